Context: an optimization exercise on an open-source flow, tuned for small area and a short achievable clock period. The choices shown serve that exercise and are no tape-out recipe. RTL that was checked went through simulation tests only; none was proved equivalent to the original. Order is by start time. A run may have started before the one above it ended, and the first run may already hold edits. Not every run is shown, and edits may drop behaviour that the tests do not exercise. The RTL of run 1 was laid out without a check of its function.

==> design.v <==
module ProgramCounter (clock, BreakFlag, NopFlag, Reset, EntradaPC, SaidaPC);
	input NopFlag, BreakFlag;
	input Reset, clock;
	input [31:0] EntradaPC;
	output reg [31:0] SaidaPC;
	always @ (posedge clock) 
	begin
		SaidaPC <= EntradaPC;
		if (Reset == 1) SaidaPC <= 0;
		if (NopFlag==1) SaidaPC <= EntradaPC;
		else if (BreakFlag == 1) SaidaPC <= 0;
	end
endmodule
module UnidadeDeControle (opcode, controleULA, FlagMuxULA, FlagEscritaMemoria,
								  controleMuxMD, controleMuxBR, FlagEscritaReg, 
								  controleEnderecamento, controleSinal, controleDesvios,
								  BreakFlag, FlagJumpReg, NopFlag, PrintFlag, FlagLoad,
								  FlagULA, flagsaida);
	input [4:0] opcode;
	output reg [3:0] controleULA;
	output reg [1:0] controleDesvios, controleEnderecamento, FlagMuxULA;
	output reg BreakFlag, FlagEscritaMemoria, controleMuxMD,
				  controleMuxBR, NopFlag, FlagEscritaReg, FlagJumpReg, controleSinal,
				  PrintFlag, FlagLoad, FlagULA, flagsaida;
	always @ (opcode) 
	begin
		BreakFlag = 0;
		NopFlag = 0;
		controleEnderecamento = 0;
		FlagEscritaReg = 0;
		FlagJumpReg = 0;
		controleSinal = 0;
		FlagMuxULA = 0;
		controleULA = 0;
		controleDesvios = 0;
		FlagEscritaMemoria = 0;
		controleMuxMD = 0;
		controleMuxBR = 0;	
		PrintFlag = 0;
		FlagLoad = 0;
		FlagULA = 0;
		flagsaida = 0;
		case (opcode)
			5'b00000:
				begin
					BreakFlag = 0;
					NopFlag = 0;
					controleEnderecamento = 2'b10;
					FlagEscritaReg = 0;
					FlagJumpReg = 0;
					controleSinal = 1'b0;
					FlagMuxULA = 2'b10;
					controleULA = 4'b0000;
					FlagULA = 1;
					controleDesvios = 2'b00;
					FlagEscritaMemoria = 1'b0;
					controleMuxMD = 1;
					controleMuxBR = 0;
				end
			5'b00001:
				begin
					BreakFlag = 0;
					NopFlag = 0;
					controleEnderecamento = 2'b10;
					FlagEscritaReg = 0;
					FlagJumpReg = 0;
					controleSinal = 1'b0;
					FlagMuxULA = 2'b10;
					controleULA = 4'b0001;
					FlagULA = 1;
					controleDesvios = 2'b00;
					FlagEscritaMemoria = 1'b0;
					controleMuxMD = 1;
					controleMuxBR = 0;
				end
			5'b00010:
				begin
					BreakFlag = 0;
					NopFlag = 0;
					controleEnderecamento = 2'b10;
					FlagEscritaReg = 0;
					FlagJumpReg = 0;
					controleSinal = 1'b0;
					FlagMuxULA = 2'b10;
					controleULA = 4'b0010;
					FlagULA = 1;
					controleDesvios = 2'b00;
					FlagEscritaMemoria = 1'b0;
					controleMuxMD = 1;
					controleMuxBR = 0;	
				end
			5'b00011:
				begin
					BreakFlag = 0;
					NopFlag = 0;
					controleEnderecamento = 2'b10;
					FlagEscritaReg = 0;
					FlagJumpReg = 0;
					controleSinal = 1'b0;
					FlagMuxULA = 2'b10;
					controleULA = 4'b0011;
					FlagULA = 1;
					controleDesvios = 2'b00;
					FlagEscritaMemoria = 1'b0;
					controleMuxMD = 1;
					controleMuxBR = 0;	
				end
			5'b00100:
				begin
					BreakFlag = 0;
					NopFlag = 0;
					controleEnderecamento = 2'b10;
					FlagEscritaReg = 0;
					FlagJumpReg = 0;
					controleSinal = 1'b0;
					FlagMuxULA = 2'b10;
					controleULA = 4'b0100;
					FlagULA = 1;
					controleDesvios = 2'b00;
					FlagEscritaMemoria = 1'b0;
					controleMuxMD = 1;
					controleMuxBR = 0;	
				end
			5'b00101:
				begin
					BreakFlag = 0;
					NopFlag = 0;
					controleEnderecamento = 2'b11;
					FlagEscritaReg = 1;
					FlagJumpReg = 0;
					controleSinal = 1;
					FlagMuxULA = 2'b00;
					controleULA = 4'b1110;
					controleDesvios = 2'b00;
					FlagEscritaMemoria = 1'b0;
					controleMuxMD = 1'b0;
					controleMuxBR = 1'b0;
				end
			5'b00110:
				begin
					BreakFlag = 0;
					NopFlag = 0;
					controleEnderecamento = 2'b11;
					FlagEscritaReg = 0;
					FlagJumpReg = 0;
					controleSinal = 1;
					FlagMuxULA = 2'b00;
					controleULA = 4'b1110;
					controleDesvios = 2'b00;
					FlagEscritaMemoria = 1;
					controleMuxMD = 1'b0;
					controleMuxBR = 1'b0;
				end
			5'b00111:
				begin
					BreakFlag = 0;
					NopFlag = 0;
					controleEnderecamento = 2'b10;
					FlagEscritaReg = 0;
					FlagJumpReg = 0;
					controleSinal = 1'b0;
					FlagMuxULA = 2'b10;
					controleULA = 4'b0101;
					FlagULA = 1;
					controleDesvios = 2'b00;
					FlagEscritaMemoria = 1'b0;
					controleMuxMD = 1;
					controleMuxBR = 0;
				end
			5'b01000:
				begin
					BreakFlag = 0;
					NopFlag = 0;
					controleEnderecamento = 2'b10;
					FlagEscritaReg = 0;
					FlagJumpReg = 0;
					controleSinal = 1'b0;
					FlagMuxULA = 2'b10;
					controleULA = 4'b0110;
					FlagULA = 1;
					controleDesvios = 2'b00;
					FlagEscritaMemoria = 1'b0;
					controleMuxMD = 1;
					controleMuxBR = 0;
				end
			5'b01001:
				begin
					BreakFlag = 0;
					NopFlag = 0;
					controleEnderecamento = 2'b10;
					FlagEscritaReg = 0;
					FlagJumpReg = 0;
					controleSinal = 1'b0;
					FlagMuxULA = 2'b10;
					controleULA = 4'b1000;
					FlagULA = 1;
					controleDesvios = 2'b00;
					FlagEscritaMemoria = 1'b0;
					controleMuxMD = 1;
					controleMuxBR = 0;
				end
			5'b01010:
				begin
					BreakFlag = 0;
					NopFlag = 0;
					controleEnderecamento = 2'b10;
					FlagEscritaReg = 0;
					FlagJumpReg = 0;
					controleSinal = 1'b0;
					FlagMuxULA = 2'b10;
					controleULA = 4'b0111;
					FlagULA = 1;
					controleDesvios = 2'b00;
					FlagEscritaMemoria = 1'b0;
					controleMuxMD = 1;
					controleMuxBR = 0;
				end
			5'b01011:
				begin
					BreakFlag = 0;
					NopFlag = 0;
					controleEnderecamento = 2'b10;
					FlagEscritaReg = 0;
					FlagJumpReg = 0;
					controleSinal = 1'b0;
					FlagMuxULA = 2'b10;
					controleULA = 4'b1001;
					FlagULA = 1;
					controleDesvios = 2'b00;
					FlagEscritaMemoria = 1'b0;
					controleMuxMD = 1;
					controleMuxBR = 0;
				end
			5'b01100:
				begin
					BreakFlag = 0;
					NopFlag = 0;
					controleEnderecamento = 2'b10;
					FlagEscritaReg = 0;
					FlagJumpReg = 0;
					controleSinal = 1'b0;
					FlagMuxULA = 2'b10;
					controleULA = 4'b1010;
					FlagULA = 1;
					controleDesvios = 2'b00;
					FlagEscritaMemoria = 1'b0;
					controleMuxMD = 1;
					controleMuxBR = 0;
				end	
			5'b01101:
				begin
					BreakFlag = 0;
					NopFlag = 0;
					controleEnderecamento = 2'b10;
					FlagEscritaReg = 0;
					FlagJumpReg = 0;
					controleSinal = 1'b0;
					FlagMuxULA = 2'b10;
					controleULA = 4'b1011;
					FlagULA = 1;
					controleDesvios = 2'b00;
					FlagEscritaMemoria = 1'b0;
					controleMuxMD = 1;
					controleMuxBR = 0;
				end
			5'b01110:
				begin
					BreakFlag = 0;
					NopFlag = 0;
					controleEnderecamento = 2'b10;
					FlagEscritaReg = 0;
					FlagJumpReg = 0;
					controleSinal = 1'b0;
					FlagMuxULA = 2'b10;
					controleULA = 4'b1100;
					FlagULA = 1;
					controleDesvios = 2'b00;
					FlagEscritaMemoria = 1'b0;
					controleMuxMD = 1;
					controleMuxBR = 0;
				end
			5'b01111:
				begin
					BreakFlag = 0;
					NopFlag = 0;
					controleEnderecamento = 2'b10;
					FlagEscritaReg = 0;
					FlagJumpReg = 0;
					controleSinal = 1'b0;
					FlagMuxULA = 2'b10;
					controleULA = 4'b1101;
					FlagULA = 1;
					controleDesvios = 2'b00;
					FlagEscritaMemoria = 1'b0;
					controleMuxMD = 1;
					controleMuxBR = 0;
				end
			5'b10000:
				begin
					BreakFlag = 0;
					NopFlag = 1;
					controleEnderecamento = 2'b10;
					FlagEscritaReg = 0;
					FlagJumpReg = 0;
					controleSinal = 1'b0;
					FlagMuxULA = 2'b00;
					controleULA = 4'b0000;
					controleDesvios = 2'b00;
					FlagEscritaMemoria = 1'b0;
					controleMuxMD = 1'b0;
					controleMuxBR = 1'b0;
				end
			5'b10001:
				begin
					BreakFlag = 1'b0;
					NopFlag = 1'b0;
					controleEnderecamento = 2'b11;   
					FlagEscritaReg = 1'b0;      
		         FlagLoad = 1'b1;            
					FlagJumpReg = 1'b0;         
					controleSinal = 1'b1;       
					FlagMuxULA = 2'b00;         
					controleULA = 4'b1110;      
					FlagULA = 1'b0;             
					controleDesvios = 2'b00;    
					FlagEscritaMemoria = 1'b0;  
					controleMuxMD = 1'b0;   
					controleMuxBR = 1'b0;   
				end
			5'b10010:
				begin
					BreakFlag = 0;
					NopFlag = 0;
					controleEnderecamento = 2'b01;
					FlagEscritaReg = 0;
					FlagJumpReg = 0;
					controleSinal = 0;
					FlagMuxULA = 2'b00;
					controleULA = 4'b1110;
					controleDesvios = 2'b10;
					FlagEscritaMemoria = 0;
					controleMuxMD = 1'b0;
					controleMuxBR = 1'b0;
				end
			5'b10011:
				begin
					BreakFlag = 0;
					NopFlag = 0;
					controleEnderecamento = 2'b11;
					FlagEscritaReg = 0;
					FlagJumpReg = 1;
					controleSinal = 0;
					FlagMuxULA = 2'b00;
					controleULA = 4'b1110;
					controleDesvios = 2'b10;
					FlagEscritaMemoria = 0;
					controleMuxMD = 1'b0;
					controleMuxBR = 1'b0;
				end	
			5'b10100:
				begin
					BreakFlag = 1;
					NopFlag = 0;
					controleEnderecamento = 2'b01;
					FlagEscritaReg = 0;
					FlagJumpReg = 0;
					controleSinal = 0;
					FlagMuxULA = 2'b00;
					controleULA = 4'b1110;
					controleDesvios = 2'b10;
					FlagEscritaMemoria = 0;
					controleMuxMD = 1'b0;
					controleMuxBR = 1'b0;
				end	
			5'b10101:
				begin
					BreakFlag = 0;
					NopFlag = 0;
					controleEnderecamento = 2'b10;
					FlagEscritaReg = 0;
					FlagJumpReg = 0;
					controleSinal = 1'b0;
					FlagMuxULA = 2'b10;
					controleULA = 4'b1011;
					controleDesvios = 2'b01;
					FlagEscritaMemoria = 1'b0;
					controleMuxMD = 1'b0;
					controleMuxBR = 1'b0;
				end
			5'b10110:
				begin
					BreakFlag = 0;
					NopFlag = 0;
					controleEnderecamento = 2'b11;
					FlagEscritaReg = 0;
					FlagJumpReg = 0;
					controleSinal = 0;
					FlagMuxULA = 2'b00;
					controleULA = 4'b0000;
					FlagULA = 1;
					controleDesvios = 2'b00;
					FlagEscritaMemoria = 1'b0;
					controleMuxMD = 1'b0;
					controleMuxBR = 1;
					PrintFlag = 1;
				end 
			5'b10111: 
				begin
					BreakFlag = 0;
					NopFlag = 0;
					controleEnderecamento = 2'b01;
					FlagEscritaReg = 0;
					FlagJumpReg = 0;
					controleSinal = 1'b0;
					FlagMuxULA = 2'b10;
					controleULA = 4'b1110;
					controleDesvios = 2'b00;
					FlagEscritaMemoria = 0;
					controleMuxMD = 1'b0;
					controleMuxBR = 1'b0;
					flagsaida = 1;
				end
			default:	
				begin
					BreakFlag = 0;
					NopFlag = 1;
					controleEnderecamento = 2'b10;
					FlagEscritaReg = 0;
					FlagJumpReg = 0;
					controleSinal = 1'b0;
					FlagMuxULA = 2'b00;
					controleULA = 4'b0000;
					controleDesvios = 2'b00;
					FlagEscritaMemoria = 1'b0;
					controleMuxMD = 1'b0;
					controleMuxBR = 1'b0;
				end
		endcase
	end
endmodule
module ModosDeEnderecamento (controle, instrucao, RA, RB, RC);
	input [26:0] instrucao;
	input [1:0] controle;
	output reg [8:0] RA, RB, RC;
	always @ (controle or instrucao) 
	begin
		RC = 0;
		RA = 0;
		RB = 0;
		case(controle)
			2'b00:
				begin
					RA = instrucao[26:18];
					RB = instrucao[17:9];					
				end
			2'b01:
				begin
					RB = instrucao[26:18];
				end
			2'b10: 
				begin
					RC = instrucao[26:18];
					RA = instrucao[17:9];
					RB = instrucao[8:0];
				end
			2'b11:
				begin
					RC = instrucao[26:18];
					RB = instrucao[17:9];
				end	
			default: 
				begin
					RC = 0;
					RA = 0;
					RB = 0;
				end
		endcase
	end
endmodule
module BancoDeRegistradores (Dado, RegLeitura1, RegLeitura2, RegEscrita,
	FlagEscrita, EnderecoPC, clock, Reset, FlagJump, DadoLeitura1, DadoLeitura2, Saida,
	FlagLoad, EscritaULA, FlagULA, Memoria);
	input [31:0] Dado, EscritaULA, Memoria;
	input [8:0] RegLeitura1, RegLeitura2;
	input [8:0] RegEscrita;
	input [31:0] EnderecoPC;
	input FlagEscrita, FlagLoad, FlagULA;
	input clock, Reset;
	input FlagJump;
	output [31:0] DadoLeitura1, DadoLeitura2;
	output [31:0] Saida;
	reg [31:0] Banco [31:0];
	integer k;
	always @ (posedge clock)
	begin
		if (Reset == 1)
		begin
			for (k = 0; k < 32; k = k + 1) Banco[k] <= 32'd0;
		end
		else
		begin
			if(FlagULA == 1) Banco[RegEscrita[4:0]] <= EscritaULA;
			else if(FlagEscrita == 1) Banco[RegEscrita[4:0]] <= Dado;
			else if(FlagJump == 1) Banco[RegEscrita[4:0]] <= EnderecoPC;
			else if(FlagLoad == 1) Banco[RegEscrita[4:0]] <= Memoria;
		end
	end
	assign Saida = Banco[RegEscrita[4:0]];
	assign DadoLeitura1 = Banco[RegLeitura1[4:0]];
	assign DadoLeitura2 = Banco[RegLeitura2[4:0]];
endmodule
module ExtensorDeBits (controle, tamanho14, tamanho23, saida);
	input [13:0] tamanho14;
	input [22:0] tamanho23;
	input controle;
	output reg [31:0] saida;
	always @(*) begin
		case(controle)
			1'b0: 
			begin
				saida = tamanho14;
				saida = {18'h0000, tamanho14};
			end
			1'b1:
			begin
				saida = tamanho23;
				saida = {9'h0000, tamanho23};
			end
		endcase
	end
endmodule
module MultiplexadorULA (flag, entrada1, entrada2, entrada3, entrada4, saida);
	input [31:0] entrada1, entrada2, entrada3, entrada4;
	input [1:0] flag;
	output reg [31:0] saida;
	always @ (*) begin
		saida = 0;
		case (flag)
			2'b00: saida = entrada1;
			2'b01: saida = entrada2;
			2'b10: saida = entrada3;
			2'b11: saida = entrada4;
			default: saida = entrada1;
		endcase
	end
endmodule
module UnidadeLogicaAritmetica (comando, entrada1, entrada2, saida, zeroflag);
	input [31:0] entrada1, entrada2;
	input [3:0] comando;
	output reg [31:0] saida;
	output reg zeroflag;
	always @ (comando or entrada1 or entrada2) 
	begin
		saida = 0;
		zeroflag = 0;
		case(comando[3:0])
			4'b0000: saida = entrada1 + entrada2;
			4'b0001: saida = entrada1 - entrada2;
			4'b0010: saida = entrada1 * entrada2;
			4'b0011: saida = (entrada2 == 0) ? 32'hFFFFFFFF : entrada1 / entrada2;
			4'b0100: saida = (entrada2 == 0) ? entrada1 : entrada1 % entrada2;
			4'b0101: saida = entrada1 & entrada2;
			4'b0110: saida = entrada1 | entrada2;
			4'b0111: saida = ~entrada1;
			4'b1000: saida = entrada1 ^ entrada2;
			4'b1001: saida = entrada1 >> entrada2;
			4'b1010: saida = entrada1 << entrada2;
			4'b1011:
				begin
					if (entrada1 == entrada2) 
					begin
						zeroflag = 1;
						saida = 1;
					end
					else 
					begin
						zeroflag = 0;
						saida = entrada2;
					end
				end
			4'b1100:
				if (entrada1 > entrada2) saida = 1;
				else saida = 0;
			4'b1101:
				if (entrada1 < entrada2) saida = 1;
				else saida = 0;
			4'b1110: saida = entrada2;
			default: saida = entrada1;
		endcase
	end
endmodule
module ControleDeDesvios (comando, clock, ZeroFlag, imediato,
								  ProgramCounter, saida, saidaULA, Reset);
	input [31:0] ProgramCounter;
	input wire [31:0] saidaULA, imediato;
	input [1:0] comando;
	input ZeroFlag, Reset;
	input clock;
	output reg [31:0] saida;
	always @ (posedge clock) 
	begin
		case(comando)
			2'b00: saida <= ProgramCounter + 1;
			2'b01: 
				begin
					if(ZeroFlag == 1 || saidaULA == 1) saida <= imediato;
					else saida <= ProgramCounter + 1;
				end
			2'b10: saida <= saidaULA;
			2'b11: saida <= ProgramCounter;
		endcase
		if (Reset == 1) saida <= 0;
	end
endmodule
module MemoriaDeDados (Endereco, DadoEscrita, clock, Reset, FlagEscrita, DadoLeitura);
	input [31:0] DadoEscrita;
	input [31:0] Endereco;
	input clock, Reset;
	input FlagEscrita;
	output [31:0] DadoLeitura;
	reg [31:0] Memoria [19:0];
	integer k;
	wire valido = (Endereco < 32'd20);
	always @ (posedge clock)
	begin
		if (Reset == 1)
		begin
			for (k = 0; k < 20; k = k + 1) Memoria[k] <= 32'd0;
		end
		else if (FlagEscrita == 1 && valido) Memoria[Endereco[4:0]] <= DadoEscrita;
	end
	assign DadoLeitura = !valido ? 32'd0 :
	                     (FlagEscrita == 1) ? DadoEscrita : Memoria[Endereco[4:0]];
endmodule
module MultiplexadorMD (flag, entrada1, entrada2, saida);
	input [31:0] entrada1, entrada2;
	input flag;
	output reg [31:0] saida;
	always @ (*) begin
		case (flag)
			1'b0: saida = entrada1;
			1'b1: saida = entrada2;
		endcase
	end
endmodule
module MultiplexadorBR (flag, entrada1, entrada2, saida);
	input [31:0] entrada1, entrada2;
	input flag;
	output reg [31:0] saida;
	always @ (*) begin
		case (flag)
			1'b0: saida = entrada1;
			1'b1: saida = entrada2;
		endcase
	end
endmodule
module Conversor (binario, ones, tens, hundreds, thousands, millions, flag);
	input flag;
	input [31:0] binario;
	output reg [3:0] ones, tens, hundreds, thousands, millions;
	integer i;
	always @ (binario or flag) 
	begin
		i = 0;
		if(flag)
			begin  
				millions = 4'b0;
				thousands = 4'b0;
				hundreds = 4'b0;
				tens = 4'b0;
				ones = 4'b0;
				for(i=31; i>=0; i=i-1)
				begin
					if(millions >= 5) millions = millions + 3;
					if(thousands >= 5) thousands = thousands + 3;
					if(hundreds >= 5) hundreds = hundreds + 3;
					if (tens >= 5) tens = tens + 3;
					if(ones >=5) ones = ones + 3;
					millions = millions << 1;
					millions[0] = thousands[3];
					thousands = thousands << 1;
					thousands[0] = hundreds[3];
					hundreds = hundreds << 1;
					hundreds[0] = tens[3];
					tens = tens << 1;
					tens[0] = ones[3];
					ones = ones << 1;
					ones[0] = binario[i];
				end 
			end
			else begin
				millions = 4'b1010;
				thousands = 4'b1010;
				hundreds = 4'b1010;
				tens = 4'b1010;
				ones = 4'b1010;
			end	
	end
endmodule 
module Display7Segmentos (entrada, display);
	input [3:0] entrada;
	output reg [6:0] display;
	always @ (*) 
	begin
	display = 7'b1111111;
		case (entrada)
			4'b0000: display = 7'b1000000;
			4'b0001: display = 7'b1111001;
			4'b0010: display = 7'b0100100;
			4'b0011: display = 7'b0110000;
			4'b0100: display = 7'b0011001;
			4'b0101: display = 7'b0010010;
			4'b0110: display = 7'b0000011;
			4'b0111: display = 7'b1111000;
			4'b1000: display = 7'b0000000;
			4'b1001: display = 7'b0011000;
			default: display = 7'b1111111;
		endcase
	end
endmodule
module EntradaSaida (entrada, saida, unidade, dezena, centena, milhar, 
uniPC, dezPC, uniFPGA, dezFPGA, saidaPC, flag, entradaFPGA, flagsaida);
	input [31:0] entrada, saidaPC, entradaFPGA;
	input flag, flagsaida;
	wire [3:0] bcdUnidade, bcdDezena, bcdCentena, bcdUnidadeMilhar, bcdDezenaMilhar, 
	bcdPCUnidade, bcdPCDezena, bcdPCcent, bcdPCmil, bcdPCmilhao, bcdUniFPGA, bcdDezFPGA,
	bcdCentFPGA, bcdMilFPGA, bcdMilhaoFPGA;
	output [6:0] unidade, dezena, centena, milhar, uniPC, dezPC, uniFPGA, dezFPGA;
	output reg [31:0] saida;
	Conversor Binary2BCD1 (.binario(entrada), .ones(bcdUnidade), .tens(bcdDezena), .hundreds(bcdCentena),
	.thousands(bcdUnidadeMilhar), .millions(bcdDezenaMilhar), .flag(flagsaida));
	Conversor Binary2BCD2 (.binario(saidaPC), .ones(bcdPCUnidade), .tens(bcdPCDezena), .hundreds(bcdPCcent),
	.thousands(bcdPCmil), .millions(bcdPCmilhao), .flag(1));
	Conversor Binary2BCD3 (.binario(entradaFPGA), .ones(bcdUniFPGA), .tens(bcdDezFPGA), .hundreds(bcdCentFPGA),
	.thousands(bcdMilFPGA), .millions(bcdMilhaoFPGA), .flag(1));
	Display7Segmentos A (.entrada(bcdUnidade), .display(unidade));
	Display7Segmentos B (.entrada(bcdDezena), .display(dezena));
	Display7Segmentos C (.entrada(bcdCentena), .display(centena));
	Display7Segmentos D (.entrada(bcdUnidadeMilhar), .display(milhar));
	Display7Segmentos F (.entrada(bcdPCUnidade), .display(uniPC));
	Display7Segmentos G (.entrada(bcdPCDezena), .display(dezPC));
	Display7Segmentos H (.entrada(bcdUniFPGA), .display(uniFPGA));
	Display7Segmentos I (.entrada(bcdDezFPGA), .display(dezFPGA));
	always @ (*) 
	begin
		saida = 0;
		if(flag == 1) saida <= entradaFPGA;
	end
endmodule
module Processador (Reset, unidade, dezena, centena, milhar, uniPC, dezPC,
entradaFPGA, clkFPGA, Instrucao, SaidaPC, saidaULA, uniFPGA, dezFPGA, checkBanco,
DadoLidoMemoria, zeroflag, DadoLeitura1, DadoLeitura2);
	input clkFPGA;
	input Reset;
	input [4:0] entradaFPGA;
	input [31:0] Instrucao;
	wire [31:0] Dado, EntradaPC, SaidaExtendida,
	saidaMUX1, saidaMUX2, entrada;
	wire [8:0] RegLeitura1, RegLeitura2, RegEscrita;
	wire [3:0] controleULA;
	wire [1:0] controleDesvios, controleEnderecamento, FlagMuxULA;
	wire BreakFlag, NopFlag, FlagEscritaReg, FlagJumpReg, controleSinal,
	FlagEscritaMemoria, controleMuxMD, controleMuxBR, printFlag, FlagLoad,
	FlagULA, flagsaida;
	wire clock = clkFPGA;
	output [6:0] unidade, dezena, centena, milhar, uniPC, dezPC, uniFPGA, dezFPGA;
	output [31:0] SaidaPC, saidaULA, checkBanco, DadoLidoMemoria, DadoLeitura1, DadoLeitura2;
	output zeroflag;
	ProgramCounter PC (
		.clock(clock),
		.BreakFlag(BreakFlag),
		.NopFlag(NopFlag),
		.Reset(Reset),
		.EntradaPC(EntradaPC),
		.SaidaPC(SaidaPC)
	);
	UnidadeDeControle UC (
		.opcode(Instrucao[31:27]),
		.controleULA(controleULA),
		.FlagMuxULA(FlagMuxULA),
		.FlagEscritaMemoria(FlagEscritaMemoria),
		.controleMuxMD(controleMuxMD),
		.controleMuxBR(controleMuxBR),
		.FlagEscritaReg(FlagEscritaReg),
		.controleEnderecamento(controleEnderecamento),
		.controleSinal(controleSinal),
		.controleDesvios(controleDesvios),
		.BreakFlag(BreakFlag),
		.FlagJumpReg(FlagJumpReg),
		.NopFlag(NopFlag),
		.PrintFlag(printFlag),
		.FlagLoad(FlagLoad),
		.FlagULA(FlagULA),
		.flagsaida(flagsaida)
	);
	ModosDeEnderecamento ME (
		.controle(controleEnderecamento),
		.instrucao(Instrucao[26:0]),
		.RA(RegLeitura1),
		.RB(RegLeitura2),
		.RC(RegEscrita)
	);
	BancoDeRegistradores BR (
		.Dado({23'd0, RegLeitura2}),
		.RegLeitura1(RegLeitura1),
		.RegLeitura2(RegLeitura2),
		.RegEscrita(RegEscrita),
		.FlagEscrita(FlagEscritaReg),
		.EnderecoPC(SaidaPC),
		.clock(clock),
		.Reset(Reset),
		.FlagJump(FlagJumpReg),
		.DadoLeitura1(DadoLeitura1),
		.DadoLeitura2(DadoLeitura2),
		.Saida(checkBanco),
		.FlagLoad(FlagLoad),
		.EscritaULA(Dado),
		.FlagULA(FlagULA),
		.Memoria(DadoLidoMemoria)
	);
	ExtensorDeBits EB (
		.controle(controleSinal),
		.tamanho14(Instrucao[31:18]),
		.tamanho23(Instrucao[31:9]),
		.saida(SaidaExtendida)
	);
	MultiplexadorULA muxULA (
		.flag(FlagMuxULA),
		.entrada1({23'd0, RegLeitura2}),
		.entrada2(SaidaExtendida),
		.entrada3(DadoLeitura2),
		.entrada4(checkBanco),
		.saida(saidaMUX1)
	);
	UnidadeLogicaAritmetica ULA (
		.comando(controleULA),
		.entrada1(DadoLeitura1),
		.entrada2(saidaMUX1),
		.saida(saidaULA),
		.zeroflag(zeroflag)
	);
	ControleDeDesvios CD (
		.comando(controleDesvios),
		.clock(clock),
		.ZeroFlag(zeroflag),
		.imediato({23'd0, RegEscrita}),
		.ProgramCounter(SaidaPC),
		.saida(EntradaPC),
		.saidaULA(saidaULA),
		.Reset(Reset)
	);
	MemoriaDeDados MD (
		.Endereco(saidaULA),
		.DadoEscrita(checkBanco),
		.clock(clock),
		.Reset(Reset),
		.FlagEscrita(FlagEscritaMemoria),
		.DadoLeitura(DadoLidoMemoria)
	);
	MultiplexadorMD muxMD (
		.flag(controleMuxMD),
		.entrada1(DadoLidoMemoria),
		.entrada2(saidaULA),
		.saida(saidaMUX2)
	);
	MultiplexadorBR muxBR (
		.flag(controleMuxBR),
		.entrada1(saidaMUX2),
		.entrada2(entrada),
		.saida(Dado)
	);
	EntradaSaida ES (
		.entrada(saidaULA),
		.saida(entrada),
		.unidade(unidade),
		.dezena(dezena),
		.centena(centena),
		.milhar(milhar),
		.uniPC(uniPC),
		.dezPC(dezPC),
		.uniFPGA(uniFPGA),
		.dezFPGA(dezFPGA),
		.saidaPC(SaidaPC),
		.flag(printFlag),
		.entradaFPGA({27'h0000, entradaFPGA}),
		.flagsaida(flagsaida)
	);
endmodule
==> run.sh <==
#!/bin/bash
# synth_recipe.tcl (not shown) runs the flow's synth.tcl, then flattens the netlist and writes it again
# the make line also repeats each setting of config.mk as NAME=value (left out here)
make -C /OpenROAD-flow-scripts/flow DESIGN_CONFIG=/design/flow/config.mk WORK_HOME=/design/flow/orfs CLKGATE_MAP_FILE= SYNTH_SCRIPT=/design/flow/synth_recipe.tcl finish
==> config.mk <==
export PLATFORM = sky130hd
export DESIGN_NAME = Processador
export DESIGN_NICKNAME = Processador
export VERILOG_FILES = /design/flow/design.v
export SDC_FILE = /design/flow/constraint.sdc
export NUM_CORES = 4
export LEC_CHECK = 0
export CAP_MARGIN = 20
export CELL_PAD_IN_SITES_DETAIL_PLACEMENT = 1
export CELL_PAD_IN_SITES_GLOBAL_PLACEMENT = 2
export CORE_MARGIN = 2
export CORE_UTILIZATION = 30
export PLACE_DENSITY = 0.45
export SLEW_MARGIN = 20
==> constraint.sdc <==
create_clock -name core_clock -period 250.0 [get_ports {clkFPGA}]
set_input_delay 50.0000 -clock core_clock [delete_from_list [all_inputs] [get_ports {clkFPGA}]]
set_output_delay 50.0000 -clock core_clock [all_outputs]
set_load 0.01 [all_outputs]
==> results.py, run 1 <==
metrics = {
    "clocking": {
        "cts_setup_buffers": 0,
        "cts_buffer_depth": 4,
        "cts_tree": "done",
        "clock_latency_ps": 1050,
        "cts_buffers": 275,
        "postCtsHoldBufs": 0,
        "cts_sinks": 2112,
        "cts_resized": 0,
        "h-tree-depth": 5,
        "clkTransAtPathRegs_ps": 60,
        "cts_root_buf": "clkbuf_16",
    },
    "global_routing": {
        "grt_pass1_wl_mm": 1570,
        "grt_pass1_vias": 181556,
        "grt_max_degree": 130,
        "grtUsageTotal_pct": 35.3,
        "antenna_found_initial": 137,
        "grt_overflow": 0,
    },
    "yosys": {
        "synth_ff_type": "edfxtp_1",
        "synth_common_cells": "nand2_1 (2882), nor2_1 (2171), edfxtp_1 (2048), clkbuf_1 (1109), ha_1 (997)",
        "synth_seq_area_share_pct": 33.5,
        "synth.distinct_cells": 180,
        "synth_seq_cells": 2112,
        "synth.most_common_cell": "nand2_1",
        "avgSynthCellArea_um2": 8.80,
        "synth_top_area_share_pct": 32.8,
        "synthesis.area_um2": 188000,
        "yosys-top-cells-area": "edfxtp_1 (33%), ha_1 (6.6%), nand2_1 (5.8%)",
        "synthArstFlopShare_pct": 0,
        "yosys.area.top_type": "edfxtp_1",
        "synth_edf_count": 2048,
        "synth_cells": 21327,
        "ys_warn_count": 16,
    },
    "placed_design": {
        "hpwlAfterDp_mm": 817,
        "place_congestion": 0.930,
        "portBuffers": 286,
    },
    "sta": {
        "fin_crit_sh_pct": 91.4,
        "holdWs_ps": 400,
        "tns_ps": 0,
        "clock_skew_ps": 163,
        "period_minus_slack_ps": 228500,
        "grt_setup_unrepaired": "false",
        "fmax_mhz": 4.38,
        "setup_viol": 0,
        "maxSlewHeadroom_pct": 12.6,
        "tightest_slew_ps": 1310,
        "slew_violations": 0,
        "finalHoldViolCount": 0,
    },
    "worst_setup_path": {
        "worstSetupStartpointType": "primary input",
        "end_kind": "output pin",
        "crit_path_max_incr_delay_ps": 980,
        "crit_fanout": 63,
        "required_ps": 200000,
        "cp_slowest_cell": "buf_4",
        "arrival_ps": 178500,
        "rr_startpoint": "BR.Banco[31][17]$_SDFFCE_PN0P_",
        "worstRegToRegCells": 382,
        "cpMostUsedCell": "ha_1",
        "critical_path_class": "in2out",
        "regToRegSetupSlack_ps": 146870,
        "rr_endpoint": "BR.Banco[9][7]$_SDFFCE_PN0P_",
    },
    "min_path": {
        "hold_depth": 1,
        "hold_start": "CD.saida[2]$_SDFF_PP0_",
        "min_to": "PC.SaidaPC[2]$_DFF_P_",
        "hp-class": "reg2reg",
    },
    "layout": {
        "drive_above_1_share_pct": 10.7,
        "final_nets": 22986,
        "syn_to_final_growth_pct": 13.6,
    },
    "outcome": {
        "outcome": "no timing/DRC/antenna violations",
    },
    "route": {
        "routed_wl_mm": 1160,
        "num_vias": 185005,
        "firstDrtPassIters": 8,
        "route.antenna.remaining_nets": 0,
        "drt_iter0_drc": 20997,
        "wl_per_cell_um": 38.5,
        "route.detailed.vias_per_inst": 6.14,
        "drc": 0,
    },
    "die": {
        "io_pins": 288,
        "row_count": 290,
        "core_um2": 623000,
        "initial_core_util_pct": 30.1,
        "dieHeight_um": 795,
        "dieArea_um2": 632000,
        "die_w_um": 795,
    },
    "job": {
        "max_cap_viol_count": 0,
    },
}
[how the worst max path moves through the flow]
stage	startpoint	to	slack [ps]	depth (start not counted)
finish	Instrucao[27]	dezena[3]	21500	486
floorplan	Instrucao[28]	milhar[4]	41740	534
CTS	Instrucao[27]	dezena[3]	23050	484
global route	Instrucao[27]	milhar[4]	11980	483
global placement	Instrucao[27]	dezena[3]	24360	480
detailed placement	Instrucao[27]	dezena[3]	23490	485
[layer usage]
layer  vias up  global-route usage [%]  part of all wire (%)
met1     96130                    48.2                    43
li1      78518                       -                     -
met2      8272                    53.4                    43
met3      2045                    5.53                   7.3
met4        40                    19.3                   6.4
met5         -                       0                 0.025
[layout make-up]
cell class / count / area (µm²)
tap: 8322 / 10400
clock inverter: 147 / 1400
multi-input combinational: 17031 / 118000
clock buffer: 342 / 7280
sequential: 2112 / 62800
fill: 72109 / 410000
inverter: 1002 / 3800
timing repair buffer: 1117 / 9340
antenna: 69 / 173
[critical path, delay by kind of cell]
kind,cells,cell delay (ps)
AND/OR/NAND/NOR,128,33750
adder cells (fa/ha/maj),57,16090
buffers and inverters,47,10350
XOR/XNOR,3,1280
AO/OA/AOI/OAI,242,63740
multiplexers,9,2440
[cells by family (layout without fill, tap and decap cells)]
group	after synthesis	in the layout	share of synthesized area (%)
AOI/OAI and AO/OA	5208	5208	19.4
xor gates and xnor gates	576	576	2.79
adders and majority gates	1414	1414	11.1
buffers and inverters	2568	2608	5.68
DFF	2112	2112	33.5
muxes	1109	1109	6.87
other	1	454	0.00200
and+or+nand+nor	8339	8339	20.7
[through the flow]
stage / instances / setup slack (ps) / area, µm² / utilization, %
final: 30142 / 21500 / 213000 / 34.2
after global routing: 30095 / 11980 / 213000 / 34.2
after CTS: 30071 / 23050 / 213000 / 34.1
after detailed placement: 29582 / 23490 / 204000 / 32.8
after global placement: 29577 / 24360 / 204000 / 32.7
after floorplan: 21711 / 41740 / 189000 / -
[registers in the layout, indices dropped and copies added, names as in the netlist]
register,flops
MD.Memoria,1024
BR.Banco,1024
PC.SaidaPC,32
CD.saida,32
[placed cells by master (no fill, tap or decap), drive strengths merged, types with 385 or more instances in the layout]
master  Yosys  routed
xnor2     404     404
nand3     592     592
o21ai     891     891
ha        997     997
nand2    2886    2886
conb        1     385
fa        411     411
a21oi     987     987
and3      494     494
nor2     2181    2181
buf       452     834
edfxtp   2048    2048
inv       980     990
mux2i     706     706
nor3      423     423
and2      500     500
Power of run 1 is not shown: default switching activity piles up to over one toggle a cycle in this logic, so the estimate is an artifact.
==> run 2: changes to the inputs <==
==> design.v (replaced) <==
module DivisorRestaurador (a, d, q, r);
	input [31:0] a, d;
	output [31:0] q, r;
	wire [32:0] hz;
	assign hz[32] = 1'b1;
	genvar k, i;
	generate
		for (k = 31; k >= 0; k = k - 1) begin : HZ
			assign hz[k] = hz[k+1] & ~d[k];
		end
	endgenerate
	wire [31:0] rs [0:32];
	assign rs[0] = 32'd0;
	generate
		for (i = 0; i < 32; i = i + 1) begin : ROW
			localparam W = i + 1;
			wire [W-1:0] t;
			if (i == 0) begin : T0
				assign t = a[31];
			end else begin : TN
				assign t = {rs[i][W-2:0], a[31-i]};
			end
			wire [W:0] df = {1'b0, t} - {1'b0, d[W-1:0]};
			wire qb = hz[W] & ~df[W];
			assign q[31-i] = qb;
			wire [W-1:0] rn = qb ? df[W-1:0] : t;
			if (W < 32) begin : PAD
				assign rs[i+1] = {{(32-W){1'b0}}, rn};
			end else begin : NOPAD
				assign rs[i+1] = rn;
			end
		end
	endgenerate
	assign r = rs[32];
endmodule
module BinBCD4 (bin, bcd);
	input [31:0] bin;
	output reg [15:0] bcd;
	integer n;
	always @(*) begin
		bcd = 16'd0;
		for (n = 31; n >= 0; n = n - 1) begin
			if (bcd[3:0]   >= 5) bcd[3:0]   = bcd[3:0]   + 4'd3;
			if (bcd[7:4]   >= 5) bcd[7:4]   = bcd[7:4]   + 4'd3;
			if (bcd[11:8]  >= 5) bcd[11:8]  = bcd[11:8]  + 4'd3;
			if (bcd[15:12] >= 5) bcd[15:12] = bcd[15:12] + 4'd3;
			bcd = {bcd[14:0], bin[n]};
		end
	end
endmodule
module BinBCD2 (bin, bcd);
	input [31:0] bin;
	output reg [7:0] bcd;
	integer n;
	always @(*) begin
		bcd = 8'd0;
		for (n = 31; n >= 0; n = n - 1) begin
			if (bcd[3:0] >= 5) bcd[3:0] = bcd[3:0] + 4'd3;
			if (bcd[7:4] >= 5) bcd[7:4] = bcd[7:4] + 4'd3;
			bcd = {bcd[6:0], bin[n]};
		end
	end
endmodule
module Seg7 (d, s);
	input [3:0] d;
	output reg [6:0] s;
	always @(*) begin
		case (d)
			4'd0: s = 7'b1000000;
			4'd1: s = 7'b1111001;
			4'd2: s = 7'b0100100;
			4'd3: s = 7'b0110000;
			4'd4: s = 7'b0011001;
			4'd5: s = 7'b0010010;
			4'd6: s = 7'b0000011;
			4'd7: s = 7'b1111000;
			4'd8: s = 7'b0000000;
			4'd9: s = 7'b0011000;
			default: s = 7'b1111111;
		endcase
	end
endmodule
module Processador (Reset, unidade, dezena, centena, milhar, uniPC, dezPC,
entradaFPGA, clkFPGA, Instrucao, SaidaPC, saidaULA, uniFPGA, dezFPGA, checkBanco,
DadoLidoMemoria, zeroflag, DadoLeitura1, DadoLeitura2);
	input clkFPGA;
	input Reset;
	input [4:0] entradaFPGA;
	input [31:0] Instrucao;
	output [6:0] unidade, dezena, centena, milhar, uniPC, dezPC, uniFPGA, dezFPGA;
	output [31:0] SaidaPC, saidaULA, checkBanco, DadoLidoMemoria, DadoLeitura1, DadoLeitura2;
	output zeroflag;
	genvar g;
	integer k;
	wire [4:0] op = Instrucao[31:27];
	wire [8:0] F1 = Instrucao[26:18];
	wire [8:0] F2 = Instrucao[17:9];
	wire [8:0] F3 = Instrucao[8:0];
	wire [31:0] dop = 32'd1 << op;
	wire oADD = dop[0],  oSUB = dop[1],  oMUL = dop[2],  oDIV = dop[3];
	wire oREM = dop[4],  oLI  = dop[5],  oSTR = dop[6],  oAND = dop[7];
	wire oOR  = dop[8],  oXOR = dop[9],  oNOT = dop[10], oSHR = dop[11];
	wire oSHL = dop[12], oEQ  = dop[13], oGT  = dop[14], oLT  = dop[15];
	wire oLD  = dop[17], oJMP = dop[18], oJAL = dop[19], oBRK = dop[20];
	wire oBEQ = dop[21], oIN  = dop[22], oOUT = dop[23];
	wire oNOP = dop[16] | (op[4] & op[3]);
	wire oALU = ~op[4] & ~oLI & ~oSTR;
	wire m01 = oJMP | oBRK | oOUT;
	wire m11 = oLI | oSTR | oLD | oJAL | oIN;
	wire m10 = ~m01 & ~m11;
	wire [4:0] ra = m10 ? F2[4:0] : 5'd0;
	wire [4:0] rb = m10 ? F3[4:0] : (m11 ? F2[4:0] : F1[4:0]);
	wire [4:0] rc = m01 ? 5'd0 : F1[4:0];
	wire [1023:0] bank;
	wire [31:0] rvalid;
	wire        we;
	wire [31:0] wdata;
	generate
		for (g = 0; g < 32; g = g + 1) begin : RF
			reg [31:0] d;
			reg v;
			wire wr = we & (F1[4:0] == g);
			always @(posedge clkFPGA) begin
				if (wr) d <= wdata;
				if (Reset) v <= 1'b0;
				else if (wr) v <= 1'b1;
			end
			assign bank[g*32 +: 32] = d;
			assign rvalid[g] = v;
		end
	endgenerate
	wire [31:0] selA = rvalid & (32'd1 << ra);
	wire [31:0] selB = rvalid & (32'd1 << rb);
	wire [31:0] selC = rvalid & (32'd1 << rc);
	reg [31:0] rdA, rdB, rdC;
	always @(*) begin
		rdA = 32'd0; rdB = 32'd0; rdC = 32'd0;
		for (k = 0; k < 32; k = k + 1) begin
			rdA = rdA | (bank[k*32 +: 32] & {32{selA[k]}});
			rdB = rdB | (bank[k*32 +: 32] & {32{selB[k]}});
			rdC = rdC | (bank[k*32 +: 32] & {32{selC[k]}});
		end
	end
	assign DadoLeitura1 = rdA;
	assign DadoLeitura2 = rdB;
	assign checkBanco = rdC;
	wire [31:0] A = rdA;
	wire [31:0] B = rdB;
	wire subm = oSUB | oLT | oGT;
	wire [31:0] Bimm = oNOP ? {23'd0, F3} : (oIN ? {23'd0, F2} : B);
	wire [32:0] sum = {1'b0, A} + {1'b0, subm ? ~Bimm : Bimm} + {32'd0, subm};
	wire eq = (A == B);
	wire lt = ~sum[32];
	wire gt = ~lt & ~eq;
	wire [31:0] prod = A * B;
	wire [31:0] quo, resto;
	DivisorRestaurador DIV (.a(A), .d(B), .q(quo), .r(resto));
	reg [31:0] shin, shl_out;
	always @(*) begin
		for (k = 0; k < 32; k = k + 1) shin[k] = oSHL ? A[31-k] : A[k];
	end
	wire [31:0] shr_out = (|B[31:5]) ? 32'd0 : (shin >> B[4:0]);
	always @(*) begin
		for (k = 0; k < 32; k = k + 1) shl_out[k] = shr_out[31-k];
	end
	wire selImm2 = oLI | oSTR | oLD | oJAL;
	wire selImm1 = oJMP | oBRK;
	wire selEq = oEQ | oBEQ;
	wire selSum = oADD | oSUB | oNOP | oIN;
	assign saidaULA =
		({32{selSum}} & sum[31:0]) |
		({32{oMUL}}   & prod) |
		({32{oDIV}}   & quo) |
		({32{oREM}}   & resto) |
		({32{oAND}}   & (A & B)) |
		({32{oOR}}    & (A | B)) |
		({32{oXOR}}   & (A ^ B)) |
		({32{oNOT}}   & ~A) |
		({32{oSHR}}   & shr_out) |
		({32{oSHL}}   & shl_out) |
		({32{selEq}}  & (eq ? 32'd1 : B)) |
		({32{oGT}}    & {31'd0, gt}) |
		({32{oLT}}    & {31'd0, lt}) |
		({32{selImm2}} & {23'd0, F2}) |
		({32{selImm1}} & {23'd0, F1}) |
		({32{oOUT}}   & B);
	assign zeroflag = selEq & eq;
	wire [31:0] mem [0:19];
	wire [19:0] mvalid;
	wire mwe = oSTR & (F2[8:5] == 4'd0) & ~(F2[4] & (F2[3] | F2[2]));
	generate
		for (g = 0; g < 20; g = g + 1) begin : MD
			reg [31:0] d;
			reg v;
			wire wr = mwe & (F2[4:0] == g);
			always @(posedge clkFPGA) begin
				if (wr) d <= rdC;
				if (Reset) v <= 1'b0;
				else if (wr) v <= 1'b1;
			end
			assign mem[g] = d;
			assign mvalid[g] = v;
		end
	endgenerate
	wire addrOk = (saidaULA[31:5] == 27'd0) & ~(saidaULA[4] & (saidaULA[3] | saidaULA[2]));
	wire [31:0] msel = {12'd0, mvalid} & (32'd1 << saidaULA[4:0]);
	reg [31:0] mrd;
	always @(*) begin
		mrd = 32'd0;
		for (k = 0; k < 20; k = k + 1) mrd = mrd | (mem[k] & {32{msel[k]}});
	end
	assign DadoLidoMemoria = addrOk ? (oSTR ? rdC : mrd) : 32'd0;
	assign we = oALU | oIN | oLI | oJAL | oLD;
	assign wdata = oALU ? saidaULA :
	               oIN  ? {27'd0, entradaFPGA} :
	               oLI  ? {23'd0, F2} :
	               oJAL ? SaidaPC : DadoLidoMemoria;
	reg [31:0] PC, NPC;
	wire [31:0] pc1 = PC + 32'd1;
	wire taken = eq | (B == 32'd1);
	always @(posedge clkFPGA) begin
		if (Reset) NPC <= 32'd0;
		else if (oJMP | oBRK) NPC <= {23'd0, F1};
		else if (oJAL) NPC <= {23'd0, F2};
		else if (oBEQ & taken) NPC <= {23'd0, F1};
		else NPC <= pc1;
		if (oNOP) PC <= NPC;
		else if (oBRK | Reset) PC <= 32'd0;
		else PC <= NPC;
	end
	assign SaidaPC = PC;
	wire [15:0] bU;
	BinBCD4 CU (.bin(B), .bcd(bU));
	wire [6:0] sU0, sU1, sU2, sU3;
	Seg7 S0 (.d(bU[3:0]),   .s(sU0));
	Seg7 S1 (.d(bU[7:4]),   .s(sU1));
	Seg7 S2 (.d(bU[11:8]),  .s(sU2));
	Seg7 S3 (.d(bU[15:12]), .s(sU3));
	assign unidade = oOUT ? sU0 : 7'b1111111;
	assign dezena  = oOUT ? sU1 : 7'b1111111;
	assign centena = oOUT ? sU2 : 7'b1111111;
	assign milhar  = oOUT ? sU3 : 7'b1111111;
	wire [7:0] bP;
	BinBCD2 CP (.bin(PC), .bcd(bP));
	Seg7 S4 (.d(bP[3:0]), .s(uniPC));
	Seg7 S5 (.d(bP[7:4]), .s(dezPC));
	wire [3:0] fU = (entradaFPGA >= 5'd30) ? entradaFPGA - 5'd30 :
	                (entradaFPGA >= 5'd20) ? entradaFPGA - 5'd20 :
	                (entradaFPGA >= 5'd10) ? entradaFPGA - 5'd10 : entradaFPGA[3:0];
	wire [3:0] fD = (entradaFPGA >= 5'd30) ? 4'd3 :
	                (entradaFPGA >= 5'd20) ? 4'd2 :
	                (entradaFPGA >= 5'd10) ? 4'd1 : 4'd0;
	Seg7 S6 (.d(fU), .s(uniFPGA));
	Seg7 S7 (.d(fD), .s(dezFPGA));
endmodule
==> results.py, run 2 <==
metrics = {
    "outcome": {
        "outcome": "no timing/DRC/antenna violations",
    },
    "global_routing": {
        "grt_pass1_wl_mm": 1250,
        "grt_max_degree": 65,
        "grt_overflow": 0,
        "antenna_found_initial": 90,
        "grtUsageTotal_pct": 36.8,
        "grt_pass1_vias": 139023,
    },
    "route": {
        "drt_iter0_drc": 18094,
        "route.antenna.remaining_nets": 0,
        "drc": 0,
        "firstDrtPassIters": 10,
        "route.detailed.vias_per_inst": 6.44,
        "num_vias": 139683,
        "wl_per_cell_um": 43.1,
        "routed_wl_mm": 935,
    },
    "clocking": {
        "postCtsHoldBufs": 0,
        "cts_resized": 0,
        "cts_setup_buffers": 0,
        "cts_tree": "done",
        "clock_latency_ps": 890,
        "cts_buffer_depth": 4,
        "cts_sinks": 1780,
        "cts_buffers": 179,
        "clkTransAtPathRegs_ps": 60,
        "h-tree-depth": 4,
        "cts_root_buf": "clkbuf_16",
    },
    "job": {
        "max_cap_viol_count": 0,
    },
    "placed_design": {
        "place_ws_ps": 14890,
        "post-place-cells": 21298,
        "place_congestion": 0.983,
        "hpwlAfterDp_mm": 647,
        "portBuffers": 286,
    },
    "layout": {
        "largest_reg_flops": 1024,
        "final_common_cell": "edfxtp_1",
        "mostFrequentLayoutCells": "edfxtp_1 (1664), inv_1 (1185), ha_1 (1129), a22oi_1 (1023), nand2_1 (923)",
        "n_fill_cell": 54148,
        "syn_to_final_growth_pct": 14.3,
        "reg_top3": "RF.d: 1024 flops, MD.d: 640 flops",
        "regMostFlops": "RF.d",
        "fin_cells": 21684,
        "final_nets": 16641,
        "multi_input_area_um2": 87500,
        "register_area_um2": 52300,
        "drive_above_1_share_pct": 12.0,
    },
    "yosys": {
        "synthArstFlopShare_pct": 0,
        "synth_seq_area_share_pct": 35.9,
        "synthesis.area_um2": 146000,
        "yosys-top-cells-area": "edfxtp_1 (34%), ha_1 (9.7%), fa_1 (6.0%)",
        "synth_edf_count": 1664,
        "yosys.area.top_type": "edfxtp_1",
        "synth_ff_type": "edfxtp_1",
        "synth_common_cells": "edfxtp_1 (1664), inv_1 (1195), ha_1 (1129), a22oi_1 (1023), nor2_1 (981)",
        "avgSynthCellArea_um2": 9.94,
        "synth_seq_cells": 1780,
        "synth_top_area_share_pct": 34.3,
        "ys_warn_count": 5,
        "synth_cells": 14666,
        "synth.most_common_cell": "edfxtp_1",
        "synth.distinct_cells": 131,
    },
    "die": {
        "die_w_um": 701,
        "dieHeight_um": 701,
        "initial_core_util_pct": 30.1,
        "core_um2": 485000,
        "dieArea_um2": 491000,
        "io_pins": 288,
        "row_count": 256,
    },
    "worst_setup_path": {
        "cp_slowest_cell": "clkdlybuf4s50_1",
        "regToRegSetupSlack_ps": 115150,
        "crit_path_max_incr_delay_ps": 960,
        "required_ps": 200000,
        "worstSetupStartpointType": "primary input",
        "critical_path_class": "in2out",
        "critPathTopFamily": "compound AO/OA/AOI/OAI gates",
        "arrival_ps": 186730,
        "worstRegToRegCells": 675,
        "path_buf_inv": 26,
        "endpoint": "DadoLidoMemoria[3]",
        "rr_endpoint": "RF[17].d[18]$_DFFE_PP_",
        "end_kind": "output pin",
        "crit_fanout": 46,
        "setup.worst_path.start": "Instrucao[31]",
        "cp.depth": 678,
        "rr_startpoint": "RF[9].v$_SDFFE_PP0P_",
        "cpMostUsedCell": "o21ai_0",
    },
    "sta": {
        "maxSlewHeadroom_pct": 15.4,
        "setup_viol": 0,
        "fin_crit_sh_pct": 94.7,
        "clock_skew_ps": 77.0,
        "tns_ps": 0,
        "period_minus_slack_ps": 236730,
        "fmax_mhz": 4.22,
        "finalHoldViolCount": 0,
        "grt_setup_unrepaired": "false",
        "slew_violations": 0,
        "tightest_slew_ps": 1260,
        "setup_slack_ps": 13270,
    },
    "min_path": {
        "min_to": "PC[14]$_DFF_P_",
        "hp-class": "reg2reg",
        "hold_depth": 1,
        "hold_start": "NPC[14]$_SDFF_PP0_",
    },
}
run 2: cell type report:
type                       count  share of cell area, %
inverter                    1216                   2.74
antenna                       66                 0.0991
clock inverter               104                  0.629
clock buffer                 212                   2.81
tap                         6450                   4.84
sequential                  1780                   31.4
timing repair buffer         956                   4.99
multi-input combinational  10900                   52.5
run 2: per-stage QoR:
step                      area, µm²  hold slack [ps]  util, %
final                        167000              425     34.4
after global routing         166000              435     34.3
after CTS                    166000              430     34.3
after detailed placement     161000              416     33.1
after global placement       160000              408     33.1
after floorplan              146000              406        -
run 2: layer usage:
layer  up-vias  GRT usage [%]  wire length [µm]
met5         -         0.0784               320
li1      56002              -                 -
met4        42           22.6             70900
met2      8673           57.9            413000
met1     72042           44.9            364000
met3      2924           9.89             87400
run 2: cells by family after synthesis:
logic type,after synthesis,share of synthesized area (%)
compound gates,4288,21.6
simple gates,3686,12.5
buf+inv,1986,5.18
flops,1780,35.9
fa+ha+maj,1569,15.7
mux,748,5.52
xor+xnor,608,3.67
other cells,1,0.00257
Power of run 2 is not shown: the default activity estimate is doubtful for this run.
==> run 3: changes to the inputs <==
--- a/design.v
+++ b/design.v
@@ -1,3 +1,4 @@
-module DivisorRestaurador (a, d, q, r);
+module DivMul (mul, a, d, q, r);
+	input mul;
 	input [31:0] a, d;
 	output [31:0] q, r;
@@ -10,4 +11,6 @@
 		end
 	endgenerate
+	wire [31:0] dx = mul ? d : ~d;
+	wire cin = ~mul;
 	wire [31:0] rs [0:32];
 	assign rs[0] = 32'd0;
@@ -15,14 +18,16 @@
 		for (i = 0; i < 32; i = i + 1) begin : ROW
 			localparam W = i + 1;
+			wire bin = ~mul & a[31-i];
 			wire [W-1:0] t;
 			if (i == 0) begin : T0
-				assign t = a[31];
+				assign t = bin;
 			end else begin : TN
-				assign t = {rs[i][W-2:0], a[31-i]};
-			end
-			wire [W:0] df = {1'b0, t} - {1'b0, d[W-1:0]};
-			wire qb = hz[W] & ~df[W];
+				assign t = {rs[i][W-2:0], bin};
+			end
+			wire [W:0] sm = {1'b0, t} + {1'b0, dx[W-1:0]} + {{W{1'b0}}, cin};
+			wire qb = hz[W] & sm[W];
 			assign q[31-i] = qb;
-			wire [W-1:0] rn = qb ? df[W-1:0] : t;
+			wire sel = (sm[W] & hz[W] & ~mul) | (mul & a[31-i]);
+			wire [W-1:0] rn = sel ? sm[W-1:0] : t;
 			if (W < 32) begin : PAD
 				assign rs[i+1] = {{(32-W){1'b0}}, rn};
@@ -34,31 +39,45 @@
 	assign r = rs[32];
 endmodule
+module Soma3 (d, y);
+	input [3:0] d;
+	output [3:0] y;
+	assign y[3] = d[3] | (d[2] & d[0]) | (d[2] & d[1]);
+	assign y[2] = (d[3] & d[0]) | (d[2] & ~d[1] & ~d[0]);
+	assign y[1] = (d[3] & ~d[0]) | (~d[2] & d[1]) | (d[1] & d[0]);
+	assign y[0] = (d[3] & ~d[0]) | (~d[3] & ~d[2] & d[0]) | (d[2] & d[1] & ~d[0]);
+endmodule
 module BinBCD4 (bin, bcd);
 	input [31:0] bin;
-	output reg [15:0] bcd;
-	integer n;
-	always @(*) begin
-		bcd = 16'd0;
-		for (n = 31; n >= 0; n = n - 1) begin
-			if (bcd[3:0]   >= 5) bcd[3:0]   = bcd[3:0]   + 4'd3;
-			if (bcd[7:4]   >= 5) bcd[7:4]   = bcd[7:4]   + 4'd3;
-			if (bcd[11:8]  >= 5) bcd[11:8]  = bcd[11:8]  + 4'd3;
-			if (bcd[15:12] >= 5) bcd[15:12] = bcd[15:12] + 4'd3;
-			bcd = {bcd[14:0], bin[n]};
-		end
-	end
-endmodule
-module BinBCD2 (bin, bcd);
-	input [31:0] bin;
-	output reg [7:0] bcd;
-	integer n;
-	always @(*) begin
-		bcd = 8'd0;
-		for (n = 31; n >= 0; n = n - 1) begin
-			if (bcd[3:0] >= 5) bcd[3:0] = bcd[3:0] + 4'd3;
-			if (bcd[7:4] >= 5) bcd[7:4] = bcd[7:4] + 4'd3;
-			bcd = {bcd[6:0], bin[n]};
-		end
-	end
+	output [15:0] bcd;
+	wire [15:0] st [0:32];
+	assign st[0] = 16'd0;
+	genvar n;
+	generate
+		for (n = 0; n < 32; n = n + 1) begin : ST
+			wire [15:0] adj;
+			Soma3 D0 (.d(st[n][3:0]),   .y(adj[3:0]));
+			Soma3 D1 (.d(st[n][7:4]),   .y(adj[7:4]));
+			Soma3 D2 (.d(st[n][11:8]),  .y(adj[11:8]));
+			Soma3 D3 (.d(st[n][15:12]), .y(adj[15:12]));
+			assign st[n+1] = {adj[14:0], bin[31-n]};
+		end
+	endgenerate
+	assign bcd = st[32];
+endmodule
+module BinBCD2x9 (bin, bcd);
+	input [8:0] bin;
+	output [7:0] bcd;
+	wire [7:0] st [0:9];
+	assign st[0] = 8'd0;
+	genvar n;
+	generate
+		for (n = 0; n < 9; n = n + 1) begin : ST
+			wire [7:0] adj;
+			Soma3 D0 (.d(st[n][3:0]), .y(adj[3:0]));
+			Soma3 D1 (.d(st[n][7:4]), .y(adj[7:4]));
+			assign st[n+1] = {adj[6:0], bin[8-n]};
+		end
+	endgenerate
+	assign bcd = st[9];
 endmodule
 module Seg7 (d, s);
@@ -153,7 +172,6 @@
 	wire lt = ~sum[32];
 	wire gt = ~lt & ~eq;
-	wire [31:0] prod = A * B;
 	wire [31:0] quo, resto;
-	DivisorRestaurador DIV (.a(A), .d(B), .q(quo), .r(resto));
+	DivMul DIV (.mul(oMUL), .a(A), .d(B), .q(quo), .r(resto));
 	reg [31:0] shin, shl_out;
 	always @(*) begin
@@ -170,7 +188,6 @@
 	assign saidaULA =
 		({32{selSum}} & sum[31:0]) |
-		({32{oMUL}}   & prod) |
 		({32{oDIV}}   & quo) |
-		({32{oREM}}   & resto) |
+		({32{oREM | oMUL}} & resto) |
 		({32{oAND}}   & (A & B)) |
 		({32{oOR}}    & (A | B)) |
@@ -217,15 +234,30 @@
 	               oJAL ? SaidaPC : DadoLidoMemoria;
 	reg [31:0] PC, NPC;
+	reg [7:0] PCd, NPCd;
 	wire [31:0] pc1 = PC + 32'd1;
 	wire taken = eq | (B == 32'd1);
+	wire jF1 = oJMP | oBRK | (oBEQ & taken);
+	wire [8:0] jimm = oJAL ? F2 : F1;
+	wire [7:0] jimmd;
+	BinBCD2x9 CJ (.bin(jimm), .bcd(jimmd));
+	wire pcmax = &PC;
+	wire [7:0] pc1d = pcmax ? 8'h00 :
+	                  (PCd[3:0] != 4'd9) ? {PCd[7:4], PCd[3:0] + 4'd1} :
+	                  (PCd[7:4] != 4'd9) ? {PCd[7:4] + 4'd1, 4'd0} : 8'h00;
 	always @(posedge clkFPGA) begin
-		if (Reset) NPC <= 32'd0;
-		else if (oJMP | oBRK) NPC <= {23'd0, F1};
-		else if (oJAL) NPC <= {23'd0, F2};
-		else if (oBEQ & taken) NPC <= {23'd0, F1};
-		else NPC <= pc1;
-		if (oNOP) PC <= NPC;
-		else if (oBRK | Reset) PC <= 32'd0;
-		else PC <= NPC;
+		if (Reset) begin
+			NPC <= 32'd0; NPCd <= 8'h00;
+		end else if (jF1 | oJAL) begin
+			NPC <= {23'd0, jimm}; NPCd <= jimmd;
+		end else begin
+			NPC <= pc1; NPCd <= pc1d;
+		end
+		if (oNOP) begin
+			PC <= NPC; PCd <= NPCd;
+		end else if (oBRK | Reset) begin
+			PC <= 32'd0; PCd <= 8'h00;
+		end else begin
+			PC <= NPC; PCd <= NPCd;
+		end
 	end
 	assign SaidaPC = PC;
@@ -242,5 +274,5 @@
 	assign milhar  = oOUT ? sU3 : 7'b1111111;
 	wire [7:0] bP;
-	BinBCD2 CP (.bin(PC), .bcd(bP));
+	assign bP = PCd;
 	Seg7 S4 (.d(bP[3:0]), .s(uniPC));
 	Seg7 S5 (.d(bP[7:4]), .s(dezPC));
==> results.py, run 3 <==
metrics = {
    "sta": {
        "clock_skew_ps": 89.7,
        "finalHoldViolCount": 0,
        "tns_ps": 0,
        "grt_setup_unrepaired": "false",
        "setup_viol": 0,
        "tightest_slew_ps": 1350,
        "maxSlewHeadroom_pct": 9.34,
        "period_minus_slack_ps": 237490,
        "fmax_mhz": 4.21,
        "fin_crit_sh_pct": 95.0,
        "slew_violations": 0,
    },
    "layout": {
        "n_fill_cell": 47849,
        "drive_above_1_share_pct": 12.2,
        "mostFrequentLayoutCells": "edfxtp_1 (1664), nor2_1 (866), a22oi_1 (857), nand2_1 (807), a21oi_1 (739)",
        "final_common_cell": "edfxtp_1",
        "reg_top3": "RF.d: 1024 flops, MD.d: 640 flops",
        "syn_to_final_growth_pct": 14.7,
        "regMostFlops": "RF.d",
        "largest_reg_flops": 1024,
        "final_nets": 14231,
    },
    "worst_setup_path": {
        "worstSetupStartpointType": "primary input",
        "cp.depth": 651,
        "worstRegToRegCells": 649,
        "required_ps": 200000,
        "crit_fanout": 57,
        "path_buf_inv": 38,
        "crit_path_max_incr_delay_ps": 1030,
        "rr_endpoint": "RF[14].d[12]$_DFFE_PP_",
        "end_kind": "output pin",
        "cp_slowest_cell": "clkdlybuf4s50_1",
        "endpoint": "DadoLidoMemoria[11]",
        "setup.worst_path.start": "Instrucao[29]",
        "critical_path_class": "in2out",
        "cpMostUsedCell": "a21oi_1",
        "rr_startpoint": "RF[9].v$_SDFFE_PP0P_",
        "arrival_ps": 187490,
        "regToRegSetupSlack_ps": 113930,
        "critPathTopFamily": "compound AO/OA/AOI/OAI gates",
    },
    "yosys": {
        "yosys-top-cells-area": "edfxtp_1 (39%), ha_1 (6.0%), a22oi_1 (5.0%)",
        "synth_common_cells": "edfxtp_1 (1664), nor2_1 (928), a22oi_1 (859), nand2_1 (810), a21oi_1 (749)",
        "synth.distinct_cells": 154,
        "synth_seq_cells": 1810,
        "synthArstFlopShare_pct": 0,
        "synth_cells": 13336,
        "synth_seq_area_share_pct": 40.8,
        "ys_warn_count": 5,
        "avgSynthCellArea_um2": 9.71,
        "synth_top_area_share_pct": 38.6,
        "synth_ff_type": "edfxtp_1",
        "yosys.area.top_type": "edfxtp_1",
        "synth.most_common_cell": "edfxtp_1",
        "synth_edf_count": 1664,
        "synthesis.area_um2": 130000,
    },
    "die": {
        "dieHeight_um": 661,
        "row_count": 241,
        "initial_core_util_pct": 30.1,
        "core_um2": 430000,
        "dieArea_um2": 437000,
        "die_w_um": 661,
        "io_pins": 288,
    },
    "clocking": {
        "cts_resized": 0,
        "cts_buffer_depth": 4,
        "cts_buffers": 191,
        "cts_sinks": 1810,
        "cts_setup_buffers": 0,
        "clkTransAtPathRegs_ps": 60,
        "postCtsHoldBufs": 0,
        "cts_root_buf": "clkbuf_16",
        "h-tree-depth": 4,
        "clock_latency_ps": 950,
        "cts_tree": "done",
    },
    "route": {
        "drt_iter0_drc": 20107,
        "routed_wl_mm": 911,
        "route.antenna.remaining_nets": 1,
        "route.detailed.vias_per_inst": 6.97,
        "num_vias": 136063,
        "drc": 0,
        "wl_per_cell_um": 46.6,
        "firstDrtPassIters": 13,
    },
    "min_path": {
        "hp-class": "reg2reg",
        "hold_depth": 1,
        "min_to": "PC[28]$_DFF_P_",
        "hold_start": "NPC[28]$_SDFF_PP0_",
    },
    "global_routing": {
        "antenna_found_initial": 122,
        "grtUsageTotal_pct": 40.2,
        "grt_overflow": 0,
        "grt_max_degree": 63,
        "grt_pass1_vias": 130448,
        "grt_pass1_wl_mm": 1200,
    },
    "placed_design": {
        "hpwlAfterDp_mm": 613,
        "portBuffers": 286,
        "place_congestion": 1.02,
    },
    "outcome": {
        "outcome": "finished with violations",
        "failed_checks": "antenna violations",
    },
    "job": {
        "max_cap_viol_count": 0,
    },
}
==> run 3: routing by layer <==
metal,share of wire [%],up-vias,global-route usage (%)
li1,-,52896,-
met1,38,69202,47.9
met2,44,10457,61.7
met3,11,3480,12.3
met4,8.3,28,28.2
met5,0.041,-,0
==> run 3: cell type report <==
type / count / area [µm²] / share of cell area [%]
inverter: 598 / 2250 / 1.51
timing repair buffer: 953 / 8060 / 5.43
sequential: 1810 / 52900 / 35.6
clock buffer: 234 / 5110 / 3.44
antenna: 130 / 325 / 0.219
clock inverter: 107 / 1020 / 0.684
tap: 5710 / 7140 / 4.81
multi-input combinational: 9980 / 71700 / 48.3
==> run 3: kinds of logic after synthesis <==
kind of cell,Yosys count,share of synthesized area (%)
AOI/OAI and AO/OA,4419,25.0
and+or+nand+nor,3907,15.3
DFF,1810,40.8
buffers and inverters,1546,4.95
adders and majority gates,671,6.64
xor gates and xnor gates,582,3.95
muxes,400,3.30
other,1,0.00290
==> run 3: through the flow <==
| stage | cells | hold WS [ps] | utilization [%] | setup WS, ps | cell area, µm² |
|---|---|---|---|---|---|
| after floorplan | 13336 | 406 | - | 36660 | 130000 |
| after global placement | 19038 | 408 | 33.0 | 16040 | 142000 |
| after detailed placement | 19047 | 415 | 33.0 | 14750 | 142000 |
| after CTS | 19388 | 429 | 34.4 | 13960 | 148000 |
| after global routing | 19415 | 438 | 34.5 | 374 | 148000 |
| final | 19522 | 427 | 34.5 | 12510 | 149000 |
Power of run 3 is not shown: the default activity estimate is doubtful for this run.
==> run 4: changes to the inputs <==
--- a/config.mk
+++ b/config.mk
@@ -6,4 +6,5 @@
 export NUM_CORES = 4
 export LEC_CHECK = 0
+export ABC_AREA = 1
 export CAP_MARGIN = 20
 export CELL_PAD_IN_SITES_DETAIL_PLACEMENT = 1
==> results.py, run 4 <==
metrics = {
    "outcome": {
        "outcome": "no timing/DRC/antenna violations",
    },
    "yosys": {
        "synthesis.area_um2": 129000,
        "synth.most_common_cell": "nand2_1",
        "avgSynthCellArea_um2": 7.92,
        "synth_top_area_share_pct": 38.8,
        "synth_seq_cells": 1810,
        "synth_common_cells": "nand2_1 (4125), inv_1 (1954), edfxtp_1 (1664), nor2_1 (1217), o21ai_0 (880)",
        "synth_edf_count": 1664,
        "synth_ff_type": "edfxtp_1",
        "ys_warn_count": 5,
        "synthArstFlopShare_pct": 0,
        "synth_cells": 16245,
        "synth.distinct_cells": 83,
        "yosys.area.top_type": "edfxtp_1",
        "synth_seq_area_share_pct": 41.1,
        "yosys-top-cells-area": "edfxtp_1 (39%), nand2_1 (12%), ha_1 (6.1%)",
    },
    "sta": {
        "tns_ps": 0,
        "setup_viol": 0,
        "clock_skew_ps": 70.7,
        "fin_crit_sh_pct": 85.7,
        "tightest_slew_ps": 1320,
        "slew_violations": 0,
        "grt_setup_unrepaired": "false",
        "finalHoldViolCount": 0,
        "fmax_mhz": 4.67,
        "period_minus_slack_ps": 214310,
        "maxSlewHeadroom_pct": 11.6,
    },
    "global_routing": {
        "grt_pass1_vias": 130503,
        "grt_pass1_wl_mm": 1170,
        "grtUsageTotal_pct": 39.6,
        "grt_busiest_layer": "met2",
        "grt_use_met2_pct": 54.4,
        "gr-usage-met3_pct": 14.1,
        "antenna_found_initial": 173,
        "grt_overflow": 0,
        "grt_max_degree": 56,
        "grt_use_met1_pct": 52.5,
    },
    "min_path": {
        "min_to": "PC[28]$_DFF_P_",
        "hp-class": "reg2reg",
        "hold_start": "NPC[28]$_SDFF_PP0_",
        "hold_depth": 2,
    },
    "die": {
        "row_count": 240,
        "core_um2": 427000,
        "io_pins": 288,
        "dieArea_um2": 434000,
        "dieHeight_um": 659,
        "initial_core_util_pct": 30.1,
        "die_w_um": 659,
    },
    "layout": {
        "multi_input_area_um2": 66900,
        "drive_above_1_share_pct": 10.8,
        "n_fill_cell": 50898,
        "regMostFlops": "RF.d",
        "reg_top3": "RF.d: 1024 flops, MD.d: 640 flops",
        "mostFrequentLayoutCells": "nand2_1 (4107), inv_1 (1943), edfxtp_1 (1664), nor2_1 (1172), o21ai_0 (863)",
        "final_common_cell": "nand2_1",
        "final_nets": 17512,
        "syn_to_final_growth_pct": 16.0,
        "register_area_um2": 52900,
        "largest_reg_flops": 1024,
    },
    "worst_setup_path": {
        "regToRegSetupSlack_ps": 137400,
        "rr_startpoint": "RF[6].v$_SDFFE_PP0P_",
        "critical_path_class": "in2out",
        "cp_slowest_cell": "nor2_4",
        "rr_endpoint": "RF[1].d[14]$_DFFE_PP_",
        "setup.worst_path.start": "Instrucao[30]",
        "path_buf_inv": 83,
        "cp.depth": 655,
        "worstRegToRegCells": 643,
        "required_ps": 200000,
        "arrival_ps": 164310,
        "worstSetupStartpointType": "primary input",
        "end_kind": "output pin",
        "cpMostUsedCell": "nand2_1",
        "crit_path_max_incr_delay_ps": 800,
        "crit_fanout": 44,
        "endpoint": "DadoLidoMemoria[29]",
        "critPathTopFamily": "compound AO/OA/AOI/OAI gates",
    },
    "clocking": {
        "clkTransAtPathRegs_ps": 60,
        "cts_buffers": 195,
        "cts_buffer_depth": 4,
        "cts_resized": 0,
        "cts_sinks": 1810,
        "cts_tree": "done",
        "clock_latency_ps": 930,
        "cts_setup_buffers": 0,
        "h-tree-depth": 4,
        "cts_root_buf": "clkbuf_16",
        "postCtsHoldBufs": 0,
    },
    "route": {
        "firstDrtPassIters": 7,
        "num_vias": 140585,
        "drc": 0,
        "wl_per_cell_um": 39.1,
        "routed_wl_mm": 893,
        "route.antenna.remaining_nets": 0,
        "route.detailed.vias_per_inst": 6.15,
        "drt_iter0_drc": 21538,
    },
    "job": {
        "max_cap_viol_count": 0,
    },
    "placed_design": {
        "hpwlAfterDp_mm": 633,
        "portBuffers": 286,
        "place_congestion": 1.05,
    },
}
[run 4: final cells by class]
type / instances / share of cell area, %
antenna: 197 / 0.330
sequential: 1810 / 35.4
timing repair buffer: 915 / 5.12
tap: 5687 / 4.77
inverter: 2095 / 5.30
clock buffer: 236 / 3.45
multi-input combinational: 11798 / 44.8
clock inverter: 103 / 0.756
[run 4: metal layers]
metal	routed length (µm)	share of wire [%]
met1	371000	42
met4	67700	7.6
met2	347000	39
met5	667	0.075
met3	106000	12
[run 4: cell families after synthesis]
kind of cell,synth area share [%]
AO/OA/AOI/OAI,16.0
XOR/XNOR,3.25
adder cells (fa/ha/maj),6.59
buffers and inverters,8.03
flip-flops,41.1
multiplexers,0.0389
other,0.00292
AND/OR/NAND/NOR,25.0
[run 4: through the flow]
stage	hold slack (ps)	util [%]	cell area, µm²	std cells	setup WS [ps]
after floorplan	394	-	129000	16245	66250
after global placement	395	33.3	142000	22300	38190
after global routing	419	34.8	149000	22660	21690
after CTS	409	34.8	149000	22641	35620
after detailed placement	400	33.3	142000	22302	36030
final	408	34.9	149000	22841	35690
Power of run 4 is not shown: the default activity estimate is doubtful for this run.
==> run 5: changes to the inputs <==
--- a/config.mk
+++ b/config.mk
@@ -12,4 +12,6 @@
 export CORE_MARGIN = 2
 export CORE_UTILIZATION = 30
+export CTS_CLUSTER_DIAMETER = 60
+export CTS_CLUSTER_SIZE = 25
 export PLACE_DENSITY = 0.45
 export SLEW_MARGIN = 20
==> results.py, run 5 <==
metrics = {
    "outcome": {
        "outcome": "no timing/DRC/antenna violations",
    },
    "layout": {
        "reg_top3": "RF.d: 1024 flops, MD.d: 640 flops",
        "regMostFlops": "RF.d",
        "final_common_cell": "nand2_1",
        "final_nets": 17464,
        "syn_to_final_growth_pct": 15.0,
        "drive_above_1_share_pct": 10.6,
        "mostFrequentLayoutCells": "nand2_1 (4107), inv_1 (1943), edfxtp_1 (1664), nor2_1 (1172), o21ai_0 (862)",
        "postLayoutCellArea_um2": 148000,
        "largest_reg_flops": 1024,
    },
    "worst_setup_path": {
        "cp_slowest_cell": "nand3_1",
        "cp.depth": 652,
        "endpoint": "DadoLidoMemoria[29]",
        "regToRegSetupSlack_ps": 137440,
        "setup.worst_path.start": "Instrucao[30]",
        "required_ps": 200000,
        "rr_endpoint": "RF[0].d[14]$_DFFE_PP_",
        "crit_path_max_incr_delay_ps": 750,
        "rr_startpoint": "RF[6].v$_SDFFE_PP0P_",
        "cpMostUsedCell": "nand2_1",
        "critical_path_class": "in2out",
        "crit_fanout": 44,
        "path_buf_inv": 83,
        "end_kind": "output pin",
        "worstRegToRegCells": 643,
        "worstSetupStartpointType": "primary input",
        "arrival_ps": 164220,
        "critPathTopFamily": "compound AO/OA/AOI/OAI gates",
    },
    "global_routing": {
        "antenna_found_initial": 162,
        "grtUsageTotal_pct": 39.6,
        "grt_pass1_vias": 129840,
        "grt_pass1_wl_mm": 1170,
        "grt_max_degree": 56,
        "grt_overflow": 0,
    },
    "placed_design": {
        "hpwlAfterDp_mm": 633,
        "portBuffers": 286,
        "dpl_cell_area_um2": 142000,
        "place_congestion": 1.05,
    },
    "route": {
        "route.detailed.vias_per_inst": 6.12,
        "routed_wl_mm": 891,
        "wl_met3_mm": 106,
        "top_layer": "met5",
        "drt_iter0_drc": 21313,
        "wl_met2_mm": 347,
        "drc": 0,
        "route.antenna.remaining_nets": 0,
        "num_vias": 139330,
        "firstDrtPassIters": 9,
        "wl_met1_mm": 370,
        "wl_per_cell_um": 39.2,
    },
    "min_path": {
        "hold_start": "NPC[12]$_SDFF_PP0_",
        "hold_depth": 2,
        "hp-class": "reg2reg",
        "min_to": "PC[12]$_DFF_P_",
    },
    "die": {
        "dieArea_um2": 434000,
        "io_pins": 288,
        "dieHeight_um": 659,
        "core_um2": 427000,
        "initial_core_util_pct": 30.1,
        "die_w_um": 659,
        "row_count": 240,
    },
    "sta": {
        "slew_violations": 0,
        "setup_viol": 0,
        "clock_skew_ps": 90.1,
        "period_minus_slack_ps": 214220,
        "fmax_mhz": 4.67,
        "fin_crit_sh_pct": 85.7,
        "grt_setup_unrepaired": "false",
        "tns_ps": 0,
        "maxSlewHeadroom_pct": 13.6,
        "finalHoldViolCount": 0,
        "tightest_slew_ps": 1300,
    },
    "clocking": {
        "cts_root_buf": "clkbuf_16",
        "cts_buffer_depth": 4,
        "cts_resized": 0,
        "postCtsHoldBufs": 0,
        "cts_tree": "done",
        "h-tree-depth": 4,
        "clkTransAtPathRegs_ps": 80,
        "cts_buffers": 148,
        "cts_setup_buffers": 0,
        "cts_sinks": 1810,
        "clock_latency_ps": 920,
    },
    "yosys": {
        "yosys-top-cells-area": "edfxtp_1 (39%), nand2_1 (12%), ha_1 (6.1%)",
        "synthArstFlopShare_pct": 0,
        "synth_cells": 16245,
        "synth_common_cells": "nand2_1 (4125), inv_1 (1954), edfxtp_1 (1664), nor2_1 (1217), o21ai_0 (880)",
        "avgSynthCellArea_um2": 7.92,
        "synth.distinct_cells": 83,
        "synth_edf_count": 1664,
        "yosys.area.top_type": "edfxtp_1",
        "synth_seq_area_share_pct": 41.1,
        "synth_ff_type": "edfxtp_1",
        "synth_seq_cells": 1810,
        "synth_top_area_share_pct": 38.8,
        "synthesis.area_um2": 129000,
        "ys_warn_count": 5,
        "synth.most_common_cell": "nand2_1",
    },
    "job": {
        "max_cap_viol_count": 0,
    },
}
-- run 5: per-stage QoR --
| step | cells | utilization (%) | worst slack [ps] | hold WS (ps) |
|---|---|---|---|---|
| 4_1_cts | 22559 | 34.5 | 35620 | 403 |
| 3_3_place_gp | 22300 | 33.3 | 38190 | 395 |
| 2_1_floorplan | 16245 | - | 66250 | 394 |
| 3_5_place_dp | 22302 | 33.3 | 36030 | 400 |
| 6_report | 22751 | 34.7 | 35780 | 403 |
| 5_1_grt | 22578 | 34.5 | 21670 | 416 |
-- run 5: routing by layer --
layer	up-vias	global-route usage, %
met5	-	0.820
met4	52	24.1
met3	2963	14.1
met1	68784	52.4
li1	57246	-
met2	10285	54.5
-- run 5: cell families after synthesis --
logic type,after synthesis,synth area share [%]
fa+ha+maj,658,6.59
mux,5,0.0389
simple gates,7327,25.0
compound gates,3330,16.0
buf+inv,2637,8.03
other cells,1,0.00292
flops,1810,41.1
xor+xnor,477,3.25
-- run 5: final cells by class --
type / count / area, µm²
diodes: 190 / 475
clock buffers: 160 / 3840
clock inverters: 97 / 1200
fillers: 50925 / 279000
inverters: 2095 / 7910
multi-input cells: 11798 / 66900
flip-flops and latches: 1810 / 52900
well taps: 5687 / 7120
repair buffers: 914 / 7640
Power of run 5 is not shown: the default activity estimate is doubtful for this run.

[static timing again, ports no longer ideal]
No port has a modelled driver above. Below, the same layouts with a new extraction and two added sets of constraints.
Step 1, drivers: a clkbuf_16 drives clkFPGA and a buf_2 each remaining input, both assumed.
Step 2 times the ports against the registers' clock, not the clock port: input delays grow and output delays shrink by t, the midpoint of the rising clock arrivals with the driver on.
a / b / c = ideal ports / drivers / drivers and shift; a / b = the first two.
run | t (ns) | slack for setup (ns) | latest minus earliest clock arrival (ns)
run 1 | 1.112 | 21.497 / 21.392 / 21.392 | 0.164 / 0.164
run 2 | 0.972 | 13.269 / 12.968 / 12.968 | 0.096 / 0.096
run 3 | 1.015 | 12.509 / 12.357 / 12.357 | 0.089 / 0.090
run 4 | 1.004 | 35.694 / 35.649 / 35.649 | 0.070 / 0.070
run 5 | 0.995 | 35.781 / 35.737 / 35.737 | 0.090 / 0.091
The setup slack of run 2, which loses most, moves by -0.301 ns with the drivers and by -0.301 ns with both steps.
